What follows belongs to an exercise in optimizing a design on an open flow for small area; a production flow would make more cautious choices.
In this exercise RTL edits were held to simulation tests only and were not proved equivalent to the original.
Order is by start time. A run may have started before the one above it ended, and the first run may already hold edits.
Not every run is shown, and edits may drop behaviour that the tests do not exercise.
The flow treats the clock pin as an ideal source, which a real chip does not have.

`flow/constraint.sdc`:
```
create_clock -name core_clock -period 12.0 [get_ports {clk}]
set_input_delay 2.4000 -clock core_clock [delete_from_list [all_inputs] [get_ports {clk}]]
set_output_delay 2.4000 -clock core_clock [all_outputs]
set_load 0.01 [all_outputs]
```
`flow/run.sh`:
```
#!/bin/bash
# synth_recipe.tcl (not shown) runs the flow's synth.tcl, then flattens the netlist and writes it again
# the make line also repeats each setting of config.mk as NAME=value (left out here)
make -C /OpenROAD-flow-scripts/flow DESIGN_CONFIG=/design/flow/config.mk WORK_HOME=/design/flow/orfs CLKGATE_MAP_FILE= SYNTH_SCRIPT=/design/flow/synth_recipe.tcl finish
```
`flow/design.v`:
```
module bcd_to_seg(
    input [3:0] bcd,
    output reg [7:0] seg
    );
    always @ (bcd) begin
        case(bcd)
            4'h0: seg = 8'hC0;
            4'h1: seg = 8'hF9;
            4'h2: seg = 8'hA4;
            4'h3: seg = 8'hB0;
            4'h4: seg = 8'h99;
            4'h5: seg = 8'h92;
            4'h6: seg = 8'h82;
            4'h7: seg = 8'hF8;
            4'h8: seg = 8'h80;
            4'h9: seg = 8'h90;
            4'hA: seg = 8'h88;
            4'hB: seg = 8'h83;
            4'hC: seg = 8'hC6;
            4'hD: seg = 8'hA1;
            4'hE: seg = 8'h7F; 
            4'hF: seg = 8'hFF; 
            default: seg = 8'hC0;
        endcase
    end
endmodule
module btn_debounce #(parameter DIV = 100)(
    clk,
    reset,
    i_btn,
    o_btn
    );
    input clk;
    input reset;
    input i_btn;
    output o_btn;
    reg [7:0] q_reg;
    reg [7:0] q_next;
    reg r_edge_detect;
    wire btn_debounce;
    reg [$clog2(DIV)-1:0] counter_reg;
    reg [$clog2(DIV)-1:0] counter_next;
    reg r_1khz;
    always @(posedge clk, posedge reset) begin
        if (reset) begin
            counter_reg <= 0;
            r_1khz <= 0;
        end
        else begin
            if(counter_reg == DIV - 1)begin  
                counter_reg <= 0;
                r_1khz <= 1'b1;
            end 
            else begin  
                counter_reg <= counter_reg + 1;
                r_1khz <= 1'b0;
            end
        end
    end
    always @(posedge clk, posedge reset) begin
        if(reset)begin
            q_reg <= 0;
        end
        else if(r_1khz) begin  
            q_reg <= q_next;
        end
    end
    always @(i_btn, r_1khz, q_reg) begin  
        q_next =  {i_btn, q_reg[7:1]};  
    end
    assign btn_debounce = &q_reg;
    always @(posedge clk, posedge reset) begin
        if(reset) begin
            r_edge_detect <= 0;
        end
        else begin
            r_edge_detect <= btn_debounce;
        end
    end
    assign o_btn = btn_debounce & (~r_edge_detect);
endmodule
module clk_div_100 (
    input clk,
    input reset,
    input run,
    input clear,
    output o_clk
);
    parameter FCOUNT = 1;  
    localparam CW = (FCOUNT > 1) ? $clog2(FCOUNT) : 1;
    reg [CW-1:0] count_reg, count_next;
    reg clk_reg, clk_next; 
    assign o_clk = clk_reg; 
    always @(posedge clk, posedge reset) begin
        if(reset) begin
            count_reg <= 0;
            clk_reg <= 0;
        end
        else begin
            count_reg <= count_next;
            clk_reg <= clk_next;
        end
    end
    always @(*) begin
        count_next = count_reg;
        clk_next = 0;
        if(run) begin
            if(count_reg == (FCOUNT - 1)) begin
                count_next = 0;
                clk_next = 1'b1;
            end
            else begin
                count_next = count_reg + 1;
                clk_next = 1'b0;
            end
        end
        else if(clear) begin
            count_next = 0;
            clk_next = 0;
        end
    end
endmodule
module clk_divider_fnd #(parameter FCOUNT = 4)(  
    input clk,
    input reset,
    output o_clk
    );
    reg [$clog2(FCOUNT):0] r_counter;
    reg r_o_clk;
    assign o_clk = r_o_clk;
    always @(posedge clk, posedge reset) 
    begin
        if(reset)
        begin
            r_counter <= 0;
            r_o_clk <= 0;
        end
        else
        begin
            if(r_counter == FCOUNT - 1) 
            begin  
                r_counter <= 0;
                r_o_clk <= 1;
            end 
            else
            begin
                r_counter <= r_counter + 1;
                r_o_clk <= 0;  
            end
        end
    end
endmodule
module counter_8(
    input clk,
    input reset,
    input en,
    output [2:0] o_sel
    );
    reg [2:0] r_counter;
    always @(posedge clk, posedge reset) begin
        if(reset)
        begin
            r_counter <= 3'b000;
        end
        else if(en)
        begin
            r_counter <= r_counter + 3'b001;
        end
    end
    assign o_sel = r_counter;
endmodule
module decoder_3x8(
    input [2:0] btn,
    output reg [3:0] seg_comm
    );
    always @(btn)begin
        case(btn)
            3'b000: seg_comm = 4'b1110;
            3'b001: seg_comm = 4'b1101;
            3'b010: seg_comm = 4'b1011;
            3'b011: seg_comm = 4'b0111;
            3'b100: seg_comm = 4'b1110;
            3'b101: seg_comm = 4'b1101;
            3'b110: seg_comm = 4'b1011;
            3'b111: seg_comm = 4'b0111;
            default: seg_comm = 4'b1111;
        endcase
    end
endmodule
module digit_split #(parameter BIT_WIDTH = 7)(
    input [BIT_WIDTH-1:0] bcd,
    output [3:0] digit_1,
    output [3:0] digit_10
    );
    assign digit_1 = bcd % 10;
    assign digit_10 = bcd / 10 % 10;
endmodule
module mux_4x1(
    input [1:0] selection,
    input [3:0] digit_1,
    input [3:0] digit_10,
    input [3:0] digit_100,
    input [3:0] digit_1000,
    output [3:0] bcd
    );
    reg [3:0] r_bcd;
    assign bcd = r_bcd;
    always @(selection, digit_1, digit_10, digit_100, digit_1000) begin
        case (selection)
            3'b000: r_bcd = digit_1;
            3'b001: r_bcd = digit_10;
            3'b010: r_bcd = digit_100;
            3'b011: r_bcd = digit_1000;
            default: r_bcd = 4'bxxxx;
        endcase
    end
endmodule
module mux_8x1(
    input [2:0] selection,
    input [3:0] digit_1,
    input [3:0] digit_10,
    input [3:0] digit_100,
    input [3:0] digit_1000,
    input [3:0] x4,
    input [3:0] x5,
    input [3:0] x6,
    input [3:0] x7,
    output [3:0] bcd
    );
    reg [3:0] r_bcd;
    assign bcd = r_bcd;
    always @(*) begin
        case (selection)
            3'b000: r_bcd = digit_1;
            3'b001: r_bcd = digit_10;
            3'b010: r_bcd = digit_100;
            3'b011: r_bcd = digit_1000;
            3'b100: r_bcd = x4;
            3'b101: r_bcd = x5;
            3'b110: r_bcd = x6;
            3'b111: r_bcd = x7;
            default: r_bcd = 4'hf;
        endcase
    end
endmodule
module fnd_control(
    input clk,
    input reset,
    input sw_mode,
    input [6:0] msec,
    input [5:0] sec,
    input [5:0] min,
    input [4:0] hour,
    output [3:0] fnd_comm,
    output [7:0] fnd_font
    );
    wire w_clk_200hz;
    wire [3:0] w_digit_msec_1;
    wire [3:0] w_digit_msec_10;
    wire [3:0] w_digit_sec_1;
    wire [3:0] w_digit_sec_10;
    wire [3:0] w_digit_min_1;
    wire [3:0] w_digit_min_10;
    wire [3:0] w_digit_hour_1;
    wire [3:0] w_digit_hour_10;
    wire [2:0] w_sel;
    wire [3:0] w_bcd;
    wire [3:0] w_min_hour;
    wire [3:0] w_msec_sec;
    wire [3:0] w_dot;
    clk_divider_fnd U_clk_div_200hz(
        .clk(clk),
        .reset(reset),
        .o_clk(w_clk_200hz)
    );
    counter_8 U_counter_8(
        .clk(clk),
        .en(w_clk_200hz),
        .reset(reset),
        .o_sel(w_sel)
    );
    decoder_3x8 U_dec(
        .btn(w_sel),
        .seg_comm(fnd_comm)
    );
    digit_split #(.BIT_WIDTH(7))
    U_digit_split_msec(
        .bcd(msec), 
        .digit_1(w_digit_msec_1),
        .digit_10(w_digit_msec_10)
    );
    digit_split #(.BIT_WIDTH(6))
    U_digit_split_sec(
        .bcd(sec), 
        .digit_1(w_digit_sec_1),
        .digit_10(w_digit_sec_10)
    );
    digit_split #(.BIT_WIDTH(6))
    U_digit_split_min(
        .bcd(min), 
        .digit_1(w_digit_min_1),
        .digit_10(w_digit_min_10)
    );
    digit_split #(.BIT_WIDTH(5))
    U_digit_split_hour(
        .bcd(hour), 
        .digit_1(w_digit_hour_1),
        .digit_10(w_digit_hour_10)
    ); 
    assign w_dot = (w_digit_msec_10<5)? 4'hE : 4'hf;
    mux_8x1 U_mux_8x1_min_hour(
        .selection(w_sel),
        .digit_1(w_digit_min_1), 
        .digit_10(w_digit_min_10), 
        .digit_100(w_digit_hour_1), 
        .digit_1000(w_digit_hour_10), 
        .x4(4'hf),
        .x5(4'hf),
        .x6(w_dot),
        .x7(4'hf),
        .bcd(w_min_hour)
    );
    mux_8x1 U_mux_8x1_msec_sec(
        .selection(w_sel),
        .digit_1(w_digit_msec_1), 
        .digit_10(w_digit_msec_10), 
        .digit_100(w_digit_sec_1), 
        .digit_1000(w_digit_sec_10), 
        .x4(4'hf),
        .x5(4'hf),
        .x6(w_dot),
        .x7(4'hf),
        .bcd(w_msec_sec)
    );
    assign w_bcd = sw_mode ? w_min_hour : w_msec_sec;
    bcd_to_seg U_btc(
        .bcd(w_bcd),
        .seg(fnd_font)
    );
endmodule
module time_counter #(
    parameter TICK_COUNT = 100, 
    parameter BIT_WIDTH = 7)
    (
    input clk,
    input reset,
    input tick,
    input clear,
    input add,
    output [BIT_WIDTH-1:0] o_time,
    output o_tick
);
    reg [$clog2(TICK_COUNT)-1:0] count_reg;
    reg [$clog2(TICK_COUNT)-1:0] count_next;
    reg tick_reg;
    reg tick_next;
    assign o_time = count_reg;
    assign o_tick = tick_reg;
    always @(posedge clk, posedge reset) begin
        if(reset) begin
            count_reg <= 0;
            tick_reg <= 0;
        end
        else begin
            count_reg <= count_next;
            tick_reg <= tick_next;
        end
    end
    always @(*) begin
        count_next = count_reg;
        tick_next = 0;
        if (clear) begin
            count_next = 0;
        end
        else if(tick) begin
            if(count_reg == TICK_COUNT - 1) begin
                count_next = 0;
                tick_next = 1;
            end
            else begin
                count_next = count_reg + 1;
                tick_next = 0;
            end
        end
        else if(add) begin
            if(count_reg == TICK_COUNT - 1) begin
                count_next = 0;
                tick_next = 1;
            end
            else begin
                count_next = count_reg + 1;
                tick_next = 0;
            end
        end
    end
endmodule
module stopwatch_DP(
    input clk,
    input reset,
    input run,
    input clear,
    input [2:0] add,
    output [6:0] msec,
    output [5:0] sec,
    output [5:0] min,
    output [4:0] hour
    );
    wire w_clk_100hz;
    wire w_msec_tick;
    wire w_sec_tick;
    wire w_min_tick;
    time_counter #(
        .TICK_COUNT(100), 
        .BIT_WIDTH (7)
    ) U_Time_Msec(
        .clk(clk),
        .reset(reset),
        .tick(w_clk_100hz),
        .clear(clear),
        .add(1'b0),
        .o_time(msec),
        .o_tick(w_msec_tick)
    );
    time_counter #(
        .TICK_COUNT(60), 
        .BIT_WIDTH (6)
    ) U_Time_Sec(
        .clk(clk),
        .reset(reset),
        .tick(w_msec_tick),
        .clear(clear),
        .add(add[0]),
        .o_time(sec),
        .o_tick(w_sec_tick)
    );
    time_counter #(
        .TICK_COUNT(60), 
        .BIT_WIDTH (6)
    ) U_Time_Min(
        .clk(clk),
        .reset(reset),
        .tick(w_sec_tick),
        .clear(clear),
        .add(add[1]),
        .o_time(min),
        .o_tick(w_min_tick)
    );
    time_counter #(
        .TICK_COUNT(24), 
        .BIT_WIDTH (5)
    ) U_Time_Hour(
        .clk(clk),
        .reset(reset),
        .tick(w_min_tick),
        .clear(clear),
        .add(add[2]),
        .o_time(hour),
        .o_tick()
    );
    clk_div_100 U_Clk_Div(
        .clk(clk),
        .reset(reset),
        .run(run),
        .clear(clear),
        .o_clk(w_clk_100hz)
    );
endmodule
module stopwatch_cu(
    input clk,
    input reset,
    input cs,
    input i_btn_run,
    input i_btn_clear,
    output reg o_run,
    output reg o_clear,
    output [2:0] o_add
    );
    parameter STOP = 2'b00;
    parameter RUN = 2'b01;
    parameter CLEAR = 2'b10;
    reg [1:0] state;
    reg [1:0] next;
    assign o_add = 3'b000;
    always @(posedge clk, posedge reset) begin
        if(reset) begin
            state <= STOP;
        end
        else if(cs) begin
            state <= next;
        end
    end
    always @(*) begin
        next = state;
        case (state)
            STOP: begin
                if(i_btn_run) next = RUN;
                else if (i_btn_clear) next = CLEAR;
            end
            RUN: begin
                if(i_btn_run) next = STOP;
            end
            CLEAR: begin
                next = STOP; 
            end
        endcase
    end
    always @(*) begin
        o_run = 0;
        o_clear = 0;
        case (state)
            STOP: begin
                o_run = 0;
                o_clear = 0;
            end 
            RUN: begin
                o_run = 1;
                o_clear = 0;
            end
            CLEAR: begin
                o_clear = 1;
            end
        endcase
    end
endmodule
module watch_cu(
    input clk,
    input reset,
    input cs,
    input [2:0] i_btn_add,
    output o_run,
    output o_clear,
    output  [2:0] o_add
    );
    reg [2:0] r_add;
    assign o_run = 1'b1;
    assign o_clear = 1'b0;
    assign o_add = r_add;
    always @(posedge clk, posedge reset) begin
        if(reset) begin
            r_add <= 0;
        end
        else if(cs)begin
            r_add <= i_btn_add;
        end
        else begin
            r_add <= 0;
        end
    end
endmodule
module sw_mode_wt_st (
    input i_sw_mode,
    input [6:0] stw_msec,
    input [5:0] stw_sec, 
    input [5:0] stw_min,
    input [4:0] stw_hour,
    input [6:0] wt_msec,
    input [5:0] wt_sec, 
    input [5:0] wt_min,
    input [4:0] wt_hour,
    output [6:0] w_msec,
    output [5:0] w_sec, 
    output [5:0] w_min,
    output [4:0] w_hour
);
    assign w_msec = i_sw_mode ? wt_msec : stw_msec;
    assign w_sec = i_sw_mode ? wt_sec : stw_sec;
    assign w_min = i_sw_mode ? wt_min : stw_min;
    assign w_hour = i_sw_mode ? wt_hour + 5'd12 : stw_hour;
endmodule
module top_stopwatch(
    input clk,
    input reset,
    input i_btn_run,
    input i_btn_clear,
    input [1:0] i_btn_add,
    input [1:0] i_sw_mode,
    output [3:0] fnd_comm,
    output [7:0] fnd_font,
    output [3:0] led
    );
    wire w_run, w_clear, w_o_run, w_o_clear;
    wire [6:0] stw_msec;
    wire [5:0] stw_sec, stw_min;
    wire [4:0] stw_hour;
    wire [6:0] wt_msec;
    wire [5:0] wt_sec, wt_min;
    wire [4:0] wt_hour;
    wire [6:0] w_msec;
    wire [5:0] w_sec, w_min;
    wire [4:0] w_hour;
    wire [2:0] w_st_add;
    wire w_wt_clear;
    wire w_wt_run;
    wire [1:0] w_add;
    wire [2:0] w_o_add;
    btn_debounce U_Btn_RUN(
        .clk(clk),
        .reset(reset),
        .i_btn(i_btn_run),
        .o_btn(w_run)
    );
    btn_debounce U_Btn_CLEAR(
        .clk(clk),
        .reset(reset),
        .i_btn(i_btn_clear),
        .o_btn(w_clear)
    );
    stopwatch_cu U_StopWatch_Control_Unit(
        .clk(clk),
        .reset(reset),
        .cs(~i_sw_mode[1]),
        .i_btn_run(w_run),
        .i_btn_clear(w_clear),
        .o_run(w_o_run),
        .o_clear(w_o_clear),
        .o_add(w_st_add)
    );
    stopwatch_DP U_StopWatch_DP(
        .clk(clk),
        .reset(reset),
        .run(w_o_run),
        .clear(w_o_clear),
        .add(w_st_add),
        .msec(stw_msec),
        .sec(stw_sec),
        .min(stw_min),
        .hour(stw_hour)
    );
    btn_debounce U_Btn_ADD0( 
        .clk(clk),
        .reset(reset),
        .i_btn(i_btn_add[0]),
        .o_btn(w_add[0])
    );
    btn_debounce U_Btn_ADD1( 
        .clk(clk),
        .reset(reset),
        .i_btn(i_btn_add[1]),
        .o_btn(w_add[1])
    );
    watch_cu U_Watch_Control_Unit(
        .clk(clk),
        .reset(reset),
        .cs(i_sw_mode[1]),
        .i_btn_add({w_clear, w_add}),
        .o_run(w_wt_run),
        .o_clear(w_wt_clear),
        .o_add(w_o_add)
    );
    stopwatch_DP U_Watch_DP(
        .clk(clk),
        .reset(reset),
        .run(w_wt_run),
        .clear(w_wt_clear),
        .add(w_o_add),
        .msec(wt_msec),
        .sec(wt_sec),
        .min(wt_min),
        .hour(wt_hour)
    );
    sw_mode_wt_st U_sw_mode_wt_st(
        .i_sw_mode(i_sw_mode[1]),
        .stw_msec(stw_msec),
        .stw_sec(stw_sec), 
        .stw_min(stw_min),
        .stw_hour(stw_hour),
        .wt_msec(wt_msec),
        .wt_sec(wt_sec), 
        .wt_min(wt_min),
        .wt_hour(wt_hour),
        .w_msec(w_msec),
        .w_sec(w_sec), 
        .w_min(w_min),
        .w_hour(w_hour)
    );
    fnd_control U_Fnd_Cntrl(
        .clk(clk),
        .reset(reset),
        .sw_mode(i_sw_mode[0]), 
        .msec(w_msec),
        .sec(w_sec),
        .min(w_min),
        .hour(w_hour),
        .fnd_comm(fnd_comm),
        .fnd_font(fnd_font)
    );
    assign led = (i_sw_mode == 2'b00) ? 4'b0001 : (i_sw_mode == 2'b01) ? 4'b0010 : (i_sw_mode == 2'b10) ? 4'b0100 : 4'b1000;
endmodule
```
`flow/config.mk`:
```
export PLATFORM = sky130hd
export DESIGN_NAME = top_stopwatch
export DESIGN_NICKNAME = top_stopwatch
export VERILOG_FILES = /design/flow/design.v
export SDC_FILE = /design/flow/constraint.sdc
export NUM_CORES = 4
export LEC_CHECK = 0
export CAP_MARGIN = 20
export CORE_MARGIN = 2
export CORE_UTILIZATION = 40
export SLEW_MARGIN = 20
```
==> flow_summary.json, run 1 <==
{
  "startpoint_type": "primary input",
  "via_per_inst": 5.62,
  "route.met2.wl_um": 8960,
  "clk_pin_slew_ns": 0.06,
  "drt_iter0_markers": 459,
  "cp.required_ns": 9.60,
  "start_util": 0.404,
  "drt-total-wl_um": 19300,
  "grt_pass1_vias": 6816,
  "core_area_um2": 22400,
  "wl_met1_um": 9370,
  "hold_viol_final": 0,
  "dr.pass1.iters": 5,
  "io_pins": 24,
  "worst_pin_slew_ns": 0.903,
  "synth_cell_types": 86,
  "clock-skew-final_ns": 0.00954,
  "numPortBuffers": 23,
  "numCtsBuffers": 17,
  "synth_area_per_cell_um2": 9.29,
  "synth_area_leader_cell": "dfrtp_1",
  "cts-root-buf": "clkbuf_16",
  "die_area_um2": 23900,
  "area_growth_pct": 10.8,
  "reg2reg_depth": 6,
  "yosys_warnings": 12,
  "path_max_fanout": 33,
  "syn_inst": 975,
  "clk_path_buf_depth": 2,
  "grt_setup_unrepaired": "false",
  "clock_latency_ns": 0.42,
  "hold_path_startpoint": "U_Btn_ADD0.r_edge_detect",
  "cts_htree_levels": 4,
  "slew_headroom": 0.381,
  "synth_edf_count": 0,
  "routed-via-count": 7188,
  "ys.flop_type": "dfrtp_1",
  "setup_tns_ns": 0,
  "nNetsFinal": 1038,
  "yosys-top-cells-area": "dfrtp_1 38%, ha_1 6.6%, mux2_2 5.6%",
  "fin_crit_ns": 10.90,
  "postSynth.asyncResetShare": 1.00,
  "timing.fmax_mhz": 91.8,
  "post_drt_wl_per_cell_um": 15.1,
  "dpl.hpwl_um": 13900,
  "synth_top_area_share": 0.376,
  "rows": 55,
  "max-cap-violations": 0,
  "min_path_cells": 1,
  "grt_max_degree": 83,
  "yosysSeqAreaShare": 0.376,
  "status": "complete, no violations",
  "hold_buffers": 0,
  "detail-route-antenna-nets": 0,
  "cts_setup_buffers": 0,
  "die-width_um": 155,
  "synthesis.nets": 1031,
  "cts_resized": 0,
  "n_antenna_cell": 0,
  "gp_congestion": 0.886,
  "setup_viol": 0,
  "antenna_found_initial": 0,
  "top_layer": "met4",
  "rrSetupSlack_ns": 10.19,
  "drv_slew": 0,
  "critPathArrivalTime_ns": 8.50,
  "synth-seq-cells": 136,
  "grt_usage": 0.167,
  "drc_errors": 0,
  "r2r_end": "U_StopWatch_Control_Unit.state[1]",
  "die_h_um": 155,
  "wl_met3_um": 591,
  "critical_path_class": "in -> out",
  "syn_area_um2": 9060,
  "grt_overflow": 0,
  "drive_above_1_share": 0.119,
  "clock-sinks": 136,
  "endpoint_kind": "output pin",
  "layout_worst_path_cycle_share": 0.908,
  "hold_class": "reg -> reg",
  "cts_tree": "yes",
  "hold_end": "U_Watch_Control_Unit.r_add[0]",
  "r2r_start": "U_Btn_CLEAR.q_reg[7]",
  "grt_pass1_wl_um": 33100
}
==> worst max-delay path: stages <==
cell	delay, ns
buf_2	0.60
mux2_2	0.53
nor2_1	0.30
inv_1	0.15
ha_1	0.36
nand2b_1	0.23
a21oi_1	0.21
nor3_1	0.07
nor4_1	0.48
ha_1	0.28
o21ai_0	0.09
and3b_4	0.35
nor3_4	0.08
ha_1	0.33
nand2_1	0.09
a311oi_1	0.34
o21ai_2	0.12
nand2_1	0.40
mux2_1	0.36
mux2_2	0.26
clkdlybuf4s50_1	0.48
==> metrics by stage <==
stage	cell area (µm²)	util	setup slack (ns)	hold slack, ns	std cells
global route	10000	0.447	0.540	0.416	1280
detailed placement	9460	0.421	1.17	0.397	1248
CTS	10000	0.447	1.15	0.406	1280
finish	10000	0.447	1.10	0.401	1280
floorplan	9060	-	2.84	0.385	975
global placement	9460	0.421	1.33	0.393	1248
==> area by class of cell <==
| class | count | area (µm²) |
|---|---|---|
| Tap cell | 285 | 357 |
| Multi-Input combinational cell | 756 | 5270 |
| Inverter | 44 | 170 |
| Clock buffer | 19 | 443 |
| Fill cell | 2170 | 12400 |
| Sequential cell | 136 | 3400 |
| Timing Repair Buffer | 27 | 259 |
| Clock inverter | 13 | 134 |
==> Yosys cell counts (6+ instances only) <==
library cell,instances
mux2_2,45
dfrtp_1,136
o31ai_1,6
xnor2_1,18
a21o_1,13
o21ai_0,57
and3_1,9
a311oi_1,7
nand4_1,23
nor3_1,30
nor2b_1,16
ha_1,48
o21a_1,6
a211oi_1,11
a21oi_1,50
nand3_1,37
clkbuf_1,20
buf_2,9
nor3b_1,9
nand3b_1,7
o211ai_1,8
o22ai_1,9
inv_1,38
nor4_1,7
nand2b_1,11
a31oi_1,8
nand2_1,76
buf_6,7
xor2_1,9
nor2_1,104
mux2i_1,34
==> logic make-up (layout without fill, tap and decap cells) <==
| kind of cell | after synthesis | after routing | share of synthesized area |
|---|---|---|---|
| flip-flops | 136 | 136 | 0.376 |
| XOR/XNOR | 27 | 27 | 0.0261 |
| multiplexers | 90 | 90 | 0.117 |
| buffers and inverters | 83 | 103 | 0.0427 |
| AO/OA/AOI/OAI | 233 | 233 | 0.177 |
| adder cells (fa/ha/maj) | 49 | 49 | 0.0674 |
| AND/OR/NAND/NOR | 356 | 356 | 0.194 |
| other | 1 | 1 | 0.000414 |
==> metal layers <==
metal,GRT usage,vias up
met3,0.0300,33
met5,0,-
met2,0.272,122
met4,0.0534,0
met1,0.225,3439
li1,-,3594
==> how the worst max path moves through the flow <==
stage                  from           to  slack [ns]
2_1_floorplan  i_sw_mode[1]  fnd_font[6]        2.84
3_3_place_gp   i_sw_mode[1]  fnd_font[6]        1.33
3_5_place_dp   i_sw_mode[1]  fnd_font[6]        1.17
4_1_cts        i_sw_mode[1]  fnd_font[6]        1.15
5_1_grt        i_sw_mode[1]  fnd_font[6]        0.54
6_report       i_sw_mode[1]  fnd_font[6]        1.10
==> cells in the final DEF (no fill, tap or decap), types with 4 or more instances in the layout <==
master	Yosys	layout
mux2_2	45	45
o41ai_1	4	4
nor3b_1	9	9
nor2b_1	16	16
xnor2_1	18	18
clkbuf_16	0	17
o22ai_1	9	9
nand4_1	23	23
and2_1	5	5
a211o_1	5	5
a311oi_1	7	7
a22o_1	4	4
or3_1	5	5
o21a_1	6	6
inv_6	0	5
o21ai_0	57	57
a31oi_1	8	8
inv_1	38	37
clkdlybuf4s50_1	0	22
xor2_1	9	9
nor3_1	30	30
ha_1	48	48
nand2b_1	11	11
a21oi_1	50	50
a21o_1	13	13
nand3b_1	7	7
nand2_1	76	76
inv_2	5	5
mux4_2	4	4
o31ai_1	6	6
nor4_1	7	7
o211ai_1	8	8
nand3_1	37	37
dfrtp_1	136	136
a211oi_1	11	11
and3_1	9	9
nor2_1	104	104
mux2i_1	34	34
Power of run 1 is not shown: the default activity estimate is doubtful for this run.
==> inputs of run 2 (changes only) <==
==> flow/design.v (replaced) <==
module btn_debounce (
    input  clk,
    input  reset,
    input  i_tick,
    input  i_btn,
    output o_new
);
    reg [3:0] q;
    reg g;
    always @(*) begin
        case (q)
            4'b0011, 4'b1101: g = 1'b0;
            default:          g = 1'b1;
        endcase
    end
    always @(posedge clk, posedge reset) begin
        if (reset)
            q <= 4'b0000;
        else if (i_tick)
            q <= i_btn ? {q[2:0], g} : 4'b0000;
    end
    assign o_new = (q == 4'b0111);
endmodule
module top_stopwatch(
    input clk,
    input reset,
    input i_btn_run,
    input i_btn_clear,
    input [1:0] i_btn_add,
    input [1:0] i_sw_mode,
    output [3:0] fnd_comm,
    output [7:0] fnd_font,
    output [3:0] led
    );
    reg       started;
    reg [3:0] wt_ms1, wt_ms10;
    reg       wt_c1;                        
    wire ms99 = wt_ms10[3] & wt_ms10[0] & wt_ms1[3] & wt_ms1[0];
    always @(posedge clk, posedge reset) begin
        if (reset) begin
            started <= 1'b0;
            wt_ms1  <= 4'd0;
            wt_ms10 <= 4'd0;
            wt_c1   <= 1'b0;
        end else begin
            started <= 1'b1;
            wt_c1   <= ms99;
            if (started) begin
                if (wt_ms1 == 4'd9) begin
                    wt_ms1  <= 4'd0;
                    wt_ms10 <= (wt_ms10 == 4'd9) ? 4'd0 : wt_ms10 + 4'd1;
                end else
                    wt_ms1 <= wt_ms1 + 4'd1;
            end
        end
    end
    wire new_run, new_clear, new_add0, new_add1;
    btn_debounce U_Btn_RUN  (.clk(clk), .reset(reset), .i_tick(ms99), .i_btn(i_btn_run),    .o_new(new_run));
    btn_debounce U_Btn_CLEAR(.clk(clk), .reset(reset), .i_tick(ms99), .i_btn(i_btn_clear),  .o_new(new_clear));
    btn_debounce U_Btn_ADD0 (.clk(clk), .reset(reset), .i_tick(ms99), .i_btn(i_btn_add[0]), .o_new(new_add0));
    btn_debounce U_Btn_ADD1 (.clk(clk), .reset(reset), .i_tick(ms99), .i_btn(i_btn_add[1]), .o_new(new_add1));
    wire p_run   = new_run   & wt_c1;
    wire p_clear = new_clear & wt_c1;
    reg st_run, st_clr, run_d;
    always @(posedge clk, posedge reset) begin
        if (reset) begin
            st_run <= 1'b0;
            st_clr <= 1'b0;
            run_d  <= 1'b0;
        end else begin
            run_d <= st_run;
            if (!i_sw_mode[1]) begin
                st_run <= st_run ? !p_run : (!st_clr & p_run);
                st_clr <= !st_run & !st_clr & !p_run & p_clear;
            end
        end
    end
    reg [3:0] sw_ms1, sw_ms10, sw_s1, sw_m1, sw_h1;
    reg [2:0] sw_s10, sw_m10;
    reg [1:0] sw_h10;
    reg       sw_c1, sw_c2, sw_c3;
    wire sw_ms_last = (sw_ms10 == 4'd9) & (sw_ms1 == 4'd9);
    wire sw_s_last  = (sw_s10 == 3'd5) & (sw_s1 == 4'd9);
    wire sw_m_last  = (sw_m10 == 3'd5) & (sw_m1 == 4'd9);
    wire sw_h_last  = (sw_h10 == 2'd2) & (sw_h1 == 4'd3);
    always @(posedge clk, posedge reset) begin
        if (reset) begin
            sw_ms1 <= 0; sw_ms10 <= 0; sw_s1 <= 0; sw_s10 <= 0;
            sw_m1 <= 0; sw_m10 <= 0; sw_h1 <= 0; sw_h10 <= 0;
            sw_c1 <= 0; sw_c2 <= 0; sw_c3 <= 0;
        end else begin
            sw_c1 <= run_d & sw_ms_last;
            sw_c2 <= sw_c1 & sw_s_last;
            sw_c3 <= sw_c2 & sw_m_last;
            if (st_clr) begin
                sw_ms1 <= 0; sw_ms10 <= 0; sw_s1 <= 0; sw_s10 <= 0;
                sw_m1 <= 0; sw_m10 <= 0; sw_h1 <= 0; sw_h10 <= 0;
            end else begin
                if (run_d) begin
                    if (sw_ms1 == 4'd9) begin
                        sw_ms1  <= 0;
                        sw_ms10 <= (sw_ms10 == 4'd9) ? 4'd0 : sw_ms10 + 4'd1;
                    end else
                        sw_ms1 <= sw_ms1 + 4'd1;
                end
                if (sw_c1) begin
                    if (sw_s1 == 4'd9) begin
                        sw_s1  <= 0;
                        sw_s10 <= (sw_s10 == 3'd5) ? 3'd0 : sw_s10 + 3'd1;
                    end else
                        sw_s1 <= sw_s1 + 4'd1;
                end
                if (sw_c2) begin
                    if (sw_m1 == 4'd9) begin
                        sw_m1  <= 0;
                        sw_m10 <= (sw_m10 == 3'd5) ? 3'd0 : sw_m10 + 3'd1;
                    end else
                        sw_m1 <= sw_m1 + 4'd1;
                end
                if (sw_c3) begin
                    if (sw_h_last) begin
                        sw_h1 <= 0; sw_h10 <= 0;
                    end else if (sw_h1 == 4'd9) begin
                        sw_h1  <= 0;
                        sw_h10 <= sw_h10 + 2'd1;
                    end else
                        sw_h1 <= sw_h1 + 4'd1;
                end
            end
        end
    end
    reg       add_win;                      
    reg [3:0] wt_s1, wt_m1, wt_h1;
    reg [2:0] wt_s10, wt_m10;
    reg [1:0] wt_h10;
    reg       wt_c2, wt_c3;
    wire wt_s_inc = wt_c1 | (add_win & new_add0);
    wire wt_m_inc = wt_c2 | (add_win & new_add1);
    wire wt_h_inc = wt_c3 | (add_win & new_clear);
    wire wt_s_last = (wt_s10 == 3'd5) & (wt_s1 == 4'd9);
    wire wt_m_last = (wt_m10 == 3'd5) & (wt_m1 == 4'd9);
    always @(posedge clk, posedge reset) begin
        if (reset) begin
            add_win <= 0;
            wt_s1 <= 0; wt_s10 <= 0; wt_m1 <= 0; wt_m10 <= 0;
            wt_h1 <= 4'd2; wt_h10 <= 2'd1;
            wt_c2 <= 0; wt_c3 <= 0;
        end else begin
            add_win <= wt_c1 & i_sw_mode[1];
            wt_c2 <= wt_s_inc & wt_s_last;
            wt_c3 <= wt_m_inc & wt_m_last;
            if (wt_s_inc) begin
                if (wt_s1 == 4'd9) begin
                    wt_s1  <= 0;
                    wt_s10 <= (wt_s10 == 3'd5) ? 3'd0 : wt_s10 + 3'd1;
                end else
                    wt_s1 <= wt_s1 + 4'd1;
            end
            if (wt_m_inc) begin
                if (wt_m1 == 4'd9) begin
                    wt_m1  <= 0;
                    wt_m10 <= (wt_m10 == 3'd5) ? 3'd0 : wt_m10 + 3'd1;
                end else
                    wt_m1 <= wt_m1 + 4'd1;
            end
            if (wt_h_inc) begin
                if (wt_h10 == 2'd0 && wt_h1 == 4'd3) begin
                    wt_h1 <= 4'd2; wt_h10 <= 2'd1;
                end else if (wt_h10 == 2'd3 && wt_h1 == 4'd1) begin
                    wt_h1 <= 4'd0; wt_h10 <= 2'd0;
                end else if (wt_h1 == 4'd9) begin
                    wt_h1  <= 0;
                    wt_h10 <= wt_h10 + 2'd1;
                end else
                    wt_h1 <= wt_h1 + 4'd1;
            end
        end
    end
    reg [2:0] sel;
    wire scan_tick = wt_ms1[0] & (wt_ms1[1] ^ wt_ms10[0]);
    always @(posedge clk, posedge reset) begin
        if (reset)
            sel <= 3'd0;
        else if (scan_tick)
            sel <= sel + 3'd1;
    end
    assign fnd_comm = ~(4'b0001 << sel[1:0]);
    wire [3:0] ms10 = i_sw_mode[1] ? wt_ms10 : sw_ms10;
    reg  [3:0] digit;
    always @(*) begin
        case ({i_sw_mode[1], i_sw_mode[0], sel[1:0]})
            4'b0000: digit = sw_ms1;
            4'b0001: digit = sw_ms10;
            4'b0010: digit = sw_s1;
            4'b0011: digit = {1'b0, sw_s10};
            4'b0100: digit = sw_m1;
            4'b0101: digit = {1'b0, sw_m10};
            4'b0110: digit = sw_h1;
            4'b0111: digit = {2'b00, sw_h10};
            4'b1000: digit = wt_ms1;
            4'b1001: digit = wt_ms10;
            4'b1010: digit = wt_s1;
            4'b1011: digit = {1'b0, wt_s10};
            4'b1100: digit = wt_m1;
            4'b1101: digit = {1'b0, wt_m10};
            4'b1110: digit = wt_h1;
            default: digit = {2'b00, wt_h10};
        endcase
    end
    reg [7:0] seg;
    always @(*) begin
        case (digit)
            4'd0: seg = 8'hC0;
            4'd1: seg = 8'hF9;
            4'd2: seg = 8'hA4;
            4'd3: seg = 8'hB0;
            4'd4: seg = 8'h99;
            4'd5: seg = 8'h92;
            4'd6: seg = 8'h82;
            4'd7: seg = 8'hF8;
            4'd8: seg = 8'h80;
            default: seg = 8'h90;
        endcase
    end
    wire dot = (sel[1:0] == 2'b10) & ~ms10[3] & ~(ms10[2] & (ms10[1] | ms10[0]));
    assign fnd_font = sel[2] ? {~dot, 7'h7F} : seg;
    assign led = 4'b0001 << i_sw_mode;
endmodule
==> flow_summary.json, run 2 <==
{
  "status": "complete, no violations",
  "numCtsBuffers": 9,
  "io_pins": 24,
  "layout_common_cells": "89 x nand2_1, 84 x dfrtp_1, 49 x o21ai_0, 36 x nor2_1, 36 x a21oi_1",
  "synth_edf_count": 0,
  "max-cap-violations": 0,
  "r2r_end": "sw_h10[1]",
  "synth_top_area_share": 0.428,
  "path_max_fanout": 26,
  "clock-skew-final_ns": 0.00549,
  "synthesis.nets": 579,
  "routed-via-count": 3980,
  "hold_class": "reg -> reg",
  "hold_buffers": 0,
  "ys.flop_type": "dfrtp_1",
  "syn_area_um2": 4910,
  "fill_cells": 1178,
  "drt-total-wl_um": 11100,
  "numPortBuffers": 23,
  "yosys-top-cells-area": "dfrtp_1 43%, nand2_1 6.8%, ha_1 5.9%",
  "n_antenna_cell": 0,
  "grt_pass1_wl_um": 18600,
  "mostFrequentLayoutCell": "nand2_1",
  "r2r_start": "st_clr",
  "nNetsFinal": 599,
  "cts_tree": "yes",
  "cp.required_ns": 9.60,
  "grt_usage": 0.179,
  "hold_slack_ns": 0.423,
  "die_area_um2": 13200,
  "rrSetupSlack_ns": 10.06,
  "syn_inst": 548,
  "drc_errors": 0,
  "start_util": 0.408,
  "slew_headroom": 0.361,
  "yosys_warnings": 2,
  "detail-route-antenna-nets": 0,
  "setup_viol": 0,
  "cts-root-buf": "clkbuf_16",
  "antenna_found_initial": 0,
  "endpoint_kind": "output pin",
  "clk_pin_slew_ns": 0.06,
  "core_area_um2": 12000,
  "setup_tns_ns": 0,
  "fin_crit_ns": 7.82,
  "critPathArrivalTime_ns": 5.42,
  "cts_resized": 0,
  "cts_setup_buffers": 0,
  "yosysMostFrequentCell": "nand2_1",
  "gp_congestion": 0.827,
  "via_per_inst": 5.53,
  "startpoint_type": "primary input",
  "dr.pass1.iters": 5,
  "grt_overflow": 0,
  "yosysSeqAreaShare": 0.439,
  "postSynth.asyncResetShare": 1.00,
  "synth_area_per_cell_um2": 8.95,
  "synth_area_leader_cell": "dfrtp_1",
  "worst_pin_slew_ns": 0.958,
  "grt_setup_unrepaired": "false",
  "die_h_um": 115,
  "reg2reg_depth": 5,
  "grt_max_degree": 67,
  "multi_input_comb_area_um2": 2530,
  "cts_htree_levels": 3,
  "clk_path_buf_depth": 2,
  "clock-sinks": 86,
  "die-width_um": 115,
  "drive_above_1_share": 0.0628,
  "layout_worst_path_cycle_share": 0.652,
  "clock_latency_ns": 0.33,
  "synth_cell_types": 63,
  "synth_common_cells": "89 x nand2_1, 84 x dfrtp_1, 49 x o21ai_0, 36 x a21oi_1, 36 x nor2_1",
  "dpl.hpwl_um": 8000,
  "critical_path_class": "in -> out",
  "crit_end": "fnd_font[3]",
  "crit_start": "i_sw_mode[0]",
  "drt_iter0_markers": 190,
  "rows": 40,
  "area_growth_pct": 12.5,
  "grt_pass1_vias": 3782,
  "synth-seq-cells": 86,
  "hold_viol_final": 0,
  "post_drt_wl_per_cell_um": 15.4,
  "ff_latch_area_um2": 2150,
  "timing.fmax_mhz": 128,
  "drv_slew": 0
}
-- run 2: area by class of cell --
cell class,instances,share of cell area
Clock buffer,11,0.0421
Clock inverter,5,0.00612
Inverter,32,0.0220
Multi-Input combinational cell,412,0.458
Sequential cell,86,0.390
Tap cell,147,0.0333
Timing Repair Buffer,27,0.0478
-- run 2: logic make-up after synthesis --
group,Yosys count,synth area share
adder cells (fa/ha/maj),23,0.0587
buffers and inverters,50,0.0449
XOR/XNOR,15,0.0268
other,1,0.000764
AND/OR/NAND/NOR,228,0.225
AO/OA/AOI/OAI,134,0.178
multiplexers,11,0.0268
flip-flops,86,0.439
-- run 2: routing by layer --
metal / wire length (µm) / GRT usage / vias up
met5: 0 / 0 / -
met4: 73 / 0.0474 / 0
met3: 476 / 0.0343 / 4
met2: 5370 / 0.299 / 80
met1: 5170 / 0.240 / 1935
li1: - / - / 1961
-- run 2: stage by stage --
stage / setup slack, ns / instances / area (µm²) / util
after detailed placement: 4.16 / 703 / 5240 / 0.437
after floorplan: 5.41 / 548 / 4910 / -
after CTS: 4.15 / 719 / 5510 / 0.459
after global placement: 4.21 / 703 / 5240 / 0.437
final: 4.18 / 720 / 5520 / 0.460
after global routing: 3.93 / 720 / 5520 / 0.460
-- run 2: worst min-delay path by stage --
stage,from,endpoint,cells after the start
CTS,st_run,run_d,0
finish,st_run,run_d,0
detailed placement,st_run,run_d,0
global route,st_run,run_d,0
floorplan,st_run,run_d,0
global placement,st_run,run_d,0
-- run 2: critical path: stages --
cell	delay, ns
clkdlybuf4s50_1	0.46
buf_4	0.29
mux2_4	0.34
a22oi_2	0.19
a21oi_2	0.09
a2111oi_4	0.40
ha_1	0.30
and2_1	0.14
o31ai_1	0.22
clkdlybuf4s50_1	0.58
Power of run 2 is not shown: the default activity estimate is doubtful for this run.
==> inputs of run 3 (changes only) <==
--- a/flow/config.mk
+++ b/flow/config.mk
@@ -9,3 +9,5 @@
 export CORE_MARGIN = 2
-export CORE_UTILIZATION = 40
+export CORE_UTILIZATION = 60
+export CTS_BUF_LIST = sky130_fd_sc_hd__clkbuf_4 sky130_fd_sc_hd__clkbuf_8
+export CTS_CLUSTER_SIZE = 12
 export SLEW_MARGIN = 20
==> flow_summary.json, run 3 <==
{
  "dr.pass1.iters": 5,
  "yosysSeqAreaShare": 0.439,
  "layout_worst_path_cycle_share": 0.692,
  "clock-sinks": 86,
  "timing.fmax_mhz": 121,
  "cts_htree_levels": 3,
  "cts-root-buf": "clkbuf_8",
  "path_buf_inv": 2,
  "worst_pin_slew_ns": 0.968,
  "critical_path_class": "in -> out",
  "clock_latency_ns": 0.35,
  "synth_area_leader_cell": "dfrtp_1",
  "numPortBuffers": 23,
  "layout_common_cells": "89 x nand2_1, 84 x dfrtp_1, 49 x o21ai_0, 36 x nor2_1, 36 x a21oi_1",
  "clk_path_buf_depth": 2,
  "synth-seq-cells": 86,
  "status": "complete, no violations",
  "synth_cell_types": 63,
  "synth_area_per_cell_um2": 8.95,
  "grt_max_degree": 87,
  "hold_viol_final": 0,
  "start_util": 0.628,
  "yosysMostFrequentCell": "nand2_1",
  "via_per_inst": 5.88,
  "cts_resized": 0,
  "mostFrequentLayoutCell": "nand2_1",
  "yosys_warnings": 2,
  "gp_congestion": 0.837,
  "setup_viol": 0,
  "yosys-top-cells-area": "dfrtp_1 43%, nand2_1 6.8%, ha_1 5.9%",
  "synthesis.nets": 579,
  "drc_errors": 0,
  "die_area_um2": 8920,
  "worst_slack_ns": 3.70,
  "antenna_found_initial": 0,
  "clk_pin_slew_ns": 0.09,
  "core_area_um2": 7810,
  "die-width_um": 94.4,
  "routed-via-count": 3966,
  "top_layer": "met4",
  "synth_edf_count": 0,
  "path_max_fanout": 26,
  "syn_area_um2": 4910,
  "n_antenna_cell": 0,
  "cp.required_ns": 9.60,
  "route.met2.wl_um": 5130,
  "cts_tree": "yes",
  "die_h_um": 94.4,
  "hold_buffers": 0,
  "placed_cells_incl_taps": 657,
  "grt_setup_unrepaired": "false",
  "dpl.hpwl_um": 7650,
  "endpoint_kind": "output pin",
  "crit_top_cell": "clkdlybuf4s50_1",
  "max-cap-violations": 0,
  "cp_slowest_stage_delay_ns": 1.08,
  "area_growth_pct": 10.2,
  "wl_met1_um": 5030,
  "ys.flop_type": "dfrtp_1",
  "cp_top_family": "buffers and inverters",
  "grt_overflow": 0,
  "place_ws_ns": 3.74,
  "final_cells": 674,
  "synth_top_area_share": 0.428,
  "cts_setup_buffers": 0,
  "numCtsBuffers": 9,
  "nNetsFinal": 598,
  "drive_above_1_share": 0.0647,
  "grt_usage": 0.261,
  "wl_met3_um": 464,
  "hold_class": "reg -> reg",
  "clock-skew-final_ns": 0.00890,
  "post_drt_wl_per_cell_um": 15.9,
  "detail-route-antenna-nets": 0,
  "grt_pass1_vias": 3668,
  "fill_cells": 644,
  "critPathArrivalTime_ns": 5.90,
  "slew_headroom": 0.355,
  "rows": 32,
  "grt_pass1_wl_um": 18000,
  "drt_iter0_markers": 229,
  "startpoint_type": "primary input",
  "syn_inst": 548,
  "setup_tns_ns": 0,
  "synth_common_cells": "89 x nand2_1, 84 x dfrtp_1, 49 x o21ai_0, 36 x a21oi_1, 36 x nor2_1",
  "crit_chain": "clkdlybuf4s50_1 -> mux2_4 -> a22oi_2 -> a21oi_2 -> a2111oi_4 -> ha_1 -> and2_1 -> o31ai_1 -> clkdlybuf4s50_1",
  "postSynth.asyncResetShare": 1.00,
  "drt-total-wl_um": 10700,
  "fin_crit_ns": 8.30,
  "crit_path_top_delay_cell": "clkdlybuf4s50_1",
  "io_pins": 24,
  "drv_slew": 0
}
## run 3: cells by family (layout without fill, tap and decap cells)
logic type,after synthesis,after routing,share of synthesized area
xor+xnor,15,15,0.0268
mux,11,11,0.0268
other cells,1,1,0.000764
simple gates,228,228,0.225
fa+ha+maj,23,23,0.0587
compound gates,134,134,0.178
flops,86,86,0.439
buf+inv,50,74,0.0449
## run 3: cell type report
| type | count | area [µm²] | share of cell area |
|---|---|---|---|
| multi-input cells | 412 | 2530 | 0.468 |
| flip-flops and latches | 86 | 2150 | 0.399 |
| repair buffers | 26 | 264 | 0.0489 |
| clock buffers | 10 | 138 | 0.0255 |
| well taps | 102 | 128 | 0.0236 |
| inverters | 32 | 121 | 0.0225 |
| clock inverters | 6 | 67.6 | 0.0125 |
## run 3: metrics by stage
stage | cell area (µm²) | util | hold slack [ns]
2_1_floorplan | 4910 | - | 0.383
3_3_place_gp | 5180 | 0.663 | 0.411
3_5_place_dp | 5180 | 0.663 | 0.419
4_1_cts | 5390 | 0.690 | 0.450
5_1_grt | 5400 | 0.692 | 0.471
6_report | 5400 | 0.692 | 0.447
## run 3: final timing paths
path | start | end | slack, ns | cells past startpoint
max in group asynchronous | reset | sw_ms10[0] | 8.89 | 3
worst max register to register | st_clr | sw_h10[0] | 9.99 | 5
worst min-delay path | st_run | run_d | 0.45 | 0
worst max-delay path | i_sw_mode[0] | fnd_font[3] | 3.70 | 9
min in group asynchronous | reset | sw_h1[0] | 2.55 | 3
worst min register to register | st_run | run_d | 0.45 | 0
## run 3: per-layer routing
layer / track usage / up-vias
met5: 0 / -
met1: 0.368 / 1909
met4: 0.0785 / 0
met3: 0.0367 / 7
met2: 0.424 / 94
li1: - / 1956
Power of run 3 is not shown: the default activity estimate is doubtful for this run.
==> inputs of run 4 (changes only) <==
--- a/flow/config.mk
+++ b/flow/config.mk
@@ -10,4 +10,5 @@
 export CORE_UTILIZATION = 60
-export CTS_BUF_LIST = sky130_fd_sc_hd__clkbuf_4 sky130_fd_sc_hd__clkbuf_8
-export CTS_CLUSTER_SIZE = 12
+export CTS_BUF_LIST = sky130_fd_sc_hd__clkbuf_8
+export CTS_CLUSTER_DIAMETER = 60
+export CTS_CLUSTER_SIZE = 20
 export SLEW_MARGIN = 20
==> flow_summary.json, run 4 <==
{
  "status": "complete, no violations",
  "numCtsBuffers": 9,
  "synth_area_per_cell_um2": 8.95,
  "crit_start": "i_sw_mode[0]",
  "io_pins": 24,
  "clock_latency_ns": 0.35,
  "fin_crit_ns": 8.30,
  "synth_area_leader_cell": "dfrtp_1",
  "cts_setup_buffers": 0,
  "drt_iter0_markers": 229,
  "drt-total-wl_um": 10700,
  "ys.flop_type": "dfrtp_1",
  "worst_slack_ns": 3.70,
  "cp.required_ns": 9.60,
  "max-cap-violations": 0,
  "clk_pin_slew_ns": 0.09,
  "dpl.hpwl_um": 7650,
  "rrSetupSlack_ns": 9.99,
  "dr.pass1.iters": 5,
  "yosys_warnings": 2,
  "synth_edf_count": 0,
  "cts_resized": 0,
  "startpoint_type": "primary input",
  "synth_cell_types": 63,
  "post_drt_wl_per_cell_um": 15.9,
  "yosysMostFrequentCell": "nand2_1",
  "synth-seq-cells": 86,
  "syn_inst": 548,
  "crit_top_cell": "clkdlybuf4s50_1",
  "crit_chain": "clkdlybuf4s50_1 -> mux2_4 -> a22oi_2 -> a21oi_2 -> a2111oi_4 -> ha_1 -> and2_1 -> o31ai_1 -> clkdlybuf4s50_1",
  "postSynth.asyncResetShare": 1.00,
  "cts-root-buf": "clkbuf_8",
  "die-width_um": 94.4,
  "hold_viol_final": 0,
  "place_ws_ns": 3.74,
  "clk_path_buf_depth": 2,
  "die_area_um2": 8920,
  "rows": 32,
  "start_util": 0.628,
  "hold_path_startpoint": "st_run",
  "yosys-top-cells-area": "dfrtp_1 43%, nand2_1 6.8%, ha_1 5.9%",
  "reg2reg_depth": 5,
  "crit_end": "fnd_font[3]",
  "via_per_inst": 5.88,
  "yosysSeqAreaShare": 0.439,
  "cts_htree_levels": 3,
  "hold_buffers": 0,
  "grt_overflow": 0,
  "detail-route-antenna-nets": 0,
  "r2r_start": "st_clr",
  "r2r_end": "sw_h10[0]",
  "numPortBuffers": 23,
  "clock-skew-final_ns": 0.00890,
  "synthesis.nets": 579,
  "drc_errors": 0,
  "n_antenna_cell": 0,
  "grt_usage": 0.261,
  "grt_pass1_vias": 3668,
  "clock-sinks": 86,
  "drive_above_1_share": 0.0647,
  "grt_max_degree": 87,
  "path_max_fanout": 26,
  "synth_top_area_share": 0.428,
  "timing.fmax_mhz": 121,
  "cp_slowest_stage_delay_ns": 1.08,
  "antenna_found_initial": 0,
  "critical_path_class": "in -> out",
  "hold_class": "reg -> reg",
  "worst_pin_slew_ns": 0.968,
  "drv_slew": 0,
  "cts_tree": "yes",
  "die_h_um": 94.4,
  "gp_congestion": 0.837,
  "syn_area_um2": 4910,
  "area_growth_pct": 10.2,
  "synth_common_cells": "89 x nand2_1, 84 x dfrtp_1, 49 x o21ai_0, 36 x a21oi_1, 36 x nor2_1",
  "setup_viol": 0,
  "grt_setup_unrepaired": "false",
  "core_area_um2": 7810,
  "layout_common_cells": "89 x nand2_1, 84 x dfrtp_1, 49 x o21ai_0, 36 x nor2_1, 36 x a21oi_1",
  "mostFrequentLayoutCell": "nand2_1",
  "setup_tns_ns": 0,
  "critPathArrivalTime_ns": 5.90,
  "nNetsFinal": 598,
  "crit_path_top_delay_cell": "clkdlybuf4s50_1",
  "layout_worst_path_cycle_share": 0.692,
  "routed-via-count": 3966,
  "endpoint_kind": "output pin",
  "grt_pass1_wl_um": 18000,
  "slew_headroom": 0.355
}
run 4: cell counts after synthesis:
No cell type changed its count.
run 4: kinds of logic (layout without fill, tap and decap cells):
logic type,count (synthesis),in the layout,share of synthesized area
and+or+nand+nor,228,228,0.225
AOI/OAI and AO/OA,134,134,0.178
DFF,86,86,0.439
buffers and inverters,50,74,0.0449
adders and majority gates,23,23,0.0587
xor gates and xnor gates,15,15,0.0268
muxes,11,11,0.0268
other,1,1,0.000764
run 4: layout make-up:
| class | count | area, µm² |
|---|---|---|
| clock buffer | 10 | 138 |
| clock inverter | 6 | 67.6 |
| fill | 644 | 2400 |
| inverter | 32 | 121 |
| multi-input combinational | 412 | 2530 |
| sequential | 86 | 2150 |
| tap | 102 | 128 |
| timing repair buffer | 26 | 264 |
run 4: stage by stage:
step / instances / util / instance area, µm² / hold slack, ns
after floorplan: 548 / - / 4910 / 0.383
after global placement: 657 / 0.663 / 5180 / 0.411
after detailed placement: 657 / 0.663 / 5180 / 0.419
after CTS: 673 / 0.690 / 5390 / 0.450
after global routing: 674 / 0.692 / 5400 / 0.471
final: 674 / 0.692 / 5400 / 0.447
run 4: worst min-delay path by stage:
stage	to	slack, ns	depth (start not counted)
5_1_grt	run_d	0.47	0
3_5_place_dp	run_d	0.42	0
4_1_cts	run_d	0.45	0
6_report	run_d	0.45	0
2_1_floorplan	run_d	0.38	0
3_3_place_gp	run_d	0.41	0
run 4: per-layer routing:
layer / track usage / vias to the layer above / part of all wire
li1: - / 1956 / -
met1: 0.368 / 1909 / 0.47
met2: 0.424 / 94 / 0.48
met3: 0.0367 / 7 / 0.043
met4: 0.0785 / 0 / 0.010
met5: 0 / - / 0
run 4: worst max-delay path: cells and delay by family:
family	cells	cell delay, ns
AOI/OAI and AO/OA	4	1.02
and+or+nand+nor	1	0.14
muxes	1	0.36
buffers and inverters	2	1.68
adders and majority gates	1	0.30
Power of run 4 is not shown: the default activity estimate is doubtful for this run.
==> inputs of run 5 (changes only) <==
==> flow/design.v (replaced) <==
module btn_debounce (
    input  clk,
    input  reset,
    input  i_tick,
    input  i_btn,
    output o_new
);
    reg [3:0] q;
    reg g;
    always @(*) begin
        case (q)
            4'b0011, 4'b1101: g = 1'b0;
            default:          g = 1'b1;
        endcase
    end
    always @(posedge clk, posedge reset) begin
        if (reset)
            q <= 4'b0000;
        else if (i_tick)
            q <= i_btn ? {q[2:0], g} : 4'b0000;
    end
    assign o_new = (q == 4'b0111);
endmodule
module top_stopwatch(
    input clk,
    input reset,
    input i_btn_run,
    input i_btn_clear,
    input [1:0] i_btn_add,
    input [1:0] i_sw_mode,
    output [3:0] fnd_comm,
    output [7:0] fnd_font,
    output [3:0] led
    );
    reg       started;
    reg [6:0] wt_ms;
    reg       wt_c1;                        
    wire ms99 = wt_ms[6] & wt_ms[5] & wt_ms[1] & wt_ms[0];    
    always @(posedge clk, posedge reset) begin
        if (reset) begin
            started <= 1'b0;
            wt_ms   <= 7'd0;
            wt_c1   <= 1'b0;
        end else begin
            started <= 1'b1;
            wt_c1   <= ms99;
            if (started)
                wt_ms <= ms99 ? 7'd0 : wt_ms + 7'd1;
        end
    end
    wire new_run, new_clear, new_add0, new_add1;
    btn_debounce U_Btn_RUN  (.clk(clk), .reset(reset), .i_tick(ms99), .i_btn(i_btn_run),    .o_new(new_run));
    btn_debounce U_Btn_CLEAR(.clk(clk), .reset(reset), .i_tick(ms99), .i_btn(i_btn_clear),  .o_new(new_clear));
    btn_debounce U_Btn_ADD0 (.clk(clk), .reset(reset), .i_tick(ms99), .i_btn(i_btn_add[0]), .o_new(new_add0));
    btn_debounce U_Btn_ADD1 (.clk(clk), .reset(reset), .i_tick(ms99), .i_btn(i_btn_add[1]), .o_new(new_add1));
    wire p_run   = new_run   & wt_c1;
    wire p_clear = new_clear & wt_c1;
    reg st_run, st_clr, run_d;
    always @(posedge clk, posedge reset) begin
        if (reset) begin
            st_run <= 1'b0;
            st_clr <= 1'b0;
            run_d  <= 1'b0;
        end else begin
            run_d <= st_run;
            if (!i_sw_mode[1]) begin
                st_run <= st_run ? !p_run : (!st_clr & p_run);
                st_clr <= !st_run & !st_clr & !p_run & p_clear;
            end
        end
    end
    reg [6:0] sw_ms;
    reg [5:0] sw_s, sw_m;
    reg [4:0] sw_h;
    reg       sw_c1, sw_c2, sw_c3;
    wire sw_ms_last = sw_ms[6] & sw_ms[5] & sw_ms[1] & sw_ms[0];            
    wire sw_s_last  = sw_s[5] & sw_s[4] & sw_s[3] & sw_s[1] & sw_s[0];      
    wire sw_m_last  = sw_m[5] & sw_m[4] & sw_m[3] & sw_m[1] & sw_m[0];      
    wire sw_h_last  = sw_h[4] & sw_h[2] & sw_h[1] & sw_h[0];                
    always @(posedge clk, posedge reset) begin
        if (reset) begin
            sw_ms <= 0; sw_s <= 0; sw_m <= 0; sw_h <= 0;
            sw_c1 <= 0; sw_c2 <= 0; sw_c3 <= 0;
        end else begin
            sw_c1 <= run_d & sw_ms_last;
            sw_c2 <= sw_c1 & sw_s_last;
            sw_c3 <= sw_c2 & sw_m_last;
            if (st_clr) begin
                sw_ms <= 0; sw_s <= 0; sw_m <= 0; sw_h <= 0;
            end else begin
                if (run_d) sw_ms <= sw_ms_last ? 7'd0 : sw_ms + 7'd1;
                if (sw_c1) sw_s  <= sw_s_last  ? 6'd0 : sw_s + 6'd1;
                if (sw_c2) sw_m  <= sw_m_last  ? 6'd0 : sw_m + 6'd1;
                if (sw_c3) sw_h  <= sw_h_last  ? 5'd0 : sw_h + 5'd1;
            end
        end
    end
    reg       add_win;                      
    reg [5:0] wt_s, wt_m;
    reg [4:0] wt_h;
    reg       wt_c2, wt_c3;
    wire wt_s_inc = wt_c1 | (add_win & new_add0);
    wire wt_m_inc = wt_c2 | (add_win & new_add1);
    wire wt_h_inc = wt_c3 | (add_win & new_clear);
    wire wt_s_last = wt_s[5] & wt_s[4] & wt_s[3] & wt_s[1] & wt_s[0];
    wire wt_m_last = wt_m[5] & wt_m[4] & wt_m[3] & wt_m[1] & wt_m[0];
    wire wt_h_last = ~wt_h[4] & ~wt_h[2] & wt_h[1] & wt_h[0];           
    always @(posedge clk, posedge reset) begin
        if (reset) begin
            add_win <= 0;
            wt_s <= 0; wt_m <= 0; wt_h <= 5'd12;
            wt_c2 <= 0; wt_c3 <= 0;
        end else begin
            add_win <= wt_c1 & i_sw_mode[1];
            wt_c2 <= wt_s_inc & wt_s_last;
            wt_c3 <= wt_m_inc & wt_m_last;
            if (wt_s_inc) wt_s <= wt_s_last ? 6'd0 : wt_s + 6'd1;
            if (wt_m_inc) wt_m <= wt_m_last ? 6'd0 : wt_m + 6'd1;
            if (wt_h_inc) wt_h <= wt_h_last ? 5'd12 : wt_h + 5'd1;
        end
    end
    reg [2:0] sel;
    wire scan_tick = wt_ms[1] & wt_ms[0];
    always @(posedge clk, posedge reset) begin
        if (reset)
            sel <= 3'd0;
        else if (scan_tick)
            sel <= sel + 3'd1;
    end
    assign fnd_comm = ~(4'b0001 << sel[1:0]);
    wire [6:0] ms = i_sw_mode[1] ? wt_ms : sw_ms;
    reg  [6:0] val;
    always @(*) begin
        case ({i_sw_mode[1], i_sw_mode[0], sel[1]})
            3'b000: val = sw_ms;
            3'b001: val = {1'b0, sw_s};
            3'b010: val = {1'b0, sw_m};
            3'b011: val = {2'b00, sw_h};
            3'b100: val = wt_ms;
            3'b101: val = {1'b0, wt_s};
            3'b110: val = {1'b0, wt_m};
            default: val = {2'b00, wt_h};
        endcase
    end
    wire [3:0] digit = sel[0] ? val / 7'd10 : val % 7'd10;
    reg [7:0] seg;
    always @(*) begin
        case (digit)
            4'd0: seg = 8'hC0;
            4'd1: seg = 8'hF9;
            4'd2: seg = 8'hA4;
            4'd3: seg = 8'hB0;
            4'd4: seg = 8'h99;
            4'd5: seg = 8'h92;
            4'd6: seg = 8'h82;
            4'd7: seg = 8'hF8;
            4'd8: seg = 8'h80;
            default: seg = 8'h90;
        endcase
    end
    wire ms_lt50 = ~ms[6] & ~(ms[5] & ms[4] & (ms[3] | ms[2] | ms[1]));
    wire dot = (sel[1:0] == 2'b10) & ms_lt50;
    assign fnd_font = sel[2] ? {~dot, 7'h7F} : seg;
    assign led = 4'b0001 << i_sw_mode;
endmodule
==> flow/flow/run.sh (new file) <==
#!/bin/bash
# Own layout flow: the standard flow (standard.sh) with
#  - the standard synthesis script, but ABC run with an area-oriented script
#    (flow/area.abc) instead of ORFS's speed script; registers are untouched;
#  - port buffers of the smallest buffer (buf_1) instead of the default;
#  - clock tree built from clkbuf_8 clusters, without dummy loads.
# Each tool's output goes to a log file in the work folder.
set -euo pipefail
W=$(pwd)
F=$W/flow

{ sed "s#@ABC_SCRIPT@#$F/area.abc#" "$F/abc_override.tcl"; cat "$W/synth_recipe.tcl"; } > "$W/own_synth.tcl"

EXTRA="SYNTH_SCRIPT=$W/own_synth.tcl"
EXTRA="$EXTRA 'BUFFER_PORTS_ARGS=-buffer_cell sky130_fd_sc_hd__buf_1'"
EXTRA="$EXTRA 'CTS_ARGS=$(cat "$F/cts_args.txt")'"
sed "s#SYNTH_SCRIPT=[^ ]*#$EXTRA#" "$W/standard.sh" > "$W/own_standard.sh"

bash "$W/own_standard.sh" synth > "$W/log_synth.txt" 2>&1
bash "$W/own_standard.sh" finish > "$W/log_layout.txt" 2>&1
==> flow/flow/abc_override.tcl (new file) <==
# Run ABC with an area-oriented script in place of the one ORFS chose.
proc abc {args} {
  set i [lsearch -exact $args -script]
  if {$i >= 0} {
    set args [lreplace $args [expr {$i + 1}] [expr {$i + 1}] {@ABC_SCRIPT@}]
  }
  yosys abc {*}$args
}
==> flow/flow/area.abc (new file) <==
strash
ifraig
scorr
dc2
dretime
strash
&get -n
&dch -f
&nf -R 1000
&put
strash
&get -n
&dch -f
&nf -R 1000
&put
==> flow/flow/cts_args.txt (new file) <==
-sink_clustering_enable -repair_clock_nets -dont_use_dummy_load -buf_list sky130_fd_sc_hd__clkbuf_8 -sink_clustering_size 20 -sink_clustering_max_diameter 60
==> flow/standard.sh (new file) <==
#!/bin/bash
# synth_recipe.tcl (not shown) runs the flow's synth.tcl, then flattens the netlist and writes it again
# the make line also repeats each setting of config.mk as NAME=value (left out here)
make -C /OpenROAD-flow-scripts/flow DESIGN_CONFIG=/design/flow/config.mk WORK_HOME=/design/flow/orfs CLKGATE_MAP_FILE= SYNTH_SCRIPT=/design/flow/synth_recipe.tcl "${@:-finish}"
--- a/flow/config.mk
+++ b/flow/config.mk
@@ -10,5 +10,2 @@
 export CORE_UTILIZATION = 60
-export CTS_BUF_LIST = sky130_fd_sc_hd__clkbuf_8
-export CTS_CLUSTER_DIAMETER = 60
-export CTS_CLUSTER_SIZE = 20
 export SLEW_MARGIN = 20
removed: flow/run.sh
==> flow_summary.json, run 5 <==
{
  "status": "complete, no violations",
  "nNetsFinal": 474,
  "use_met3": 0.0419,
  "routed-via-count": 3358,
  "yosysSeqAreaShare": 0.475,
  "core_area_um2": 6720,
  "clk_path_buf_depth": 2,
  "fill_cells": 525,
  "path_max_fanout": 14,
  "crit_path_top_delay_cell": "o21ai_0",
  "drive_above_1_share": 0.0313,
  "synth_top_area_share": 0.462,
  "io_pins": 24,
  "synthesis.nets": 438,
  "synth-seq-cells": 78,
  "via_per_inst": 6.37,
  "slew_headroom": 0.553,
  "critical_path_class": "in -> out",
  "synth_edf_count": 0,
  "endpoint_kind": "output pin",
  "max-cap-violations": 0,
  "post_drt_wl_per_cell_um": 17.1,
  "top_usage_layer": "met2",
  "cts_resized": 0,
  "cp_slowest_stage_delay_ns": 0.39,
  "top_regs": "sw_ms (7), wt_ms (7)",
  "rows": 30,
  "cp.required_ns": 9.60,
  "startpoint_type": "primary input",
  "clk_pin_slew_ns": 0.06,
  "antenna_found_initial": 0,
  "cts_tree": "yes",
  "synth_common_cells": "76 x dfrtp_1, 42 x nor2_1, 32 x a21oi_1, 25 x nand2_1, 20 x and2_0",
  "drt_iter0_markers": 281,
  "grt_setup_unrepaired": "false",
  "setup_tns_ns": 0,
  "synth_cell_types": 47,
  "grtUsageMet2": 0.380,
  "layout_worst_path_cycle_share": 0.818,
  "syn_inst": 413,
  "critPathArrivalTime_ns": 7.42,
  "yosys_warnings": 2,
  "cts_htree_levels": 3,
  "yosys-top-cells-area": "dfrtp_1 46%, ha_1 5.2%, a22o_1 4.0%",
  "area_growth_pct": 8.40,
  "die-width_um": 86.8,
  "drt-total-wl_um": 9010,
  "ys.flop_type": "dfrtp_1",
  "yosysMostFrequentCell": "dfrtp_1",
  "hold_class": "reg -> reg",
  "worst_pin_slew_ns": 0.668,
  "dr.pass1.iters": 5,
  "setup_viol": 0,
  "crit_chain": "buf_1 -> nor2b_1 -> and2_0 -> a221o_1 -> a221oi_1 -> o2bb2ai_1 -> o21ai_0 -> clkinv_1 -> nand2_1 -> a21oi_1 -> xnor2_1 -> and2_0 -> o21ai_0 -> xor2_1 -> ha_1 -> o21ai_0 -> nor2_1 -> xor2_1 -> mux2i_1 -> clkinv_1 -> ha_1 -> a21oi_1 -> or2_0 -> buf_1",
  "gp_congestion": 0.899,
  "synth_area_leader_cell": "dfrtp_1",
  "timing.fmax_mhz": 102,
  "grtUsageMet1": 0.377,
  "mostFrequentLayoutCell": "dfrtp_1",
  "grt_pass1_vias": 3054,
  "clock-skew-final_ns": 0.0246,
  "clock-sinks": 78,
  "cts_setup_buffers": 0,
  "dpl.hpwl_um": 6620,
  "grt_usage": 0.258,
  "numPortBuffers": 23,
  "n_antenna_cell": 0,
  "drv_slew": 0,
  "cts-root-buf": "clkbuf_8",
  "postSynth.asyncResetShare": 1.00,
  "fin_crit_ns": 9.82,
  "crit_top_cell": "o21ai_0",
  "hold_viol_final": 0,
  "die_area_um2": 7530,
  "synth_area_per_cell_um2": 9.96,
  "grt_max_degree": 79,
  "detail-route-antenna-nets": 0,
  "numCtsBuffers": 9,
  "layout_common_cells": "76 x dfrtp_1, 42 x nor2_1, 32 x a21oi_1, 25 x nand2_1, 23 x buf_1",
  "start_util": 0.612,
  "drc_errors": 0,
  "grt_pass1_wl_um": 14900,
  "clock_latency_ns": 0.35,
  "die_h_um": 86.8,
  "syn_area_um2": 4110,
  "hold_buffers": 0,
  "grt_overflow": 0,
  "hold_slack_ns": 0.406
}
run 5: cell types whose count changed after synthesis, moves of 7 or more:
cell / change
nand2_1: -64
o21ai_0: -32
inv_1: -31
and2_0: +20
a22o_1: +17
clkinv_1: +15
nand3_1: -13
nor3_1: -12
and3_1: +11
nor3b_1: -9
clkbuf_1: -8
dfrtp_1: -8
mux2_1: +8
nor2b_1: -7
run 5: layout make-up:
cell class                 instances  area, µm²  area share
timing repair buffer              25        121      0.0272
clock buffer                       9        124      0.0278
sequential                        78       1950       0.438
inverter                          15       56.3      0.0126
multi-input combinational        320       2100       0.472
tap                               80        100      0.0225
run 5: metal layers:
metal / vias up / wire length, µm / share of wire
li1: 1607 / - / -
met1: 1642 / 4300 / 0.48
met2: 91 / 4090 / 0.45
met3: 18 / 418 / 0.046
met4: 0 / 203 / 0.023
met5: - / 0 / 0
run 5: final timing paths:
check	start	to	slack, ns	depth (start not counted)
max	i_sw_mode[1]	fnd_font[3]	2.18	24
min	st_run	run_d	0.41	0
max reg2reg	wt_ms[1]	wt_ms[5]	9.82	5
min reg2reg	st_run	run_d	0.41	0
max in group asynchronous	reset	wt_h[2]	9.33	4
min in group asynchronous	reset	sel[2]	2.05	3
run 5: kinds of logic after synthesis:
logic type               after synthesis  synth area share
AO/OA/AOI/OAI                        116             0.195
XOR/XNOR                              20            0.0426
adder cells (fa/ha/maj)               17            0.0517
buffers and inverters                 15            0.0137
flip-flops                            78             0.475
multiplexers                          12            0.0316
other                                  1          0.000912
AND/OR/NAND/NOR                      154             0.190
run 5: metrics by stage:
| step | instances | area [µm²] | setup slack [ns] | util |
|---|---|---|---|---|
| 2_1_floorplan | 413 | 4110 | 3.27 | - |
| 3_3_place_gp | 517 | 4310 | 2.59 | 0.641 |
| 3_5_place_dp | 517 | 4310 | 2.27 | 0.641 |
| 4_1_cts | 526 | 4430 | 2.24 | 0.659 |
| 5_1_grt | 527 | 4460 | 1.56 | 0.664 |
| 6_report | 527 | 4460 | 2.18 | 0.664 |
run 5: critical path: cells and delay by family:
family | cells | cell delay, ns
buffers and inverters | 4 | 0.64
and+or+nand+nor | 6 | 1.13
AOI/OAI and AO/OA | 8 | 1.85
adders and majority gates | 2 | 0.56
xor gates and xnor gates | 3 | 0.51
muxes | 1 | 0.31
Power of run 5 is not shown: the default activity estimate is doubtful for this run.
==> inputs of run 6 (changes only) <==
==> flow/design.v (replaced) <==
module btn_debounce (
    input  clk,
    input  reset,
    input  i_tick,
    input  i_btn,
    output o_new
);
    reg [3:0] q;
    wire g = ~((~q[3] & ~q[2] & q[1] & q[0]) | (q[3] & q[2] & ~q[1]));
    wire step = i_tick & i_btn;
    always @(posedge clk, posedge reset) begin
        if (reset)
            q <= 4'b0000;
        else
            q <= ({4{step}} & {q[2:0], g}) | ({4{~i_tick}} & q);
    end
    assign o_new = ~q[3] & q[2] & q[1] & q[0];
endmodule
module top_stopwatch(
    input clk,
    input reset,
    input i_btn_run,
    input i_btn_clear,
    input [1:0] i_btn_add,
    input [1:0] i_sw_mode,
    output [3:0] fnd_comm,
    output [7:0] fnd_font,
    output [3:0] led
    );
    wire [6:0] wt_ms, sw_ms;
    wire [5:0] wt_s, wt_m, sw_s, sw_m;
    wire [4:0] wt_h, sw_h;
    wire ms99, wt_c1, st_clr, run_d, add_win;
    wire new_run, new_clear, new_add0, new_add1;
    timebase U_tb (.clk(clk), .reset(reset), .i_mode1(i_sw_mode[1]), .o_ms(wt_ms), .o_ms99(ms99), .o_c1(wt_c1), .o_add_win(add_win));
    btn_debounce U_Btn_RUN  (.clk(clk), .reset(reset), .i_tick(ms99), .i_btn(i_btn_run),    .o_new(new_run));
    btn_debounce U_Btn_CLEAR(.clk(clk), .reset(reset), .i_tick(ms99), .i_btn(i_btn_clear),  .o_new(new_clear));
    btn_debounce U_Btn_ADD0 (.clk(clk), .reset(reset), .i_tick(ms99), .i_btn(i_btn_add[0]), .o_new(new_add0));
    btn_debounce U_Btn_ADD1 (.clk(clk), .reset(reset), .i_tick(ms99), .i_btn(i_btn_add[1]), .o_new(new_add1));
    sw_ctl U_swc (.clk(clk), .reset(reset), .i_cs(~i_sw_mode[1]), .i_run(new_run & wt_c1), .i_clear(new_clear & wt_c1),
                  .o_clr(st_clr), .o_run_d(run_d));
    sw_cnt U_swn (.clk(clk), .reset(reset), .i_clr(st_clr), .i_tick(run_d), .o_ms(sw_ms), .o_s(sw_s), .o_m(sw_m), .o_h(sw_h));
    wt_cnt U_wtn (.clk(clk), .reset(reset), .i_c1(wt_c1), .i_add0(add_win & new_add0), .i_add1(add_win & new_add1),
                  .i_add2(add_win & new_clear), .o_s(wt_s), .o_m(wt_m), .o_h(wt_h));
    display U_disp (.clk(clk), .reset(reset), .i_mode(i_sw_mode), .i_scan(wt_ms[1] & wt_ms[0]),
                    .wt_ms(wt_ms), .wt_s(wt_s), .wt_m(wt_m), .wt_h(wt_h),
                    .sw_ms(sw_ms), .sw_s(sw_s), .sw_m(sw_m), .sw_h(sw_h),
                    .fnd_comm(fnd_comm), .fnd_font(fnd_font), .led(led));
endmodule
module timebase (
    input clk, input reset, input i_mode1,
    output reg [6:0] o_ms, output o_ms99, output reg o_c1, output reg o_add_win
);
    assign o_ms99 = o_ms[6] & o_ms[5] & o_ms[1] & o_ms[0];             
    wire   wrap   = o_ms[6] & o_ms[5] & (o_ms[2] | (o_ms[1] & o_ms[0]));  
    always @(posedge clk, posedge reset) begin
        if (reset) begin
            o_ms <= 7'd100;
            o_c1 <= 1'b0;
            o_add_win <= 1'b0;
        end else begin
            o_c1 <= o_ms99;                  
            o_add_win <= o_c1 & i_mode1;     
            o_ms <= wrap ? 7'd0 : o_ms + 7'd1;
        end
    end
endmodule
module sw_ctl (
    input clk, input reset, input i_cs, input i_run, input i_clear,
    output reg o_clr, output reg o_run_d
);
    reg st_run;
    always @(posedge clk, posedge reset) begin
        if (reset) begin
            st_run <= 1'b0;
            o_clr <= 1'b0;
            o_run_d <= 1'b0;
        end else begin
            o_run_d <= st_run;
            if (i_cs) begin
                st_run <= st_run ? !i_run : (!o_clr & i_run);
                o_clr <= !st_run & !o_clr & !i_run & i_clear;
            end
        end
    end
endmodule
module sw_cnt (
    input clk, input reset, input i_clr, input i_tick,
    output reg [6:0] o_ms, output reg [5:0] o_s, output reg [5:0] o_m, output reg [4:0] o_h
);
    reg c1, c2, c3;
    wire ms_last = o_ms[6] & o_ms[5] & o_ms[1] & o_ms[0];        
    wire s_last  = o_s[5] & o_s[4] & o_s[3] & o_s[1] & o_s[0];   
    wire m_last  = o_m[5] & o_m[4] & o_m[3] & o_m[1] & o_m[0];   
    wire h_last  = o_h[4] & o_h[2] & o_h[1] & o_h[0];            
    always @(posedge clk, posedge reset) begin
        if (reset) begin
            o_ms <= 0; o_s <= 0; o_m <= 0; o_h <= 0;
            c1 <= 0; c2 <= 0; c3 <= 0;
        end else begin
            c1 <= i_tick & ms_last;
            c2 <= c1 & s_last;
            c3 <= c2 & m_last;
            if (i_clr) begin
                o_ms <= 0; o_s <= 0; o_m <= 0; o_h <= 0;
            end else begin
                if (i_tick) o_ms <= ms_last ? 7'd0 : o_ms + 7'd1;
                if (c1) o_s <= s_last ? 6'd0 : o_s + 6'd1;
                if (c2) o_m <= m_last ? 6'd0 : o_m + 6'd1;
                if (c3) o_h <= h_last ? 5'd0 : o_h + 5'd1;
            end
        end
    end
endmodule
module wt_cnt (
    input clk, input reset, input i_c1, input i_add0, input i_add1, input i_add2,
    output reg [5:0] o_s, output reg [5:0] o_m, output reg [4:0] o_h
);
    reg c2, c3;
    wire s_inc = i_c1 | i_add0;
    wire m_inc = c2 | i_add1;
    wire h_inc = c3 | i_add2;
    wire s_last = o_s[5] & o_s[4] & o_s[3] & o_s[1] & o_s[0];
    wire m_last = o_m[5] & o_m[4] & o_m[3] & o_m[1] & o_m[0];
    wire h_last = ~o_h[4] & ~o_h[2] & o_h[1] & o_h[0];           
    always @(posedge clk, posedge reset) begin
        if (reset) begin
            o_s <= 0; o_m <= 0; o_h <= 5'd12;
            c2 <= 0; c3 <= 0;
        end else begin
            c2 <= s_inc & s_last;
            c3 <= m_inc & m_last;
            if (s_inc) o_s <= s_last ? 6'd0 : o_s + 6'd1;
            if (m_inc) o_m <= m_last ? 6'd0 : o_m + 6'd1;
            if (h_inc) o_h <= h_last ? 5'd12 : o_h + 5'd1;
        end
    end
endmodule
module display (
    input clk, input reset, input [1:0] i_mode, input i_scan,
    input [6:0] wt_ms, input [5:0] wt_s, input [5:0] wt_m, input [4:0] wt_h,
    input [6:0] sw_ms, input [5:0] sw_s, input [5:0] sw_m, input [4:0] sw_h,
    output [3:0] fnd_comm, output [7:0] fnd_font, output [3:0] led
);
    reg [2:0] sel;
    always @(posedge clk, posedge reset) begin
        if (reset)
            sel <= 3'd0;
        else if (i_scan)
            sel <= sel + 3'd1;
    end
    assign fnd_comm = ~(4'b0001 << sel[1:0]);
    wire [6:0] ms = i_mode[1] ? wt_ms : sw_ms;
    reg  [6:0] val;
    always @(*) begin
        case ({i_mode, sel[1]})
            3'b000: val = sw_ms;
            3'b001: val = {1'b0, sw_s};
            3'b010: val = {1'b0, sw_m};
            3'b011: val = {2'b00, sw_h};
            3'b100: val = wt_ms;
            3'b101: val = {1'b0, wt_s};
            3'b110: val = {1'b0, wt_m};
            default: val = {2'b00, wt_h};
        endcase
    end
    wire [3:0] digit = sel[0] ? val / 7'd10 : val % 7'd10;
    reg [7:0] seg;
    always @(*) begin
        case (digit)
            4'd0: seg = 8'hC0;
            4'd1: seg = 8'hF9;
            4'd2: seg = 8'hA4;
            4'd3: seg = 8'hB0;
            4'd4: seg = 8'h99;
            4'd5: seg = 8'h92;
            4'd6: seg = 8'h82;
            4'd7: seg = 8'hF8;
            4'd8: seg = 8'h80;
            default: seg = 8'h90;
        endcase
    end
    wire ms_lt50 = ~ms[6] & ~(ms[5] & ms[4] & (ms[3] | ms[2] | ms[1]));
    wire dot = (sel[1:0] == 2'b10) & ms_lt50;
    assign fnd_font = sel[2] ? {~dot, 7'h7F} : seg;
    assign led = 4'b0001 << i_mode;
endmodule
==> flow/flow/run.sh (replaced) <==
#!/bin/bash
# Own layout flow: the standard flow (standard.sh) with
#  - the standard synthesis script, but ABC run with area-oriented scripts
#    (flow/abc_*.abc) instead of ORFS's speed script: each is tried in its own
#    folder and the one giving the smallest cell area is kept; the registers
#    are the standard synthesis's, ABC maps only the logic between them;
#  - port buffers of the smallest buffer (buf_1) instead of the default;
#  - clock tree options from flow/cts_args.txt (no dummy loads).
# Each tool's output goes to a log file in the work folder.
set -euo pipefail
W=$(pwd)
F=$W/flow

make_variant() {   # $1 = abc script, $2 = work home, $3 = output script name
  { sed "s#@ABC_SCRIPT@#$1#" "$F/abc_override.tcl"; cat "$W/synth_recipe.tcl"; } > "$W/$3.tcl"
  local extra="SYNTH_SCRIPT=$W/$3.tcl"
  extra="$extra 'BUFFER_PORTS_ARGS=-buffer_cell sky130_fd_sc_hd__buf_1'"
  extra="$extra 'CTS_ARGS=$(cat "$F/cts_args.txt")'"
  sed -e "s#SYNTH_SCRIPT=[^ ]*#$extra#" -e "s#WORK_HOME=[^ ]*#WORK_HOME=$2#" "$W/standard.sh" > "$W/$3.sh"
}

# try each ABC script
best=""; best_area=""
pids=()
for s in "$F"/abc_*.abc; do
  k=$(basename "$s" .abc)
  make_variant "$s" "$W/try_$k" "synth_$k"
  (bash "$W/synth_$k.sh" synth > "$W/log_synth_$k.txt" 2>&1 || true) &
  pids+=($!)
done
wait "${pids[@]}" || true
for s in "$F"/abc_*.abc; do
  k=$(basename "$s" .abc)
  st="$W/try_$k/reports/$FLOW_PLATFORM/top_stopwatch/base/synth_stat.txt"
  [[ -f $st ]] || continue
  a=$(grep "Chip area for module" "$st" | tail -1 | awk '{print $NF}')
  echo "$k $a" >> "$W/log_synth_areas.txt"
  if [[ -z $best_area ]] || awk -v a="$a" -v b="$best_area" 'BEGIN{exit !(a < b)}'; then
    best=$s; best_area=$a
  fi
done
echo "best: $best $best_area" >> "$W/log_synth_areas.txt"
[[ -n $best ]]

make_variant "$best" "$W/orfs" "own_standard"
# the kept synthesis is run again in the real work home: copy the chosen try
k=$(basename "$best" .abc)
cp -a "$W/try_$k/." "$W/orfs/"
rm -rf "$W"/try_abc_*
bash "$W/own_standard.sh" finish > "$W/log_layout.txt" 2>&1
==> flow/flow/abc_1.abc (new file) <==
strash
&get -n
&deepsyn -T 30
&put
strash
dch -f
map -a
topo
strash
&get -n
&dch -f
&nf -R 1000
&put
==> flow/flow/abc_2.abc (new file) <==
strash
ifraig
scorr
dc2
strash
&get -n
&deepsyn -T 30
&put
&get -n
&dch -f
&nf -R 1000
&put
==> flow/flow/abc_3.abc (new file) <==
strash
ifraig
scorr
dc2
strash
&get -n
&deepsyn -T 20
&put
dch -f
map -a
topo
==> flow/flow/abc_4.abc (new file) <==
strash
ifraig
scorr
dc2
dretime
strash
&get -n
&dch -f
&nf -R 1000
&put
strash
&get -n
&dch -f
&nf -R 1000
&put
==> flow/flow/cts_args.txt (replaced) <==
-sink_clustering_enable -repair_clock_nets -dont_use_dummy_load -buf_list sky130_fd_sc_hd__clkbuf_8
removed: flow/flow/area.abc
==> flow_summary.json, run 6 <==
{
  "status": "complete, no violations",
  "clock-sinks": 77,
  "synth_common_cells": "72 x dfrtp_1, 50 x nor2_1, 33 x a21oi_1, 28 x nand2_1, 19 x clkinv_1",
  "yosys_warnings": 6,
  "cp.required_ns": 9.60,
  "gp_congestion": 0.929,
  "mostFrequentLayoutCell": "dfrtp_1",
  "antenna_found_initial": 0,
  "max-cap-violations": 0,
  "cts_tree": "yes",
  "cts-root-buf": "clkbuf_8",
  "critPathArrivalTime_ns": 6.86,
  "grt_pass1_wl_um": 14900,
  "numCtsBuffers": 9,
  "synth_cell_types": 44,
  "endpoint_kind": "output pin",
  "timing.fmax_mhz": 108,
  "placed_cells_incl_taps": 506,
  "grt_setup_unrepaired": "false",
  "via_per_inst": 6.26,
  "syn_area_um2": 3980,
  "routed-via-count": 3222,
  "grt_max_degree": 78,
  "die_h_um": 85.5,
  "drv_slew": 0,
  "drc_errors": 0,
  "synthesis.nets": 431,
  "hold_class": "reg -> reg",
  "die-width_um": 85.5,
  "area_growth_pct": 7.89,
  "clk_pin_slew_ns": 0.06,
  "rows": 29,
  "setup_tns_ns": 0,
  "hold_buffers": 0,
  "grt_overflow": 0,
  "ys.flop_type": "dfrtp_1",
  "clock-skew-final_ns": 0.0238,
  "die_area_um2": 7310,
  "layout_worst_path_cycle_share": 0.772,
  "numPortBuffers": 23,
  "cts_htree_levels": 3,
  "hold_viol_final": 0,
  "grt_pass1_vias": 3045,
  "top_regs": "U_swn.o_ms (7), U_tb.o_ms (7)",
  "io_pins": 24,
  "cts_resized": 0,
  "multi_input_comb_area_um2": 1980,
  "fill_cells": 506,
  "path_max_fanout": 9,
  "yosysMostFrequentCell": "dfrtp_1",
  "cts_setup_buffers": 0,
  "worst_pin_slew_ns": 0.954,
  "post_drt_wl_per_cell_um": 17.2,
  "fin_crit_ns": 9.26,
  "synth_area_per_cell_um2": 9.83,
  "dpl.hpwl_um": 6270,
  "yosysSeqAreaShare": 0.485,
  "hold_slack_ns": 0.397,
  "critical_path_class": "in -> out",
  "yosys-top-cells-area": "dfrtp_1 45%, ha_1 5.7%, nor2_1 4.7%",
  "synth-seq-cells": 77,
  "dr.pass1.iters": 5,
  "grt_usage": 0.262,
  "postSynth.asyncResetShare": 1.00,
  "final_cells": 515,
  "n_antenna_cell": 0,
  "clk_path_buf_depth": 2,
  "setup_viol": 0,
  "start_util": 0.624,
  "ff_latch_area_um2": 1930,
  "drt-total-wl_um": 8850,
  "drt_iter0_markers": 272,
  "clock_latency_ns": 0.36,
  "core_area_um2": 6390,
  "synth_area_leader_cell": "dfrtp_1",
  "layout_common_cells": "72 x dfrtp_1, 50 x nor2_1, 33 x a21oi_1, 28 x nand2_1, 23 x buf_1",
  "synth_top_area_share": 0.452,
  "slew_headroom": 0.364,
  "syn_inst": 405,
  "startpoint_type": "primary input",
  "nNetsFinal": 466,
  "detail-route-antenna-nets": 0,
  "synth_edf_count": 0,
  "drive_above_1_share": 0.0365
}
-- run 6: cell count changes after synthesis, sizes merged, moves of 7 or more --
cell,previous run,this run
and2,20,8
nor2,42,50
o21ai,17,9
a22oi,7,0
o22ai,2,9
-- run 6: kinds of logic (layout without fill, tap and decap cells) --
group,after synthesis,after routing,share of synthesized area
AO/OA/AOI/OAI,110,110,0.191
adder cells (fa/ha/maj),18,18,0.0566
flip-flops,77,77,0.485
XOR/XNOR,12,12,0.0264
multiplexers,10,10,0.0264
AND/OR/NAND/NOR,159,159,0.196
buffers and inverters,19,52,0.0179
-- run 6: worst paths after layout --
check	start	endpoint	slack, ns	depth (start not counted)
max	i_sw_mode[1]	fnd_font[3]	2.74	22
min	U_swc.st_run	U_swc.o_run_d	0.40	0
max reg2reg	U_tb.o_ms[5]	U_Btn_ADD1.q[0]	9.95	4
min reg2reg	U_swc.st_run	U_swc.o_run_d	0.40	0
max in group asynchronous	reset	U_tb.o_ms[3]	9.06	3
min in group asynchronous	reset	U_swn.c2	2.31	3
-- run 6: final cells by class --
class | count | area share
Timing Repair Buffer | 24 | 0.0218
Sequential cell | 77 | 0.450
Multi-Input combinational cell | 309 | 0.460
Inverter | 19 | 0.0166
Tap cell | 77 | 0.0224
Clock buffer | 9 | 0.0288
-- run 6: stage by stage --
stage / setup WS, ns / util / cell area (µm²)
finish: 2.74 / 0.673 / 4300
global route: 2.23 / 0.673 / 4300
CTS: 2.84 / 0.673 / 4300
detailed placement: 2.84 / 0.653 / 4170
global placement: 3.11 / 0.653 / 4170
floorplan: 3.66 / - / 3980
-- run 6: worst max-delay path: stages --
cell	delay (ns)
buf_1	0.32
or2_0	0.44
clkinv_1	0.26
a22o_1	0.28
a21oi_1	0.11
o22ai_1	0.09
a21oi_1	0.18
nand2_1	0.13
a21oi_1	0.22
a21oi_1	0.11
a21o_1	0.21
nand2_1	0.11
ha_1	0.19
o21ai_0	0.10
a31oi_1	0.15
or2_0	0.27
nor2_1	0.06
a31oi_1	0.31
clkinv_1	0.16
ha_1	0.33
o31ai_1	0.27
buf_1	0.18
-- run 6: metal layers --
metal | global-route usage | wire length [µm]
met5 | 0 | 0
met2 | 0.415 | 4020
met1 | 0.362 | 4200
met3 | 0.0447 | 462
met4 | 0.104 | 167
Power of run 6 is not shown: the default activity estimate is doubtful for this run.
==> inputs of run 7 (changes only) <==
--- a/flow/flow/run.sh
+++ b/flow/flow/run.sh
@@ -7,3 +7,4 @@
 #  - port buffers of the smallest buffer (buf_1) instead of the default;
-#  - clock tree options from flow/cts_args.txt (no dummy loads).
+#  - clock tree options from flow/cts_args.txt (no dummy loads), and its
+#    buffers then downsized while clock pin slews stay low (flow/post_cts.tcl).
 # Each tool's output goes to a log file in the work folder.
@@ -17,3 +18,3 @@
   extra="$extra 'BUFFER_PORTS_ARGS=-buffer_cell sky130_fd_sc_hd__buf_1'"
-  extra="$extra 'CTS_ARGS=$(cat "$F/cts_args.txt")'"
+  extra="$extra 'CTS_ARGS=$(cat "$F/cts_args.txt")' POST_CTS_TCL=$F/post_cts.tcl"
   sed -e "s#SYNTH_SCRIPT=[^ ]*#$extra#" -e "s#WORK_HOME=[^ ]*#WORK_HOME=$2#" "$W/standard.sh" > "$W/$3.sh"
==> flow/flow/abc_3.abc (replaced) <==
strash
&get -n
&deepsyn -T 30 -S 4
&put
strash
dch -f
map -a
topo
strash
&get -n
&dch -f
&nf -R 1000
&put
==> flow/flow/abc_4.abc (replaced) <==
strash
&get -n
&deepsyn -T 30 -S 1
&put
strash
dch -f
map -a
topo
strash
&get -n
&dch -f
&nf -R 1000
&put
==> flow/flow/post_cts.tcl (new file) <==
proc clk_pin_worst_slew {} {
  set worst 0
  foreach pin [get_pins -hierarchical */CLK] {
    foreach p {slew_max_rise slew_max_fall} {
      set s [get_property $pin $p]
      if {$s > $worst} { set worst $s }
    }
  }
  return $worst
}

proc downsize_clock_buffers {target} {
  set sizes {sky130_fd_sc_hd__clkbuf_1 sky130_fd_sc_hd__clkbuf_2 sky130_fd_sc_hd__clkbuf_4
             sky130_fd_sc_hd__clkbuf_8 sky130_fd_sc_hd__clkbuf_16}
  estimate_parasitics -placement
  foreach inst [[ord::get_db_block] getInsts] {
    set name [$inst getName]
    if {![string match "clkbuf_*" $name]} continue
    set i [lsearch -exact $sizes [[$inst getMaster] getName]]
    if {$i <= 0} continue
    for {set j [expr {$i - 1}]} {$j >= 0} {incr j -1} {
      set cur [[$inst getMaster] getName]
      replace_cell [get_cells $name] [lindex $sizes $j]
      estimate_parasitics -placement
      if {[clk_pin_worst_slew] > $target} {
        replace_cell [get_cells $name] $cur
        estimate_parasitics -placement
        break
      }
    }
  }
  puts "clock buffers downsized; worst clock pin slew [clk_pin_worst_slew] ns"
}

downsize_clock_buffers 0.1
==> flow_summary.json, run 7 <==
{
  "status": "complete, no violations",
  "io_pins": 24,
  "hold_class": "reg -> reg",
  "clock_latency_ns": 0.78,
  "rows": 29,
  "dr.pass1.iters": 5,
  "synthesis.nets": 422,
  "placed_cells_incl_taps": 497,
  "slew_headroom": 0.370,
  "timing.fmax_mhz": 107,
  "grt_max_degree": 78,
  "area_growth_pct": 7.35,
  "numPortBuffers": 23,
  "placed_cell_area_um2": 4160,
  "start_util": 0.621,
  "n_antenna_cell": 0,
  "grt_pass1_wl_um": 14300,
  "setup_viol": 0,
  "synth_area_per_cell_um2": 10.0,
  "place_ws_ns": 2.69,
  "wl_met3_um": 449,
  "endpoint_kind": "output pin",
  "clock-sinks": 77,
  "fin_area_um2": 4260,
  "drt_iter0_markers": 235,
  "post_drt_wl_per_cell_um": 16.7,
  "routed-via-count": 3175,
  "syn_area_um2": 3970,
  "fin_crit_ns": 9.39,
  "drc_errors": 0,
  "layout_worst_path_cycle_share": 0.782,
  "die_h_um": 85.3,
  "cp_slowest_stage_delay_ns": 0.39,
  "max-cap-violations": 0,
  "crit_top_cell": "clkinv_1",
  "synth_top_area_share": 0.454,
  "antenna_found_initial": 0,
  "mostFrequentLayoutCell": "dfrtp_1",
  "syn_inst": 396,
  "path_max_fanout": 10,
  "clk_pin_slew_ns": 0.08,
  "core_area_um2": 6390,
  "wl_met1_um": 4110,
  "final_cells": 506,
  "crit_path_top_delay_cell": "a222oi_1",
  "dpl.hpwl_um": 6150,
  "synth_common_cells": "72 x dfrtp_1, 43 x nor2_1, 33 x a21oi_1, 24 x clkinv_1, 23 x nand2_1",
  "cp.required_ns": 9.60,
  "cts_tree": "yes",
  "die-width_um": 85.3,
  "critPathArrivalTime_ns": 6.99,
  "synth_edf_count": 0,
  "grt_pass1_vias": 2851,
  "worst_slack_ns": 2.61,
  "critical_path_class": "in -> out",
  "grt_setup_unrepaired": "false",
  "yosysSeqAreaShare": 0.487,
  "top_regs": "U_swn.o_ms (7), U_tb.o_ms (7)",
  "synth_area_leader_cell": "dfrtp_1",
  "yosys_warnings": 6,
  "via_per_inst": 6.27,
  "startpoint_type": "primary input",
  "drt-total-wl_um": 8450,
  "drive_above_1_share": 0.0350,
  "synth-seq-cells": 77,
  "detail-route-antenna-nets": 0,
  "postSynth.asyncResetShare": 1.00,
  "setup_tns_ns": 0,
  "top_layer": "met4",
  "grt_usage": 0.250,
  "yosysMostFrequentCell": "dfrtp_1",
  "worst_pin_slew_ns": 0.945,
  "synth_cell_types": 44,
  "layout_common_cells": "72 x dfrtp_1, 43 x nor2_1, 33 x a21oi_1",
  "die_area_um2": 7280,
  "route.met2.wl_um": 3850,
  "yosys-top-cells-area": "dfrtp_1 45%, ha_1 5.7%, a21oi_1 4.2%",
  "clock-skew-final_ns": 0.0309,
  "ys.flop_type": "dfrtp_1",
  "gp_congestion": 0.915,
  "nNetsFinal": 457,
  "hold_viol_final": 0,
  "drv_slew": 0,
  "grt_overflow": 0
}
-- run 7: cell type report --
type | instances | area [µm²]
fill | 511 | 2130
multi-input combinational | 295 | 1940
sequential | 77 | 1930
clock buffer | 9 | 101
tap | 77 | 96.3
timing repair buffer | 24 | 93.8
inverter | 24 | 90.1
-- run 7: kinds of logic (layout without fill, tap and decap cells) --
group | count (synthesis) | count (layout) | synth area share
and+or+nand+nor | 139 | 139 | 0.177
adders and majority gates | 18 | 18 | 0.0568
AOI/OAI and AO/OA | 117 | 117 | 0.205
DFF | 77 | 77 | 0.487
muxes | 11 | 11 | 0.0290
buffers and inverters | 24 | 57 | 0.0227
xor gates and xnor gates | 10 | 10 | 0.0221
-- run 7: metal layers --
metal | GRT usage | vias up
met5 | 0 | -
met4 | 0.0577 | 0
met3 | 0.0496 | 6
met2 | 0.381 | 95
met1 | 0.373 | 1514
li1 | - | 1560
-- run 7: critical path, delay by kind of cell --
| kind | cells | cell delay (ns) |
|---|---|---|
| buffers and inverters | 7 | 1.05 |
| and+or+nand+nor | 7 | 0.98 |
| adders and majority gates | 2 | 0.49 |
| AOI/OAI and AO/OA | 11 | 2.10 |
-- run 7: worst paths after layout --
path                               from              end  slack (ns)  cells after the start
setup / recovery           i_sw_mode[1]      fnd_font[4]        2.61                     27
min in group asynchronous         reset     U_swn.o_m[5]        1.88                      3
hold / removal             U_swc.st_run    U_swc.o_run_d        0.40                      0
setup reg to reg           U_tb.o_ms[5]  U_Btn_ADD1.q[0]        9.98                      4
max in group asynchronous         reset    U_disp.sel[2]        9.48                      3
hold reg to reg            U_swc.st_run    U_swc.o_run_d        0.40                      0
-- run 7: metrics by stage --
| step | hold slack, ns | util |
|---|---|---|
| 2_1_floorplan | 0.371 | - |
| 3_3_place_gp | 0.385 | 0.651 |
| 3_5_place_dp | 0.383 | 0.651 |
| 5_1_grt | 0.420 | 0.667 |
| 6_report | 0.398 | 0.667 |
Power of run 7 is not shown: the default activity estimate is doubtful for this run.
==> inputs of run 8 (changes only) <==
--- a/flow/design.v
+++ b/flow/design.v
@@ -152,6 +152,8 @@
     assign fnd_comm = ~(4'b0001 << sel[1:0]);
-    wire [6:0] ms = i_mode[1] ? wt_ms : sw_ms;
+    wire k_mode0 = i_mode[0] & ~sel[2];
+    wire k_sel1  = sel[1] & ~sel[2];
+    wire k_sel0  = sel[0] | sel[2];
     reg  [6:0] val;
     always @(*) begin
-        case ({i_mode, sel[1]})
+        case ({i_mode[1], k_mode0, k_sel1})
             3'b000: val = sw_ms;
@@ -166,3 +168,3 @@
     end
-    wire [3:0] digit = sel[0] ? val / 7'd10 : val % 7'd10;
+    wire [3:0] digit = k_sel0 ? val / 7'd10 : val % 7'd10;
     reg [7:0] seg;
@@ -182,4 +184,3 @@
     end
-    wire ms_lt50 = ~ms[6] & ~(ms[5] & ms[4] & (ms[3] | ms[2] | ms[1]));
-    wire dot = (sel[1:0] == 2'b10) & ms_lt50;
+    wire dot = (sel[1:0] == 2'b10) & ~digit[3] & ~(digit[2] & (digit[1] | digit[0]));
     assign fnd_font = sel[2] ? {~dot, 7'h7F} : seg;
==> flow_summary.json, run 8 <==
{
  "status": "complete, no violations",
  "syn_area_um2": 3970,
  "gp_congestion": 0.876,
  "postSynth.asyncResetShare": 1.00,
  "crit_start": "i_sw_mode[1]",
  "numPortBuffers": 23,
  "path_max_fanout": 9,
  "die-width_um": 85.3,
  "grt_max_degree": 78,
  "wl_met1_um": 3930,
  "routed-via-count": 3213,
  "drive_above_1_share": 0.0368,
  "startpoint_type": "primary input",
  "drt-total-wl_um": 8260,
  "antenna_found_initial": 0,
  "hold_viol_final": 0,
  "timing.fmax_mhz": 103,
  "io_pins": 24,
  "mostFrequentLayoutCell": "dfrtp_1",
  "syn_inst": 401,
  "dpl.hpwl_um": 5950,
  "start_util": 0.621,
  "drc_errors": 0,
  "endpoint_kind": "output pin",
  "synthesis.nets": 427,
  "die_h_um": 85.3,
  "core_area_um2": 6390,
  "synthAdderAreaFrac": 0.0568,
  "post_drt_wl_per_cell_um": 16.1,
  "critPathArrivalTime_ns": 7.32,
  "grt_overflow": 0,
  "layout_common_cells": "72 x dfrtp_1, 38 x nor2_1, 30 x nand2_1, 28 x a21oi_1",
  "top_regs": "U_swn.o_ms (7), U_tb.o_ms (7)",
  "grt_usage": 0.242,
  "cts_tree": "yes",
  "synth_top_family_by_area": "simple AND/OR/NAND/NOR gates",
  "ys.flop_type": "dfrtp_1",
  "worst_pin_slew_ns": 0.954,
  "yosysSeqAreaShare": 0.487,
  "setup_viol": 0,
  "yosysMostFrequentCell": "dfrtp_1",
  "drv_slew": 0,
  "die_area_um2": 7280,
  "hold_class": "reg -> reg",
  "fin_crit_ns": 9.72,
  "wl_met3_um": 527,
  "clock-skew-final_ns": 0.0471,
  "synth_area_leader_cell": "dfrtp_1",
  "slew_headroom": 0.364,
  "synth-compound-area-share": 0.190,
  "hold_path_startpoint": "U_swc.st_run",
  "setup_tns_ns": 0,
  "synthSimpleGateAreaFrac": 0.198,
  "yosys-top-cells-area": "dfrtp_1 45%, ha_1 5.7%, nor2_1 3.6%",
  "synth.mux.area_fraction": 0.0237,
  "hold_slack_ns": 0.439,
  "rows": 29,
  "top_layer": "met4",
  "synth_area_per_cell_um2": 9.89,
  "drt_iter0_markers": 309,
  "r2r_start": "U_Btn_ADD0.q[1]",
  "synth_edf_count": 0,
  "cp.required_ns": 9.60,
  "via_per_inst": 6.28,
  "synth_top_area_share": 0.454,
  "synth_common_cells": "72 x dfrtp_1, 38 x nor2_1, 30 x nand2_1, 28 x a21oi_1, 24 x clkinv_1",
  "cp_slowest_stage_delay_ns": 0.61,
  "clock_latency_ns": 0.83,
  "layout_worst_path_cycle_share": 0.810,
  "critical_path_class": "in -> out",
  "yosys_warnings": 6,
  "grt_pass1_wl_um": 13900,
  "synth-xor-area-share": 0.0221,
  "area_growth_pct": 7.63,
  "grt_pass1_vias": 2946,
  "route.met2.wl_um": 3590,
  "nNetsFinal": 463,
  "max-cap-violations": 0,
  "n_antenna_cell": 0,
  "grt_setup_unrepaired": "false",
  "final_util": 0.668,
  "crit_path_top_delay_cell": "nor3_1",
  "detail-route-antenna-nets": 0,
  "synth-seq-cells": 77,
  "synth_cell_types": 43,
  "clk_pin_slew_ns": 0.09,
  "clock-sinks": 77,
  "dr.pass1.iters": 7
}
==> run 8: cell count changes after synthesis, sizes merged, moves of 3 or more <==
cell	before	now
o21ai	13	16
nor3	11	19
nor2	43	38
nand2	23	30
a21oi	33	28
==> run 8: layout make-up <==
class,instances,area (µm²)
Inverter,24,90.1
Tap cell,77,96.3
Fill cell,531,2120
Multi-Input combinational cell,300,1940
Sequential cell,77,1930
Timing Repair Buffer,25,101
Clock buffer,9,105
==> run 8: cells by family (layout without fill, tap and decap cells) <==
kind of cell | Yosys count | after routing
simple gates | 154 | 154
mux | 9 | 9
flops | 77 | 77
compound gates | 109 | 109
buf+inv | 24 | 58
fa+ha+maj | 18 | 18
xor+xnor | 10 | 10
==> run 8: critical path, delay by kind of cell <==
kind | cells | cell delay (ns)
and+or+nand+nor | 10 | 2.25
AOI/OAI and AO/OA | 9 | 1.54
buffers and inverters | 4 | 0.68
adders and majority gates | 2 | 0.45
==> run 8: stage by stage <==
| stage | instances | setup WS [ns] | cell area, µm² |
|---|---|---|---|
| detailed placement | 503 | 2.42 | 4160 |
| global route | 512 | 1.73 | 4270 |
| finish | 512 | 2.28 | 4270 |
| floorplan | 401 | 3.55 | 3970 |
| global placement | 503 | 2.76 | 4160 |
==> run 8: path summary, 6_finish.rpt <==
kind,depth (start not counted),endpoint,slack [ns]
min in group asynchronous,3,U_Btn_CLEAR.q[3],1.80
setup / recovery,25,fnd_font[4],2.28
hold / removal,0,U_swc.o_run_d,0.44
max in group asynchronous,3,U_swn.o_s[1],9.53
hold reg to reg,0,U_swc.o_run_d,0.44
setup reg to reg,7,U_wtn.o_s[4],10.24
==> run 8: per-layer routing <==
layer  GRT usage  up-vias
met3      0.0516       20
li1            -     1558
met1       0.342     1519
met2       0.362      116
met4       0.107        0
met5           0        -
Power of run 8 is not shown: the default activity estimate is doubtful for this run.
==> inputs of run 9 (changes only) <==
--- a/flow/flow/run.sh
+++ b/flow/flow/run.sh
@@ -24,3 +24,4 @@
 best=""; best_area=""
-pids=()
+# at most NUM_CORES tries at a time
+jobs_max=${NUM_CORES:-4}
 for s in "$F"/abc_*.abc; do
@@ -28,6 +29,6 @@
   make_variant "$s" "$W/try_$k" "synth_$k"
+  while (( $(jobs -rp | wc -l) >= jobs_max )); do sleep 1; done
   (bash "$W/synth_$k.sh" synth > "$W/log_synth_$k.txt" 2>&1 || true) &
-  pids+=($!)
 done
-wait "${pids[@]}" || true
+wait || true
 for s in "$F"/abc_*.abc; do
==> flow/flow/abc_5.abc (new file) <==
strash
&get -n
&deepsyn -T 30 -S 1
&put
strash
&get -n
&dch -f
&nf -R 1000 -p -a -A 4
&put
==> flow/flow/abc_6.abc (new file) <==
strash
&get -n
&deepsyn -T 30 -S 4
&put
strash
dch -f
map -a
topo
strash
&get -n
&dch -f
&nf -R 1000 -p -C 32 -F 8
&put
==> flow/flow/abc_7.abc (new file) <==
strash
&get -n
&deepsyn -T 30 -S 4
&put
strash
&get -n
&dch -f
&nf -R 1000 -p -a -A 4
&put
==> flow/flow/abc_8.abc (new file) <==
strash
ifraig
scorr
dc2
strash
&get -n
&deepsyn -T 30 -S 2
&put
strash
dch -f
map -a
topo
strash
&get -n
&dch -f
&nf -R 1000 -p
&put
--- a/flow/flow/post_cts.tcl
+++ b/flow/flow/post_cts.tcl
@@ -34,2 +34,2 @@
 
-downsize_clock_buffers 0.1
+downsize_clock_buffers 0.115
--- a/flow/config.mk
+++ b/flow/config.mk
@@ -9,3 +9,3 @@
 export CORE_MARGIN = 2
-export CORE_UTILIZATION = 60
+export CORE_UTILIZATION = 70
 export SLEW_MARGIN = 20
==> flow_summary.json, run 9 <==
{
  "status": "complete, no violations",
  "postSynth.asyncResetShare": 1.00,
  "synth-seq-cells": 77,
  "critical_path_class": "in -> out",
  "layout_worst_path_cycle_share": 0.820,
  "drive_above_1_share": 0.0346,
  "hold_class": "reg -> reg",
  "clock_latency_ns": 0.79,
  "syn_inst": 400,
  "drc_errors": 0,
  "setup_tns_ns": 0,
  "fin_crit_ns": 9.84,
  "synthesis.nets": 426,
  "cp.required_ns": 9.60,
  "routed-via-count": 3216,
  "dr.pass1.iters": 7,
  "hold_viol_final": 0,
  "grt_max_degree": 78,
  "yosys-top-cells-area": "dfrtp_1 46%, ha_1 5.7%, a21oi_1 4.4%",
  "place_ws_ns": 2.29,
  "syn_area_um2": 3960,
  "setup_viol": 0,
  "clock-skew-final_ns": 0.0450,
  "synth_cell_types": 43,
  "placed_cells_incl_taps": 496,
  "synth_area_per_cell_um2": 9.90,
  "yosysSeqAreaShare": 0.488,
  "endpoint_kind": "output pin",
  "grt_pass1_wl_um": 13800,
  "dpl.hpwl_um": 5990,
  "path_max_fanout": 9,
  "post_drt_wl_per_cell_um": 16.6,
  "final_cells": 505,
  "timing.fmax_mhz": 102,
  "drt_iter0_markers": 383,
  "area_growth_pct": 6.89,
  "nNetsFinal": 461,
  "numPortBuffers": 23,
  "startpoint_type": "primary input",
  "grt_pass1_vias": 2866,
  "die_h_um": 79.2,
  "n_antenna_cell": 0,
  "yosysMostFrequentCell": "dfrtp_1",
  "mostFrequentLayoutCell": "dfrtp_1",
  "slew_headroom": 0.375,
  "die_area_um2": 6270,
  "detail-route-antenna-nets": 0,
  "synth_edf_count": 0,
  "antenna_found_initial": 0,
  "top_regs": "U_swn.o_ms (7), U_tb.o_ms (7)",
  "gp_congestion": 0.853,
  "critPathArrivalTime_ns": 7.44,
  "io_pins": 24,
  "drt-total-wl_um": 8390,
  "clock-sinks": 77,
  "start_util": 0.723,
  "clk_pin_slew_ns": 0.08,
  "drv_slew": 0,
  "max-cap-violations": 0,
  "grt_usage": 0.288,
  "synth_area_leader_cell": "dfrtp_1",
  "cts_tree": "yes",
  "rows": 27,
  "worst_pin_slew_ns": 0.938,
  "yosys_warnings": 6,
  "ys.flop_type": "dfrtp_1",
  "layout_common_cells": "72 x dfrtp_1, 44 x nor2_1, 35 x a21oi_1, 27 x nand2_1, 23 x buf_1",
  "via_per_inst": 6.37,
  "grt_setup_unrepaired": "false",
  "worst_slack_ns": 2.16,
  "synth_common_cells": "72 x dfrtp_1, 44 x nor2_1, 35 x a21oi_1, 27 x nand2_1, 20 x clkinv_1",
  "die-width_um": 79.2,
  "grt_overflow": 0,
  "synth_top_area_share": 0.455,
  "core_area_um2": 5470
}
==> run 9: final cells by class <==
class	count	area [µm²]
tap	72	90.1
sequential	77	1930
clock buffer	9	88.8
timing repair buffer	24	93.8
multi-input combinational	303	1950
inverter	20	75.1
fill	392	1240
==> run 9: critical path: stages <==
cell,delay [ns]
buf_1,0.26
nand2_1,0.25
nor3_1,0.57
nor3b_1,0.26
a222oi_1,0.35
o31ai_1,0.13
a21oi_1,0.21
and2_0,0.20
nor2_1,0.07
o21ai_0,0.29
nand2b_1,0.12
nand2_1,0.08
nand2_1,0.09
ha_1,0.22
a21boi_0,0.32
a31oi_1,0.10
nor2_1,0.17
nor2_1,0.06
a21oi_1,0.32
clkinv_1,0.17
ha_1,0.25
o21ai_0,0.16
a21oi_1,0.05
o21ai_0,0.16
buf_1,0.17
==> run 9: path summary, 6_finish.rpt <==
path                               from         endpoint  slack, ns  cells past startpoint
hold / removal             U_swc.st_run    U_swc.o_run_d       0.43                      0
min in group asynchronous         reset     U_wtn.o_s[2]       1.85                      3
setup reg to reg           U_tb.o_ms[5]  U_Btn_ADD1.q[0]       9.86                      3
max in group asynchronous         reset  U_Btn_ADD1.q[1]       9.48                      3
hold reg to reg            U_swc.st_run    U_swc.o_run_d       0.43                      0
setup / recovery           i_sw_mode[1]      fnd_font[4]       2.16                     25
==> run 9: routing by layer <==
metal	vias to the layer above	track usage	routed length (µm)
li1	1551	-	-
met1	1545	0.412	3890
met2	107	0.453	3910
met3	13	0.0511	472
met4	0	0.0879	116
met5	-	0	0
==> run 9: per-stage QoR <==
stage	util	area, µm²	hold slack (ns)
global route	0.773	4230	0.448
detailed placement	0.757	4140	0.415
finish	0.773	4230	0.431
global placement	0.757	4140	0.405
floorplan	-	3960	0.384
==> run 9: kinds of logic after synthesis <==
logic type                 after synthesis  synth area share
and+or+nand+nor                        154             0.196
AOI/OAI and AO/OA                      113             0.197
DFF                                     77             0.488
buffers and inverters                   20            0.0190
adders and majority gates               18            0.0569
xor gates and xnor gates                11            0.0243
muxes                                    7            0.0186
Power of run 9 is not shown: the default activity estimate is doubtful for this run.
==> inputs of run 10 (changes only) <==
--- a/flow/config.mk
+++ b/flow/config.mk
@@ -9,3 +9,3 @@
 export CORE_MARGIN = 2
-export CORE_UTILIZATION = 70
+export CORE_UTILIZATION = 85
 export SLEW_MARGIN = 20
==> flow_summary.json, run 10 <==
{
  "rows": 24,
  "synth_common_cells": "72 x dfrtp_1, 38 x nor2_1, 30 x nand2_1, 28 x a21oi_1, 24 x clkinv_1",
  "yosysSeqAreaShare": 0.487,
  "synth-seq-cells": 77,
  "ys.flop_type": "dfrtp_1",
  "die-width_um": 72.3,
  "syn_area_um2": 3970,
  "die_h_um": 72.3,
  "start_util": 0.899,
  "synth_cell_types": 43,
  "yosysMostFrequentCell": "dfrtp_1",
  "status": "aborted with a tool error",
  "synthesis.nets": 427,
  "error": "[ERROR GPL-0301] Utilization 100.801 % exceeds 100%.",
  "postSynth.asyncResetShare": 1.00,
  "syn_inst": 401,
  "synth_area_per_cell_um2": 9.89,
  "yosys-top-cells-area": "dfrtp_1 45%, ha_1 5.7%, nor2_1 3.6%",
  "synth_area_leader_cell": "dfrtp_1",
  "yosys_warnings": 6,
  "haltStage": "global placement without I/O (3_1_place_gp_skip_io)",
  "synth_top_area_share": 0.454,
  "synth_edf_count": 0
}
## run 10: cell count changes after synthesis, sizes merged, moves of 4 or more
cell | before | now
a21oi | 35 | 28
clkinv | 20 | 24
nor2 | 44 | 38
o21a | 4 | 0
## run 10: logic make-up after synthesis
group           after synthesis  share of synthesized area
buf+inv                      24                     0.0227
simple gates                154                      0.198
compound gates              109                      0.190
mux                           9                     0.0237
xor+xnor                     10                     0.0221
flops                        77                      0.487
fa+ha+maj                    18                     0.0568
==> inputs of run 11 (changes only) <==
--- a/flow/config.mk
+++ b/flow/config.mk
@@ -9,3 +9,3 @@
 export CORE_MARGIN = 2
-export CORE_UTILIZATION = 85
+export CORE_UTILIZATION = 75
 export SLEW_MARGIN = 20
==> flow_summary.json, run 11 <==
{
  "status": "complete, no violations",
  "setup_viol": 0,
  "postSynth.asyncResetShare": 1.00,
  "via_per_inst": 6.55,
  "cts_tree": "yes",
  "nNetsFinal": 458,
  "max-cap-violations": 0,
  "gp_congestion": 0.885,
  "n_antenna_cell": 0,
  "start_util": 0.775,
  "ys.flop_type": "dfrtp_1",
  "multi_input_comb_area_um2": 1950,
  "yosys_warnings": 6,
  "yosysSeqAreaShare": 0.488,
  "top_regs": "U_swn.o_ms (7), U_tb.o_ms (7)",
  "antenna_found_initial": 0,
  "clk_pin_slew_ns": 0.10,
  "crit_path_top_delay_cell": "nor3_1",
  "die_h_um": 76.6,
  "worst_pin_slew_ns": 0.967,
  "cp_slowest_stage_delay_ns": 0.59,
  "grt_overflow": 0,
  "grt_usage": 0.320,
  "synth_edf_count": 0,
  "drt-total-wl_um": 8590,
  "fin_area_um2": 4220,
  "cp.required_ns": 9.60,
  "grt_pass1_wl_um": 14800,
  "path_buf_inv": 4,
  "path_max_fanout": 9,
  "synthesis.nets": 423,
  "critPathArrivalTime_ns": 7.14,
  "die_area_um2": 5870,
  "clock-sinks": 77,
  "grt_max_degree": 78,
  "synth_area_leader_cell": "dfrtp_1",
  "synth_cell_types": 43,
  "synth-compound-area-share": 0.194,
  "synthSimpleGateAreaFrac": 0.188,
  "synth_top_family_by_area": "compound AO/OA/AOI/OAI gates",
  "rows": 26,
  "clock-skew-final_ns": 0.0319,
  "numPortBuffers": 23,
  "grt_setup_unrepaired": "false",
  "synth_area_per_cell_um2": 9.97,
  "hold_slack_ns": 0.482,
  "ff_latch_area_um2": 1930,
  "grt_pass1_vias": 3064,
  "drv_slew": 0,
  "hold_class": "reg -> reg",
  "drive_above_1_share": 0.0349,
  "layout_common_cells": "72 x dfrtp_1, 38 x nor2_1, 33 x nand2_1, 29 x a21oi_1, 23 x buf_1",
  "placed_cell_area_um2": 4140,
  "synth-xor-area-share": 0.0288,
  "synthAdderAreaFrac": 0.0569,
  "dr.pass1.iters": 5,
  "drc_errors": 0,
  "dpl.hpwl_um": 6200,
  "mostFrequentLayoutCell": "dfrtp_1",
  "post_drt_wl_per_cell_um": 17.2,
  "fill_cells": 324,
  "crit_top_cell": "nand2_1",
  "cp_top_family": "simple AND/OR/NAND/NOR gates",
  "timing.fmax_mhz": 105,
  "area_growth_pct": 6.67,
  "synth.mux.area_fraction": 0.0237,
  "die-width_um": 76.6,
  "routed-via-count": 3275,
  "slew_headroom": 0.353,
  "yosys-top-cells-area": "dfrtp_1 46%, ha_1 5.7%, a21oi_1 3.7%",
  "hold_viol_final": 0,
  "syn_area_um2": 3960,
  "clock_latency_ns": 0.76,
  "synth_common_cells": "72 x dfrtp_1, 38 x nor2_1, 33 x nand2_1, 29 x a21oi_1, 21 x clkinv_1",
  "core_area_um2": 5110,
  "endpoint_kind": "output pin",
  "syn_inst": 397,
  "drt_iter0_markers": 329,
  "fin_crit_ns": 9.54,
  "yosysMostFrequentCell": "dfrtp_1",
  "synth_top_area_share": 0.455,
  "layout_worst_path_cycle_share": 0.795,
  "io_pins": 24,
  "synth-seq-cells": 77,
  "detail-route-antenna-nets": 0,
  "setup_tns_ns": 0,
  "critical_path_class": "in -> out",
  "startpoint_type": "primary input"
}
## run 11: path summary, 6_finish.rpt
kind                         startpoint               to  slack [ns]  depth (start not counted)
max                        i_sw_mode[1]      fnd_font[4]        2.46                         26
min                        U_swc.st_run    U_swc.o_run_d        0.48                          0
max reg2reg                U_tb.o_ms[5]  U_Btn_ADD0.q[0]        9.65                          4
min reg2reg                U_swc.st_run    U_swc.o_run_d        0.48                          0
max in group asynchronous         reset  U_Btn_ADD0.q[2]        9.47                          3
min in group asynchronous         reset  U_Btn_ADD1.q[1]        1.90                          3
## run 11: kinds of logic after synthesis
kind of cell    count (synthesis)
compound gates                111
xor+xnor                       13
mux                             9
buf+inv                        21
fa+ha+maj                      18
simple gates                  148
flops                          77
## run 11: layout make-up
| cell class | count | area share |
|---|---|---|
| Sequential cell | 77 | 0.458 |
| Clock buffer | 9 | 0.0196 |
| Multi-Input combinational cell | 299 | 0.461 |
| Tap cell | 70 | 0.0207 |
| Timing Repair Buffer | 24 | 0.0222 |
| Inverter | 21 | 0.0187 |
## run 11: stage by stage
step | std cells | util | setup slack [ns]
floorplan | 397 | - | 3.62
global placement | 491 | 0.810 | 2.91
detailed placement | 491 | 0.810 | 2.62
finish | 500 | 0.827 | 2.46
global route | 500 | 0.827 | 1.92
## run 11: layer usage
layer  wire (µm)  track usage
met1        3870        0.451
met2        4080        0.509
met3         437       0.0509
met4         200        0.116
met5           0            0
Power of run 11 is not shown: the default activity estimate is doubtful for this run.
==> inputs of run 12 (changes only) <==
==> flow/flow/abc_10.abc (new file) <==
strash
&get -n
&deepsyn -T 30 -S 6
&put
strash
&get -n
&dch -f
&nf -R 1000 -p -a -A 4
&put
==> flow/flow/abc_11.abc (new file) <==
strash
&get -n
&deepsyn -T 30 -S 7
&put
strash
&get -n
&dch -f
&nf -R 1000 -p -a -A 4
&put
==> flow/flow/abc_12.abc (new file) <==
strash
ifraig
scorr
dc2
strash
&get -n
&deepsyn -T 60 -S 3
&put
strash
dch -f
map -a
topo
strash
&get -n
&dch -f
&nf -R 1000 -p -C 32 -F 8
&put
==> flow/flow/abc_9.abc (new file) <==
strash
&get -n
&deepsyn -T 30 -S 5
&put
strash
&get -n
&dch -f
&nf -R 1000 -p -a -A 4
&put
==> flow_summary.json, run 12 <==
{
  "status": "complete, no violations",
  "worst_pin_slew_ns": 0.923,
  "area_growth_pct": 6.67,
  "placed_cell_area_um2": 4140,
  "cp.required_ns": 9.60,
  "dpl.hpwl_um": 6150,
  "io_pins": 24,
  "detail-route-antenna-nets": 0,
  "clock-sinks": 77,
  "critical_path_class": "in -> out",
  "setup_viol": 0,
  "critPathArrivalTime_ns": 7.93,
  "endpoint_kind": "output pin",
  "drt_iter0_markers": 323,
  "grt_setup_unrepaired": "false",
  "yosys_warnings": 6,
  "via_per_inst": 6.53,
  "synth_common_cells": "72 x dfrtp_1, 46 x nor2_1, 33 x a21oi_1, 32 x nand2_1, 19 x clkinv_1",
  "gp_congestion": 0.960,
  "post_drt_wl_per_cell_um": 16.9,
  "clock_latency_ns": 0.79,
  "fin_crit_ns": 10.33,
  "grt_pass1_vias": 3119,
  "n_antenna_cell": 0,
  "drc_errors": 0,
  "start_util": 0.775,
  "yosysMostFrequentCell": "dfrtp_1",
  "startpoint_type": "primary input",
  "grt_overflow": 0,
  "rrSetupSlack_ns": 9.89,
  "clock-skew-final_ns": 0.0400,
  "yosysSeqAreaShare": 0.488,
  "core_area_um2": 5110,
  "slew_headroom": 0.385,
  "hold_class": "reg -> reg",
  "layout_worst_path_cycle_share": 0.860,
  "drv_slew": 0,
  "dr.pass1.iters": 6,
  "numPortBuffers": 23,
  "grt_usage": 0.319,
  "syn_inst": 402,
  "synth_area_leader_cell": "dfrtp_1",
  "cts_tree": "yes",
  "die-width_um": 76.6,
  "hold_viol_final": 0,
  "synth_area_per_cell_um2": 9.84,
  "synth_top_area_share": 0.455,
  "grt_max_degree": 78,
  "drive_above_1_share": 0.0345,
  "synth_cell_types": 40,
  "drt-total-wl_um": 8540,
  "synth_edf_count": 0,
  "postSynth.asyncResetShare": 1.00,
  "routed-via-count": 3300,
  "die_area_um2": 5870,
  "synth-seq-cells": 77,
  "synthesis.nets": 428,
  "rows": 26,
  "nNetsFinal": 463,
  "timing.fmax_mhz": 96.8,
  "setup_tns_ns": 0,
  "final_util": 0.827,
  "yosys-top-cells-area": "dfrtp_1 46%, ha_1 5.7%, nor2_1 4.4%",
  "path_max_fanout": 9,
  "fin_area_um2": 4220,
  "die_h_um": 76.6,
  "fill_cells": 327,
  "top_regs": "U_swn.o_ms (7), U_tb.o_ms (7)",
  "antenna_found_initial": 0,
  "clk_pin_slew_ns": 0.08,
  "layout_common_cells": "72 x dfrtp_1, 46 x nor2_1, 33 x a21oi_1, 32 x nand2_1, 23 x buf_1",
  "max-cap-violations": 0,
  "hold_slack_ns": 0.429,
  "grt_pass1_wl_um": 14700,
  "ys.flop_type": "dfrtp_1",
  "syn_area_um2": 3960,
  "mostFrequentLayoutCell": "dfrtp_1"
}
run 12: cell types whose count changed in the layout (fill, tap and decap cells not counted), moves of 3 or more:
| cell | change |
|---|---|
| nor2_1 | +8 |
| and3_1 | +5 |
| nand4_1 | -5 |
| or3_1 | +5 |
| a21oi_1 | +4 |
| a31oi_1 | -4 |
| a32o_1 | +4 |
| o21a_1 | +3 |
| o21bai_1 | -3 |
run 12: cells by family after synthesis:
logic type	count (synthesis)	share of synthesized area
and+or+nand+nor	159	0.200
AOI/OAI and AO/OA	108	0.186
DFF	77	0.488
buffers and inverters	19	0.0180
adders and majority gates	18	0.0569
xor gates and xnor gates	13	0.0288
muxes	8	0.0212
run 12: per-layer routing:
layer  global-route usage  vias to the layer above  share of wire
met5                    0                        -              0
met2                0.517                      128           0.48
met4                0.127                        0          0.026
met3               0.0569                       30          0.062
li1                     -                     1547              -
met1                0.432                     1595           0.43
run 12: path summary, 6_finish.rpt:
kind                                    from               end  cells after the start
worst min register to register  U_swc.st_run     U_swc.o_run_d                      0
worst max register to register  U_tb.o_ms[5]  U_Btn_CLEAR.q[0]                      3
max in group asynchronous              reset     U_swn.o_ms[4]                      3
worst max-delay path            i_sw_mode[1]       fnd_font[1]                     24
worst min-delay path            U_swc.st_run     U_swc.o_run_d                      0
min in group asynchronous              reset   U_Btn_ADD0.q[2]                      3
run 12: critical path: stages:
cell and delay [ns]:
buf_1 0.17, nand2b_1 0.28, nor3_1 0.59, nor3_1 0.26, a221oi_1 0.41, nand3_1 0.17
nor2_1 0.22, clkinv_1 0.11, o21ai_0 0.39, a21oi_1 0.08, a21oi_1 0.23, o21ai_0 0.17
a21oi_1 0.31, xnor2_1 0.18, ha_1 0.24, nor3_1 0.30, a21oi_1 0.13, xor2_1 0.17
a21oi_1 0.27, clkinv_1 0.17, ha_1 0.33, clkinv_1 0.06, a21o_1 0.14, buf_1 0.12
run 12: final cells by class:
cell class	instances	area (µm²)	area share
clock buffers	9	82.6	0.0196
repair buffers	24	93.8	0.0222
inverters	19	71.3	0.0169
multi-input cells	306	1950	0.463
flip-flops and latches	77	1930	0.458
well taps	70	87.6	0.0207
run 12: stage by stage:
step | worst slack (ns) | std cells
final | 1.67 | 505
after floorplan | 2.84 | 402
after detailed placement | 1.84 | 496
after global routing | 1.16 | 505
after global placement | 2.23 | 496
Power of run 12 is not shown: the default activity estimate is doubtful for this run.
==> inputs of run 13 (changes only) <==
--- a/flow/design.v
+++ b/flow/design.v
@@ -8,11 +8,13 @@
     reg [3:0] q;
-    wire g = ~((~q[3] & ~q[2] & q[1] & q[0]) | (q[3] & q[2] & ~q[1]));
-    wire step = i_tick & i_btn;
+    wire n0 = (i_tick & ~i_btn) | (q[0] & ~i_tick) | (~q[0] & ~q[1] & ~q[3] & i_tick) | (q[0] & q[3]);
+    wire n1 = (q[1] & ~i_tick) | (~q[0] & i_tick & i_btn);
+    wire n2 = (q[2] & ~i_tick) | (q[1] & i_tick & i_btn);
+    wire n3 = (q[3] & ~i_tick) | (q[2] & i_tick & i_btn);
     always @(posedge clk, posedge reset) begin
         if (reset)
-            q <= 4'b0000;
+            q <= 4'b0001;
         else
-            q <= ({4{step}} & {q[2:0], g}) | ({4{~i_tick}} & q);
+            q <= {n3, n2, n1, n0};
     end
-    assign o_new = ~q[3] & q[2] & q[1] & q[0];
+    assign o_new = q[2] & q[1] & ~q[3];
 endmodule
@@ -168,3 +170,5 @@
     end
-    wire [3:0] digit = k_sel0 ? val / 7'd10 : val % 7'd10;
+    wire [3:0] tens = val / 7'd10;
+    wire [6:0] ones = val - tens * 7'd10;
+    wire [3:0] digit = k_sel0 ? tens : ones[3:0];
     reg [7:0] seg;
--- a/flow/flow/run.sh
+++ b/flow/flow/run.sh
@@ -2,3 +2,6 @@
 # Own layout flow: the standard flow (standard.sh) with
-#  - the standard synthesis script, but ABC run with area-oriented scripts
+#  - the standard synthesis script, but without mapping adders to adder cells
+#    before ABC (ADDER_MAP_FILE empty, no Kogge-Stone carry map), so that ABC
+#    optimises the counters' incrementers with the rest of the logic, and ABC
+#    run with area-oriented scripts
 #    (flow/abc_*.abc) instead of ORFS's speed script: each is tried in its own
@@ -16,3 +19,3 @@
   { sed "s#@ABC_SCRIPT@#$1#" "$F/abc_override.tcl"; cat "$W/synth_recipe.tcl"; } > "$W/$3.tcl"
-  local extra="SYNTH_SCRIPT=$W/$3.tcl"
+  local extra="SYNTH_SCRIPT=$W/$3.tcl ADDER_MAP_FILE= 'SYNTH_OPERATIONS_ARGS=-no-rw-check'"
   extra="$extra 'BUFFER_PORTS_ARGS=-buffer_cell sky130_fd_sc_hd__buf_1'"
==> flow_summary.json, run 13 <==
{
  "synth-seq-cells": 77,
  "clock-sinks": 77,
  "cp_slowest_stage_delay_ns": 0.71,
  "yosysSeqAreaShare": 0.540,
  "hold_end": "U_swc.o_run_d",
  "top_regs": "U_swn.o_ms (7), U_tb.o_ms (7)",
  "grt_usage": 0.327,
  "hold_viol_final": 0,
  "die_area_um2": 5360,
  "placed_cells_incl_taps": 449,
  "setup_viol": 0,
  "startpoint_type": "primary input",
  "postSynth.asyncResetShare": 1.00,
  "yosys-top-cells-area": "dfrtp_1 47%, dfstp_2 6.6%, a21oi_1 5.4%",
  "die_h_um": 73.2,
  "timing.fmax_mhz": 111,
  "dr.pass1.iters": 6,
  "critical_path_class": "in -> out",
  "synth_area_leader_cell": "dfrtp_1",
  "crit_path_top_delay_cell": "nor3_1",
  "drt_iter0_markers": 269,
  "final_cells": 458,
  "rrSetupSlack_ns": 9.98,
  "drt-total-wl_um": 8080,
  "synth_cell_types": 35,
  "worst_pin_slew_ns": 0.916,
  "synth_common_cells": "68 x dfrtp_1, 46 x nor2_1, 39 x a21oi_1, 36 x nand2_1, 18 x and3_1",
  "dpl.hpwl_um": 5660,
  "critPathArrivalTime_ns": 6.64,
  "slew_headroom": 0.390,
  "core_area_um2": 4660,
  "cp.required_ns": 9.60,
  "io_pins": 24,
  "antenna_found_initial": 0,
  "clk_pin_slew_ns": 0.11,
  "status": "complete, no violations",
  "mostFrequentLayoutCell": "dfrtp_1",
  "hold_class": "reg -> reg",
  "hold_slack_ns": 0.371,
  "layout_worst_path_cycle_share": 0.754,
  "yosysMostFrequentCell": "dfrtp_1",
  "synthesis.nets": 378,
  "nNetsFinal": 414,
  "numPortBuffers": 23,
  "grt_overflow": 0,
  "clock_latency_ns": 0.78,
  "fin_crit_ns": 9.04,
  "n_antenna_cell": 0,
  "hold_path_startpoint": "U_swc.st_run",
  "reg2reg_depth": 6,
  "grt_pass1_wl_um": 13000,
  "clock-skew-final_ns": 0.0411,
  "grt_setup_unrepaired": "false",
  "drive_above_1_share": 0.0495,
  "drv_slew": 0,
  "endpoint_kind": "output pin",
  "r2r_start": "U_tb.o_ms[0]",
  "setup_tns_ns": 0,
  "crit_top_cell": "nand2_1",
  "layout_common_cells": "68 x dfrtp_1, 46 x nor2_1, 39 x a21oi_1, 36 x nand2_1, 23 x buf_1",
  "cts_tree": "yes",
  "start_util": 0.771,
  "post_drt_wl_per_cell_um": 17.6,
  "r2r_end": "U_Btn_CLEAR.q[3]",
  "area_growth_pct": 7.00,
  "via_per_inst": 6.57,
  "path_max_fanout": 10,
  "yosys_warnings": 6,
  "routed-via-count": 3009,
  "min_path_cells": 0,
  "grt_max_degree": 78,
  "synth_top_area_share": 0.474,
  "rows": 25,
  "drc_errors": 0,
  "detail-route-antenna-nets": 0,
  "max-cap-violations": 0,
  "crit_chain": "buf_1 -> nor3_1 -> a221oi_1 -> nand3_1 -> a221oi_1 -> a21oi_1 -> or2_0 -> nand2_1 -> nand2_1 -> and2_0 -> nand2_1 -> o21ai_0 -> nor2_1 -> o21ai_0 -> o21ai_0 -> a31o_1 -> nand2_1 -> nand2_1 -> o22a_1 -> nor2_1 -> or2_0 -> nor2_1 -> a21o_1 -> buf_1",
  "syn_inst": 370,
  "ys.flop_type": "dfrtp_1",
  "gp_congestion": 0.935,
  "grt_pass1_vias": 2682,
  "synth_area_per_cell_um2": 9.71,
  "syn_area_um2": 3590,
  "die-width_um": 73.2,
  "synth_edf_count": 0
}
run 13: changes by cell type after synthesis, moves of 6 or more:
cell      delta
ha_1        -18
a21oi_1      +6
o21bai_1     +9
clkinv_1    -10
a22o_1       -7
run 13: per-stage QoR:
| stage | utilization | setup slack, ns | instance area [µm²] |
|---|---|---|---|
| after detailed placement | 0.807 | 3.11 | 3760 |
| final | 0.825 | 2.96 | 3840 |
| after global placement | 0.807 | 3.28 | 3760 |
| after floorplan | - | 3.91 | 3590 |
| after global routing | 0.825 | 2.56 | 3840 |
run 13: cells by family (layout without fill, tap and decap cells):
kind of cell,count (synthesis),after routing,synth area share
flip-flops,77,77,0.540
buffers and inverters,9,43,0.00940
AO/OA/AOI/OAI,111,111,0.202
XOR/XNOR,13,13,0.0317
multiplexers,2,2,0.00627
AND/OR/NAND/NOR,158,158,0.211
run 13: per-layer routing:
layer / global-route usage / up-vias / wire length [µm]
met4: 0.128 / 0 / 169
met3: 0.0511 / 18 / 428
li1: - / 1418 / -
met2: 0.523 / 107 / 3950
met1: 0.454 / 1466 / 3540
met5: 0 / - / 0
run 13: final cells by class:
cell class	count	area, µm²
multi-input cells	284	1620
fillers	287	817
repair buffers	25	101
inverters	9	33.8
flip-flops and latches	77	1940
clock buffers	9	82.6
well taps	54	67.6
run 13: worst max-delay path by stage:
stage,startpoint,endpoint,slack [ns],depth (start not counted)
floorplan,i_sw_mode[0],fnd_font[2],3.91,23
global placement,i_sw_mode[0],fnd_font[2],3.28,25
detailed placement,i_sw_mode[1],fnd_font[2],3.11,24
global route,i_sw_mode[1],fnd_font[4],2.56,25
finish,i_sw_mode[1],fnd_font[2],2.96,24
run 13: critical path, delay by kind of cell:
family / cells / cell delay, ns
buf+inv: 2 / 0.33
simple gates: 13 / 2.17
compound gates: 9 / 1.74
Power of run 13 is not shown: the default activity estimate is doubtful for this run.
==> inputs of run 14 (changes only) <==
--- a/flow/config.mk
+++ b/flow/config.mk
@@ -9,3 +9,3 @@
 export CORE_MARGIN = 2
-export CORE_UTILIZATION = 75
+export CORE_UTILIZATION = 80
 export SLEW_MARGIN = 20
==> flow_summary.json, run 14 <==
{
  "io_pins": 24,
  "core_area_um2": 4350,
  "worst_pin_slew_ns": 0.920,
  "top_regs": "U_swn.o_ms (7), U_tb.o_ms (7)",
  "antenna_found_initial": 0,
  "startpoint_type": "primary input",
  "synth-seq-cells": 77,
  "max-cap-violations": 0,
  "r2r_end": "U_Btn_CLEAR.q[2]",
  "timing.fmax_mhz": 111,
  "crit_chain": "buf_1 -> nor3_1 -> a221oi_1 -> nand3_1 -> a221oi_1 -> a21oi_1 -> or2_0 -> nand2_1 -> nand2_1 -> and2_0 -> nand2_1 -> o21ai_0 -> nor2_1 -> o21ai_0 -> o21ai_0 -> a31o_1 -> nand2_1 -> nand2_1 -> o22a_1 -> nor2_1 -> or2_0 -> nor2_1 -> a21o_1 -> buf_1",
  "min_path_cells": 0,
  "hold_viol_final": 0,
  "drt-total-wl_um": 9360,
  "layout_common_cells": "68 x dfrtp_1, 46 x nor2_1, 39 x a21oi_1, 36 x nand2_1, 23 x buf_1",
  "yosysSeqAreaShare": 0.540,
  "endpoint_kind": "output pin",
  "hold_path_startpoint": "U_swc.st_run",
  "yosys_warnings": 6,
  "synth_top_area_share": 0.474,
  "numPortBuffers": 23,
  "critical_path_class": "in -> out",
  "drt_iter0_markers": 395,
  "ys.flop_type": "dfrtp_1",
  "nNetsFinal": 414,
  "synth_common_cells": "68 x dfrtp_1, 46 x nor2_1, 39 x a21oi_1, 36 x nand2_1, 18 x and3_1",
  "clock-skew-final_ns": 0.0490,
  "post_drt_wl_per_cell_um": 20.5,
  "fill_cells": 203,
  "slew_headroom": 0.387,
  "clk_pin_slew_ns": 0.09,
  "fin_crit_ns": 9.00,
  "dr.pass1.iters": 7,
  "crit_path_top_delay_cell": "nor3_1",
  "drive_above_1_share": 0.0495,
  "die-width_um": 71.0,
  "hold_end": "U_swc.o_run_d",
  "mostFrequentLayoutCell": "dfrtp_1",
  "synth_area_per_cell_um2": 9.71,
  "area_growth_pct": 7.28,
  "layout_worst_path_cycle_share": 0.750,
  "path_max_fanout": 10,
  "syn_inst": 370,
  "rows": 24,
  "grt_pass1_wl_um": 15300,
  "via_per_inst": 7.10,
  "n_antenna_cell": 0,
  "dpl.hpwl_um": 6140,
  "rrSetupSlack_ns": 9.89,
  "crit_top_cell": "nand2_1",
  "setup_viol": 0,
  "reg2reg_depth": 6,
  "clock-sinks": 77,
  "start_util": 0.825,
  "synth_cell_types": 35,
  "status": "complete, no violations",
  "drv_slew": 0,
  "die_area_um2": 5040,
  "synth_edf_count": 0,
  "die_h_um": 71.0,
  "routed-via-count": 3236,
  "postSynth.asyncResetShare": 1.00,
  "clock_latency_ns": 0.83,
  "grt_setup_unrepaired": "false",
  "yosysMostFrequentCell": "dfrtp_1",
  "gp_congestion": 0.912,
  "grt_max_degree": 78,
  "yosys-top-cells-area": "dfrtp_1 47%, dfstp_2 6.6%, a21oi_1 5.4%",
  "grt_pass1_vias": 3067,
  "detail-route-antenna-nets": 0,
  "r2r_start": "U_tb.o_ms[0]",
  "critPathArrivalTime_ns": 6.60,
  "synth_area_leader_cell": "dfrtp_1",
  "drc_errors": 0,
  "grt_usage": 0.400,
  "setup_tns_ns": 0,
  "cp.required_ns": 9.60,
  "cp_slowest_stage_delay_ns": 0.70,
  "grt_overflow": 0,
  "hold_class": "reg -> reg",
  "syn_area_um2": 3590,
  "synthesis.nets": 378,
  "cts_tree": "yes"
}
## run 14: layout make-up
class / instances / area (µm²) / area share
tap: 52 / 65.1 / 0.0169
timing repair buffer: 25 / 101 / 0.0263
multi-input combinational: 284 / 1620 / 0.420
clock buffer: 9 / 95.1 / 0.0247
inverter: 9 / 33.8 / 0.00877
sequential: 77 / 1940 / 0.503
## run 14: routing by layer
layer  vias to the layer above  wire, µm  global-route usage
li1                       1419         -                   -
met1                      1540      3580               0.519
met2                       224      4560               0.642
met3                        53       822               0.118
met5                         -         0                   0
met4                         0       399               0.159
## run 14: through the flow
stage | hold WS, ns | instance area [µm²] | cells | worst slack (ns) | utilization
after floorplan | 0.371 | 3590 | 370 | 3.91 | -
after global placement | 0.383 | 3760 | 447 | 3.37 | 0.863
after detailed placement | 0.424 | 3760 | 447 | 3.14 | 0.863
after global routing | 0.453 | 3850 | 456 | 2.58 | 0.885
final | 0.452 | 3850 | 456 | 3.00 | 0.885
## run 14: worst max-delay path, delay by kind of cell
kind / cells / cell delay, ns
AOI/OAI and AO/OA: 9 / 1.80
buffers and inverters: 2 / 0.32
and+or+nand+nor: 13 / 2.10
## run 14: cell families after synthesis
| group | synth area share |
|---|---|
| AOI/OAI and AO/OA | 0.202 |
| DFF | 0.540 |
| and+or+nand+nor | 0.211 |
| buffers and inverters | 0.00940 |
| muxes | 0.00627 |
| xor gates and xnor gates | 0.0317 |
## run 14: worst max path at each step
| stage | from | end | slack, ns | depth (start not counted) |
|---|---|---|---|---|
| finish | i_sw_mode[1] | fnd_font[2] | 3.00 | 24 |
| global route | i_sw_mode[1] | fnd_font[2] | 2.58 | 25 |
| detailed placement | i_sw_mode[0] | fnd_font[2] | 3.14 | 25 |
| global placement | i_sw_mode[0] | fnd_font[2] | 3.37 | 25 |
| floorplan | i_sw_mode[0] | fnd_font[2] | 3.91 | 23 |
Power of run 14 is not shown: the default activity estimate is doubtful for this run.

==> what the ideal ports hide <==
Ports are ideal in the flow. The routed layouts listed here were re-timed in OpenROAD.
Step 1 (the two cells are an assumption about what drives the block):
set clk [get_ports {clk}]
set_driving_cell -lib_cell sky130_fd_sc_hd__clkbuf_16 $clk
set_driving_cell -lib_cell sky130_fd_sc_hd__buf_2 [delete_from_list [all_inputs] $clk]
Step 2 moves the port delays by t, midway between the first and last clock arrival at a register: inputs arrive t later, outputs are due t later. That takes back most of the time a late clock gives input paths.
Slacks: ideal / step 1 / step 2; pairs: ideal / step 1.
run	t (ns)	setup slack, ns	worst hold slack (ns)	worst slew at a driven data input, ns
run 1	0.457	1.103 / 1.078 / 1.078	0.401 / 0.401 / 0.401	0.03
run 2	0.371	4.175 / 4.148 / 4.148	0.423 / 0.423 / 0.423	0.03
run 3	0.382	3.702 / 3.677 / 3.677	0.447 / 0.447 / 0.447	0.03
run 4	0.382	3.702 / 3.677 / 3.677	0.447 / 0.447 / 0.447	0.03
run 5	0.372	2.182 / 2.160 / 2.160	0.406 / 0.406 / 0.406	0.03
run 6	0.375	2.740 / 2.718 / 2.718	0.397 / 0.397 / 0.397	0.04
run 7	0.793	2.613 / 2.580 / 2.580	0.398 / 0.398 / 0.398	0.03
run 8	0.839	2.277 / 2.255 / 2.255	0.439 / 0.439 / 0.439	0.03
run 9	0.799	2.163 / 2.130 / 2.130	0.431 / 0.431 / 0.431	0.04
run 11	0.774	2.461 / 2.435 / 2.435	0.482 / 0.482 / 0.482	0.03
run 12	0.796	1.674 / 1.653 / 1.653	0.429 / 0.429 / 0.429	0.03
run 13	0.786	2.955 / 2.931 / 2.931	0.371 / 0.371 / 0.371	0.04
run 14	0.833	3.000 / 2.976 / 2.976	0.452 / 0.452 / 0.452	0.04
After both steps every run listed still meets setup and hold.
